Source: an optimization exercise on an open RTL-to-GDS flow (aim: small area). Production flows keep margins and buffers that such runs may drop.
The RTL was checked by simulation tests, not by an equivalence proof against the original design.
Order is by start time. A run may have started before the one above it ended, and the first run may already hold edits.
The series may have gaps, and a smaller design here may also do less where the tests do not look.
No activity file was given, so power comes from the tool's default toggle rates.

## config.mk

```make
export PLATFORM = sky130hd
export DESIGN_NAME = cxd2545_core
export DESIGN_NICKNAME = cxd2545_core
export VERILOG_FILES = /design/flow/design.v
export SDC_FILE = /design/flow/constraint.sdc
export NUM_CORES = 4
export LEC_CHECK = 0
export CAP_MARGIN = 20
export CORE_MARGIN = 2
export CORE_UTILIZATION = 40
export PLACE_DENSITY = 0.6
export SLEW_MARGIN = 20
```

## constraint.sdc

```tcl
create_clock -name core_clock -period 10.0 [get_ports {clk}]
set_input_delay 2.0000 -clock core_clock [delete_from_list [all_inputs] [get_ports {clk}]]
set_output_delay 2.0000 -clock core_clock [all_outputs]
set_load 0.01 [all_outputs]
```

## design.v

```verilog
`timescale 1 ps / 1 ps
module CXD2545_CPU (
		input  wire        clk,          
		input  wire        rst_n,        
		input  wire [3:0]  m_addr,       
		output wire [31:0] m_read_data,  
		input  wire [31:0] m_write_data, 
		input  wire        m_read,       
		input  wire        m_write,      
		output wire        m_irq,        
		input  wire        CLOK,         
		input  wire        DATA,         
		input  wire        XLAT          
	);
	reg [23:0] cxd_cmd;
	reg [23:0] cxd_cur_cmd;
	reg reg_cur_clok;
	reg reg_prev_clok;
	reg reg_data_cur;
	reg reg_cur_xlat;
	reg reg_prev_xlat;
	reg irq;
	assign m_read_data[23:0] = cxd_cmd;
	assign m_read_data[31:24] = 8'h00;
	assign m_irq = irq;
	always @(posedge clk) begin
		if(rst_n == 1) begin
			irq <= 1'b1;
			cxd_cmd <= 24'h000000;
			cxd_cur_cmd <= 24'h000000;
			reg_cur_clok <= 1'b0;
			reg_prev_clok <= 1'b0;
			reg_data_cur <= 1'b0;
			reg_cur_xlat <= 1'b0;
			reg_prev_xlat <= 1'b0;
		end else begin
			reg_prev_clok <= reg_cur_clok;
			reg_cur_clok <= CLOK;
			reg_prev_xlat <= reg_cur_xlat;
			reg_cur_xlat <= XLAT;
			reg_data_cur <= DATA;
			if((reg_prev_clok == 1'b0) && (reg_cur_clok == 1'b1)) begin
				cxd_cur_cmd[23:0] <= {reg_data_cur, cxd_cur_cmd[23:1]};
			end
			if((reg_prev_xlat == 1'b1) && (reg_cur_xlat == 1'b0)) begin
				cxd_cmd <= cxd_cur_cmd;
				irq <= 1'b0;
			end
			if((m_read == 1'b0) && (m_addr == 4'h1)) begin
				irq <= 1'b1;
			end
		end
	end
endmodule
module CXD2545_SENS(
		input sclk,
		input rst,
		input clk,
		input data,
		input xlat,
		input [15:0] sens_data,
		output reg sens
);
reg [3:0] cnt;
reg [7:0] shift_reg;
reg [3:0] select_reg;
reg prev_clk;
reg prev_xlat;
always @(posedge sclk) begin
	if(rst == 1'b1) begin
		cnt <= 0;
		shift_reg <= 0;
		select_reg <= 0;
		prev_xlat <= 1'b0;
		prev_clk <= 1'b0;
		sens <= 1'b0;
	end else begin
	if((prev_xlat == 1'b1) && (xlat == 1'b0)) begin
		cnt <= 0;
		shift_reg[7:0] <= 0;
	end else begin
		if((prev_clk == 1'b0) && (clk == 1'b1)) begin
			shift_reg[7:0] <= {data, shift_reg[7:1]};
			if(cnt < 7) begin
				cnt <= cnt + 1'b1;
			end else begin
				select_reg <= {data, shift_reg[7:5]};
				cnt <= 0;
			end
		end
	end
	prev_xlat <= xlat;
	prev_clk <= clk;
	sens <= sens_data[select_reg];
	end
end
endmodule
module CXD2545_SOCT(
	input sclk,
	input rst,
	input xlat,
	input [7:0] PER,
	input [2:0] C1,
	input [2:0] C2,
	input FOK,
	input GFS,
	input LOCK,
	input EMPH,
	input clk,
	output reg out
);
reg [16:0] soct;
reg prev_xlat;
reg prev_clk;
always @(posedge sclk) begin
	if(rst == 1'b1) begin
		soct <= 17'h00000;
		out <= 1'b0;
		prev_clk <= 1'b0;
		prev_xlat <= 1'b0;
	end else begin
	if((prev_xlat == 1'b1) && (xlat == 1'b0)) begin
		soct <= {PER[1], PER[2], PER[3], PER[4], PER[5], PER[6], PER[7], 
					 C1[2:0], C2[2:0], FOK, GFS, LOCK, EMPH};
		out <= PER[0];
	end
	if((clk == 1'b0) && (prev_clk == 1'b1)) begin
		soct <= {soct[15:0], 1'b0};
		out <= soct[16];
	end
	prev_clk <= clk;
	prev_xlat <= xlat;
	end
end
endmodule
module CXD2545_TRACK_COUNTER(
	input clk,
	input rst,
	input [15:0] div,
	input [15:0] toggle_cnt,
	input trigger,
	output reg toggle_clk,
	output reg [31:0] track_count
);
reg [32:0] cnt_50;
reg [32:0] cnt_div_50;
reg prev_trigger;
reg [30:0] trc_cnt;
reg trk_clk;
always @(posedge clk) begin
	if(rst == 1'b1) begin
		cnt_50 <= 0;
		cnt_div_50 <= 0;
		prev_trigger <= 1'b0;
		trc_cnt <= 0;
		trk_clk <= 1'b0;
		toggle_clk <= 1'b0;
		track_count <= 0;
	end else
	if(cnt_50 < div) begin
		cnt_50 <= cnt_50 + 1'b1;
	end else begin
		cnt_50 <= 0;
		trk_clk <= ~trk_clk;
		if(cnt_div_50 < 256) begin
			cnt_div_50 <= cnt_div_50 + 1'b1;
		end else begin
			cnt_div_50 <= 0;
			toggle_clk <= ~toggle_clk;
		end
		if((prev_trigger == 1'b1) && (trigger == 1'b0)) begin
			track_count <= {1'b1, trc_cnt};
		end else if((prev_trigger == 1'b0) && (trigger == 1'b1)) begin
			trc_cnt <= 0;
			track_count <= 0;
		end else begin
			trc_cnt <= trc_cnt + 1'b1;
		end
	prev_trigger <= trigger;
	end
end
endmodule
`timescale 1 ps / 1 ps
module CXD2545S_OUT (
		input  wire        clk,       
		input  wire        rst,       
		output wire        in_ready,  
		input  wire        in_valid,  
		input  wire [31:0] in_data,   
		input  wire        in_sof,    
		input  wire        in_eof,    
		input  wire [1:0]  in_empty,  
		output reg			cd_c2po,
		output wire			cd_clk,
		output reg			cd_lr,
		output reg			cd_data
	);
	assign in_ready = wait_data;	
	reg [47:0] cddata;
	reg [47:0] cddata_new;
	reg wait_data;
	reg [9:0] word_cnt;
	reg new_c2po;
	always @(posedge clk) begin
		if(rst == 0) begin
			wait_data <= 1'b1;
			word_cnt <= 10'h000;
			new_c2po <= 1'b0;
			cddata <= 48'h000000000000;
			cddata_new <= 48'h000000000000;
		end else begin
			if((wait_data == 1) && (in_valid == 1)) begin
				if(in_sof == 1'b1) begin
					word_cnt <= 10'h000;
				end else begin
					word_cnt <= word_cnt + 1'b1;
				end
				if((word_cnt < 587) || (in_sof == 1'b1)) begin
					cddata_new <= { in_data[31], in_data[31], in_data[31], in_data[31], in_data[31], in_data[31], in_data[31], in_data[31], in_data[31:16],
										 in_data[15], in_data[15], in_data[15], in_data[15], in_data[15], in_data[15], in_data[15], in_data[15], in_data[15:0]
									  };
					wait_data  <= 1'b0;
				end
			end
			if((cd_cnt == 0) && (clk_out == 1)) begin
				if(wait_data == 0) begin
					wait_data <= 1'b1;
					cddata 	 <= cddata_new;
					new_c2po  <= 1'b0;
				end else begin
					cddata 	<= 48'h000000000000;
					new_c2po <= 1'b1;
				end
			end
		end
	end
	reg [5:0] cd_cnt;
	reg clk_out;
	reg [47:0] cdout_data;
	reg c2po_delay;
	always @(posedge clk) begin
		if(rst == 0) begin
			clk_out <= 1'b0;
			cd_c2po <= 1'b0;
			cd_cnt <= 6'd0;
			cdout_data <= 48'h000000000000;
			c2po_delay <= 1'b0;
			cd_lr <= 1'b0;
			cd_data <= 1'b0;
		end else begin
		clk_out <= ~clk_out;
		if(clk_out == 1'b1) begin
			cd_c2po <= c2po_delay;
			if(cd_cnt > 0) begin
				cd_cnt <= cd_cnt - 1'b1;
			end else begin
				cd_cnt <= 47;
				cdout_data <= cddata;
				c2po_delay <= new_c2po;
			end
			cd_lr   <= (cd_cnt < 24) ? 1'b0 : 1'b1;
			cd_data <= cdout_data[cd_cnt];
		end
		end
	end
	assign cd_clk = clk_out;
endmodule
`timescale 1 ps / 1 ps
module CXD2545S_SUBQ (
	input  wire        clk,        
	input  wire        reset,      
	input  wire        in_eof,     
	input  wire        in_sof,     
	output wire        out_ready,  
	input  wire        in_valid,   
	input  wire [31:0] in_data,    
	input  wire [1:0]  in_empty,   
	input  wire        in_sqck,    
	output reg         out_sqso,   
	output reg         out_scor,   
	output wire        out_emph    
);
assign out_ready = 1'b1;
reg [95:0] sub_q;
reg [31:0] sub_q_2;
reg [31:0] sub_q_1;
reg sqck_cur;
reg sqck_prev;
reg [3:0] scor_latch;
assign out_emph = 1'b0;
always @(posedge clk) begin
	if(reset == 1'b1) begin
		sub_q <= 96'h0;
		sub_q_2 <= 32'h0;
		sub_q_1 <= 32'h0;
		out_sqso <= 1'b0;
		out_scor <= 1'b0;
		scor_latch <= 4'h0;
		sqck_cur <= 1'b0;
		sqck_prev <= 1'b0;
	end else begin
	if(in_valid == 1'b1) begin
		sub_q_1 <= in_data;
		sub_q_2 <= sub_q_1;
		if(in_eof == 1'b1) begin
			sub_q <= {sub_q_2, sub_q_1, in_data};
			out_sqso <= 1'b1;
		end
	end
	if((in_valid == 1'b1) && (in_eof == 1'b1)) begin
			scor_latch <= 4'b1111;
			out_scor <= 1'b1;
	end else begin
		if(scor_latch > 0) begin
			scor_latch <= scor_latch - 1'b1;
		end else begin
			out_scor <= 1'b0;
		end
	end
	if((sqck_cur == 1'b0) && (sqck_prev == 1'b1)) begin
		out_sqso <= sub_q[95];
		sub_q <= {sub_q[94:0], 1'b0};
	end
	sqck_cur  <= in_sqck; 
	sqck_prev <= sqck_cur;
	end
end
endmodule
`timescale 1 ps / 1 ps
module avalon_st_drainer (
		input  wire        clk,        
		input  wire        reset,      
		output wire        out_valid,  
		output wire        out_sof,    
		output wire        out_eof,    
		output wire [31:0] out_data,   
		output wire [1:0]  out_empty,  
		input  wire        out_ready,  
		input  wire        in_valid,   
		input  wire        in_sof,     
		input  wire        in_eof,     
		input  wire [31:0] in_data,    
		input  wire [1:0]  in_empty,   
		output wire        in_ready,   
		input  wire        drain       
);
assign out_eof		= (lock_drain == 1'b0) ? in_eof	  : 1'b0;
assign out_valid	= (lock_drain == 1'b0) ? in_valid  : 1'b0;
assign in_ready	= ((drain == 1'b0)  || (in_sof == 1'b1)) ? out_ready	: 1'b1;
assign out_sof		= in_sof;
assign out_empty 	= in_empty;
assign out_data	= in_data;
reg lock_drain;
always @(posedge clk) begin
	if(reset == 1'b0) begin
		lock_drain <= 1'b0;
	end else
	if(drain == 1'b1) begin 
		lock_drain <= 1'b1;
	end else begin
		if(in_sof == 1'b1) begin
			lock_drain <= 1'b0;
		end
	end
end
endmodule
module cxd2545_core (
	input         clk,
	input         rst_n,
	input         cxd_clk,
	input         cxd_data,
	input         cxd_xlat,
	input         sqck,
	input         host_read_n,
	input  [3:0]  host_addr,
	output [23:0] host_cmd,
	output        host_irq_n,
	input  [15:0] sens_pins,
	input         soct_sel,
	input         trc_en,
	input         drain,
	input  [15:0] trc_div,
	output [31:0] track_count,
	output        trc_toggle,
	input         st_valid,
	input  [31:0] st_data,
	input         st_sof,
	input         st_eof,
	output        st_ready,
	output        sens,
	output        subq,
	output        scor,
	output        c2po,
	output        cd_bclk,
	output        cd_lrck,
	output        cd_data
);
	wire rst = ~rst_n;
	reg REG_CLK1, REG_DATA1, REG_XLAT1, REG_SQCK1;
	reg REG_CLK2, REG_DATA2, REG_XLAT2, REG_SQCK2;
	reg REG_CLK,  REG_DATA,  REG_XLAT,  REG_SQCK;
	always @(posedge clk) begin
		if(rst == 1'b1) begin
			{REG_CLK1, REG_DATA1, REG_XLAT1, REG_SQCK1} <= 4'b0000;
			{REG_CLK2, REG_DATA2, REG_XLAT2, REG_SQCK2} <= 4'b0000;
			{REG_CLK,  REG_DATA,  REG_XLAT,  REG_SQCK}  <= 4'b0000;
		end else begin
			REG_CLK1  <= cxd_clk;
			REG_DATA1 <= cxd_data;
			REG_XLAT1 <= cxd_xlat;
			REG_SQCK1 <= sqck;
			REG_CLK2  <= REG_CLK1;
			REG_DATA2 <= REG_DATA1;
			REG_XLAT2 <= REG_XLAT1;
			REG_SQCK2 <= REG_SQCK1;
			REG_CLK   <= REG_CLK2;
			REG_DATA  <= REG_DATA2;
			REG_XLAT  <= REG_XLAT2;
			REG_SQCK  <= REG_SQCK2;
		end
	end
	wire [31:0] cpu_read_data;
	assign host_cmd = cpu_read_data[23:0];
	CXD2545_CPU cpu_inst (
		.clk(clk),
		.rst_n(rst),
		.m_addr(host_addr),
		.m_read_data(cpu_read_data),
		.m_write_data(32'h00000000),
		.m_read(host_read_n),
		.m_write(1'b1),
		.m_irq(host_irq_n),
		.CLOK(cxd_clk),
		.DATA(cxd_data),
		.XLAT(cxd_xlat)
	);
	wire c2po_w;
	CXD2545_TRACK_COUNTER trc_cnt_inst (
		.clk(clk),
		.rst(rst),
		.div(trc_div),
		.toggle_cnt(16'd256),
		.toggle_clk(trc_toggle),
		.trigger(trc_en),
		.track_count(track_count)
	);
	CXD2545_SENS sens_inst (
		.sclk(clk),
		.rst(rst),
		.clk(REG_CLK),
		.data(REG_DATA),
		.xlat(REG_XLAT),
		.sens_data({sens_pins[15:14], c2po_w, trc_toggle, sens_pins[11], ~c2po_w, sens_pins[9:0]}),
		.sens(sens)
	);
	wire soct_out;
	CXD2545_SOCT soct_inst (
		.sclk(clk),
		.rst(rst),
		.xlat(REG_XLAT),
		.PER(8'hff),
		.C1(3'b000),
		.C2(3'b000),
		.FOK(sens_pins[5]),
		.GFS(~c2po_w),
		.LOCK(~c2po_w),
		.EMPH(1'b0),
		.clk(REG_SQCK),
		.out(soct_out)
	);
	wire        drn_valid, drn_sof, drn_eof;
	wire [31:0] drn_data;
	wire [1:0]  drn_empty;
	wire        split_ready;
	avalon_st_drainer drain_inst (
		.clk(clk),
		.reset(rst_n),
		.out_valid(drn_valid),
		.out_sof(drn_sof),
		.out_eof(drn_eof),
		.out_data(drn_data),
		.out_empty(drn_empty),
		.out_ready(split_ready),
		.in_valid(st_valid),
		.in_sof(st_sof),
		.in_eof(st_eof),
		.in_data(st_data),
		.in_empty(2'b00),
		.in_ready(st_ready),
		.drain(drain)
	);
	wire sout_ready, subq_ready;
	assign split_ready = sout_ready & subq_ready;
	wire split_valid = drn_valid & split_ready;
	CXD2545S_OUT sout_inst (
		.clk(clk),
		.rst(rst_n),
		.in_ready(sout_ready),
		.in_valid(split_valid),
		.in_data(drn_data),
		.in_sof(drn_sof),
		.in_eof(drn_eof),
		.in_empty(drn_empty),
		.cd_c2po(c2po_w),
		.cd_clk(cd_bclk),
		.cd_lr(cd_lrck),
		.cd_data(cd_data)
	);
	wire sqso, scor_w;
	CXD2545S_SUBQ subq_inst (
		.clk(clk),
		.reset(rst),
		.in_eof(drn_eof),
		.in_sof(drn_sof),
		.out_ready(subq_ready),
		.in_valid(split_valid),
		.in_data(drn_data),
		.in_empty(drn_empty),
		.in_sqck(REG_SQCK),
		.out_sqso(sqso),
		.out_scor(scor_w),
		.out_emph()
	);
	assign c2po = c2po_w;
	assign scor = (soct_sel == 1'b0) ? scor_w : 1'b0;
	assign subq = (soct_sel == 1'b0) ? sqso : soct_out;
endmodule
```

## run.sh

```bash
#!/bin/bash
# synth_recipe.tcl (not shown) runs the flow's synth.tcl, then flattens the netlist and writes it again
# the make line also repeats each setting of config.mk as NAME=value (left out here)
make -C /OpenROAD-flow-scripts/flow DESIGN_CONFIG=/design/flow/config.mk WORK_HOME=/design/flow/orfs CLKGATE_MAP_FILE= SYNTH_SCRIPT=/design/flow/synth_recipe.tcl finish
```

==> results of run 1 <==
-- power by group through the flow --
stage | Combinational, W | Sequential, W | Clock [W]
after global routing | 0.000354 | 0.00215 | 0.00215
final | 0.000315 | 0.00215 | 0.00202
after floorplan | 0.000230 | 0.00217 | 0
after detailed placement | 0.000317 | 0.00219 | 0
after CTS | 0.000319 | 0.00215 | 0.00207
after global placement | 0.000309 | 0.00219 | 0
-- Yosys cell counts, types with 13 or more instances --
master      n
mux4_2     14
o21ai_0    59
xor2_1     19
inv_1      39
clkbuf_1  164
a311oi_1   96
a22o_1     32
nand3_1   128
and2_1     21
dfxtp_1   511
or3_1      17
or4_1      23
nand2_1   452
buf_1      15
ha_1       25
nor3_1     17
mux2i_1    39
a21oi_1   258
nor2_1    226
nand4_1    49
and3_1     17
buf_2      13
o31ai_1    22
-- metrics by stage --
step | util (%) | area [µm²]
floorplan | - | 20400
detailed placement | 44.2 | 22200
global route | 47.8 | 24000
CTS | 47.8 | 24000
finish | 47.8 | 24000
global placement | 44.1 | 22100
-- cell type report --
cell class	count	area, µm²
clock buffers	85	1600
clock inverters	14	201
fillers	4791	26200
inverters	40	163
multi-input cells	1665	9370
flip-flops and latches	511	10200
well taps	672	841
repair buffers	161	1570
-- worst max-delay path by stage --
stage / start / end / slack [ps] / cells after the start
final: soct_sel / subq / 4720 / 3
after CTS: st_sof / st_ready / 4690 / 4
after global routing: st_sof / st_ready / 4650 / 4
after global placement: trc_div[14] / trc_cnt_inst.cnt_div_50[27] / 4330 / 10
after detailed placement: trc_div[14] / trc_cnt_inst.cnt_div_50[27] / 4580 / 10
after floorplan: soct_sel / subq / 5660 / 1
-- cells by family after synthesis --
group / count (synthesis)
buffers and inverters: 234
flip-flops: 511
AO/OA/AOI/OAI: 526
XOR/XNOR: 31
multiplexers: 54
other: 1
AND/OR/NAND/NOR: 1013
adder cells (fa/ha/maj): 25
-- per-layer routing --
metal  track usage (%)  share of wire (%)  vias up
met2              29.2                 45      349
met3              3.05                5.0       74
met5                 0              0.075        -
li1                  -                  -     8495
met4              5.54                2.1        6
met1              25.3                 48     8091
==> flow_summary.ini, run 1 <==
[status]
outcome = finished clean

[cts]
clock_path_buffers = 3
cts_tree = done
clk_latency_ps = 610
cts-buffers-inserted = 54
cts.clk_slew.worst_paths_ps = 60
cts_hold_buf = 0
cts-root-buf = clkbuf_16
htree_levels = 2
cts-resized-gates = 0
post_cts_buffers = 0
clock_sinks = 511

[route]
vias_per_cell = 5.41
wl_per_cell_um = 15.6
antenna_left = 0
vias = 17000
totalWireLength_um = 49200
first_pass_iters = 5
drcViolationCount = 0
drtIter0Drc = 1273

[synth]
synth_ff_type = dfxtp_1
mappedNetlistArea_um2 = 20400
synth_edf_count = 0
async_flop_share_pct = 0
synth_adder_area_share_pct = 1.54
yosys.area.top_type = dfxtp_1
yosysTopAreaCellShare_pct = 50.2
synth_compound_area_share_pct = 16.5
synth.area.mux_share_pct = 3.52
synth-xor-area-share_pct = 1.33
ys_warn_count = 8
synth_area_leaders = dfxtp_1, nand2_1, a21oi_1
synth-simple-area-share_pct = 22.5
synth_top_family_by_area = simple AND/OR/NAND/NOR gates
syn_inst = 2395
synth.distinct_cells = 66
seq_area_frac_synth_pct = 50.2
ys_ff_latch = 511
synth_area_per_cell_um2 = 8.50

[sta]
fin_ws_ps = 4720
fin_crit_ps = 5280
relSlewSlack_pct = 27.5
setup-violations-final = 0
holdWs_ps = 435
finalHoldViolations = 0
slew_violations = 0
finalCritPeriodShare_pct = 52.8
rsz0062_at_grt = no
max_clock_freq_mhz = 189
setup-tns-final_ps = 0
worst_pin_slew_ps = 1090
skew_ps = 27.8

[finish]
largestRegisters = subq_inst.sub_q x96, trc_cnt_inst.cnt_50 x33, trc_cnt_inst.cnt_div_50 x33
drive_above_1_share_pct = 5.45
instances_no_fill = 3148
layout_common_cells = dfxtp_1, nand2_1, a21oi_1, nor2_1, clkdlybuf4s50_1
num_antenna_cells = 0
top_register = subq_inst.sub_q
final_common_cell = dfxtp_1
fin_nets = 2539
largest_reg_flops = 96
area_growth_pct = 17.7

[run]
maxCapViolations = 0

[worst_hold_path]
hold_end = REG_DATA
hold_class = flop to flop
min_from = REG_DATA2
whs_path_depth = 1

[setup_path]
critPathRequiredTime_ps = 8000
r2r-end = trc_cnt_inst.cnt_div_50[27]
r2r_cells = 8
critPathLaunchType = input pin
worst-setup-path-type = input pin to output port
crit_chain = clkdlybuf4s50_1, mux2_2, clkdlybuf4s50_1
worst_path_most_repeated_cell = clkdlybuf4s50_1
worstPathArrival_ps = 3280
crit_buf_inv = 2
end_kind = output port
worst-r2r-setup-slack_ps = 6760
slowest_delay_ps = 480
crit_fanout = 2
path_delay_family = buffers and inverters
r2r-start = trc_cnt_inst.cnt_50[14]
critPathSlowestCell = clkdlybuf4s50_1

[power]
power.density_nw_per_um2 = 187
p_clk_share_pct = 45.1
swShare_pct = 23.8
p_switching_w = 0.00107
peakVddDrop_mv = 0.141
p_leak_nw = 8.32
p_int_w = 0.00341
power_frac_comb_pct = 7.0
finalPower_w = 0.00448
p_seq_share_pct = 47.9

[floorplan]
start_util_pct = 40.6
rows = 82
die_h_um = 230
die_area_um2 = 52700
core-area_um2 = 50200
die_x_um = 230
io_pins = 147

[global_route]
grt_pass1_wl_um = 81500
antenna_found_initial = 3
grt_start_max_net_pins = 198
grt_util_all_layers_pct = 18.3
overflow = 0
grt_pass1_vias = 15800

[placement]
dp_cells = 3049
dpl_worst_slack_ps = 4580
io_buffers = 143
dp_hpwl_um = 30400
place_congestion = 0.801
==> run 2, diff against run 1 <==
==> design.v (replaced) <==
module cxd2545_core (
	input         clk,
	input         rst_n,
	input         cxd_clk,
	input         cxd_data,
	input         cxd_xlat,
	input         sqck,
	input         host_read_n,
	input  [3:0]  host_addr,
	output [23:0] host_cmd,
	output        host_irq_n,
	input  [15:0] sens_pins,
	input         soct_sel,
	input         trc_en,
	input         drain,
	input  [15:0] trc_div,
	output [31:0] track_count,
	output        trc_toggle,
	input         st_valid,
	input  [31:0] st_data,
	input         st_sof,
	input         st_eof,
	output        st_ready,
	output        sens,
	output        subq,
	output        scor,
	output        c2po,
	output        cd_bclk,
	output        cd_lrck,
	output        cd_data
);
	wire rst = ~rst_n;
	reg [4:1] clk_d, xlat_d;
	reg [5:1] sqck_d;
	reg [3:1] data_d;
	always @(posedge clk) begin
		data_d <= {data_d[2:1], cxd_data};
		if (rst) begin
			clk_d  <= 4'b0;
			xlat_d <= 4'b0;
			sqck_d <= 5'b0;
		end else begin
			clk_d  <= {clk_d[3:1], cxd_clk};
			xlat_d <= {xlat_d[3:1], cxd_xlat};
			sqck_d <= {sqck_d[4:1], sqck};
		end
	end
	wire cpu_clk_rise  = clk_d[1] & ~clk_d[2];
	wire cpu_xlat_fall = ~xlat_d[1] & xlat_d[2];
	wire s_clk_rise    = clk_d[3] & ~clk_d[4];
	wire s_xlat_fall   = ~xlat_d[3] & xlat_d[4];
	wire soct_sq_fall  = ~sqck_d[3] & sqck_d[4];
	wire subq_sq_fall  = ~sqck_d[4] & sqck_d[5];
	reg [23:0] cur_cmd;
	reg [23:0] cmd;
	reg        irq_n;
	always @(posedge clk) begin
		if (rst) begin
			cur_cmd <= 24'h0;
			cmd     <= 24'h0;
			irq_n   <= 1'b1;
		end else begin
			if (cpu_clk_rise)
				cur_cmd <= {data_d[1], cur_cmd[23:1]};
			if (cpu_xlat_fall)
				cmd <= cur_cmd;
			if (!host_read_n && host_addr == 4'h1)
				irq_n <= 1'b1;
			else if (cpu_xlat_fall)
				irq_n <= 1'b0;
		end
	end
	assign host_cmd   = cmd;
	assign host_irq_n = irq_n;
	reg cd_c2po;
	assign c2po = cd_c2po;
	reg [15:0] pre_cnt;
	reg [8:0]  div_cnt;
	reg        toggle;
	reg        prev_trig;
	reg        trk_done;
	reg [30:0] trk_cnt;
	wire tick = ~(pre_cnt < trc_div);
	always @(posedge clk) begin
		if (rst) begin
			pre_cnt   <= 16'h0;
			div_cnt   <= 9'h0;
			toggle    <= 1'b0;
			prev_trig <= 1'b0;
			trk_done  <= 1'b0;
		end else if (!tick) begin
			pre_cnt <= pre_cnt + 1'b1;
		end else begin
			pre_cnt <= 16'h0;
			if (!div_cnt[8]) begin
				div_cnt <= div_cnt + 1'b1;
			end else begin
				div_cnt <= 9'h0;
				toggle  <= ~toggle;
			end
			prev_trig <= trc_en;
			if (prev_trig && !trc_en)
				trk_done <= 1'b1;
			else if (!prev_trig && trc_en)
				trk_done <= 1'b0;
		end
	end
	always @(posedge clk) begin
		if (tick) begin
			if (!prev_trig && trc_en)
				trk_cnt <= 31'h0;
			else if (!trk_done && !(prev_trig && !trc_en))
				trk_cnt <= trk_cnt + 1'b1;
		end
	end
	assign trc_toggle  = toggle;
	assign track_count = {trk_done, trk_cnt & {31{trk_done}}};
	reg [2:0] s_cnt;
	reg [2:0] s_shift;
	reg [3:0] s_sel;
	reg       sens_r;
	wire [15:0] sens_data = {sens_pins[15:14], cd_c2po, toggle, sens_pins[11],
	                         ~cd_c2po, sens_pins[9:0]};
	always @(posedge clk) begin
		if (s_clk_rise)
			s_shift <= {data_d[3], s_shift[2:1]};
	end
	always @(posedge clk) begin
		if (rst) begin
			s_cnt  <= 3'h0;
			s_sel  <= 4'h0;
			sens_r <= 1'b0;
		end else begin
			if (s_xlat_fall) begin
				s_cnt <= 3'h0;
			end else if (s_clk_rise) begin
				s_cnt <= s_cnt + 1'b1;
				if (s_cnt == 3'd7)
					s_sel <= {data_d[3], s_shift};
			end
			sens_r <= sens_data[s_sel];
		end
	end
	assign sens = sens_r;
	reg [4:0] o_pos;
	reg       o_fok;
	reg       o_lock;
	reg       o_out;
	always @(posedge clk) begin
		if (s_xlat_fall && !soct_sq_fall) begin
			o_fok  <= sens_pins[5];
			o_lock <= ~cd_c2po;
		end
	end
	always @(posedge clk) begin
		if (rst) begin
			o_pos <= 5'd16;
			o_out <= 1'b0;
		end else if (soct_sq_fall) begin
			if (!o_pos[4])
				o_pos <= o_pos + 1'b1;
			o_out <= (o_pos <= 5'd6) | (o_pos == 5'd13 && o_fok) |
			         ((o_pos == 5'd14 || o_pos == 5'd15) && o_lock);
		end else if (s_xlat_fall) begin
			o_pos <= 5'd0;
			o_out <= 1'b1;
		end
	end
	reg lock_drain;
	always @(posedge clk) begin
		if (rst)
			lock_drain <= 1'b0;
		else if (drain)
			lock_drain <= 1'b1;
		else if (st_sof)
			lock_drain <= 1'b0;
	end
	reg wait_data;
	assign st_ready = (!drain || st_sof) ? wait_data : 1'b1;
	wire acc = st_valid & ~lock_drain & wait_data;
	reg [9:0]  word_cnt;
	reg [31:0] w_new;
	reg [31:0] w_next;
	reg        w_next_v;
	reg        new_c2po;
	reg [31:0] w_out;
	reg        w_out_v;
	reg        c2po_delay;
	reg [5:0]  cd_cnt;
	reg        clk_out;
	reg        cd_data_r;
	wire frame = (cd_cnt == 6'd0) & clk_out;
	always @(posedge clk) begin
		if (acc && (word_cnt < 10'd587 || st_sof))
			w_new <= st_data;
		if (frame) begin
			if (!wait_data)
				w_next <= w_new;
			w_out <= w_next;
		end
	end
	reg frame_bit;
	always @(*) begin
		if (cd_cnt >= 6'd40)
			frame_bit = w_out[31];
		else if (cd_cnt >= 6'd24)
			frame_bit = w_out[cd_cnt - 6'd8];
		else if (cd_cnt >= 6'd16)
			frame_bit = w_out[15];
		else
			frame_bit = w_out[cd_cnt[3:0]];
	end
	always @(posedge clk) begin
		if (rst) begin
			wait_data  <= 1'b1;
			word_cnt   <= 10'h0;
			w_next_v   <= 1'b0;
			new_c2po   <= 1'b0;
			w_out_v    <= 1'b0;
			c2po_delay <= 1'b0;
			cd_c2po    <= 1'b0;
			cd_cnt     <= 6'd0;
			clk_out    <= 1'b0;
			cd_data_r  <= 1'b0;
		end else begin
			if (acc) begin
				if (st_sof)
					word_cnt <= 10'h0;
				else
					word_cnt <= word_cnt + 1'b1;
				if (word_cnt < 10'd587 || st_sof)
					wait_data <= 1'b0;
			end
			if (frame) begin
				if (!wait_data)
					wait_data <= 1'b1;
				w_next_v  <= ~wait_data;
				new_c2po  <= wait_data;
			end
			clk_out <= ~clk_out;
			if (clk_out) begin
				cd_c2po <= c2po_delay;
				if (cd_cnt != 6'd0) begin
					cd_cnt <= cd_cnt - 1'b1;
				end else begin
					cd_cnt     <= 6'd47;
					w_out_v    <= w_next_v;
					c2po_delay <= new_c2po;
				end
				cd_data_r <= w_out_v & frame_bit;
			end
		end
	end
	assign cd_bclk = clk_out;
	assign cd_lrck = (cd_cnt >= 6'd23) && (cd_cnt != 6'd47);
	assign cd_data = cd_data_r;
	wire load_q = acc & st_eof;
	reg [31:0] q1, q2;
	reg [95:0] sub_q;
	reg        sub_q_v;
	reg        sqso;
	reg        scor_r;
	reg [3:0]  scor_latch;
	always @(posedge clk) begin
		if (subq_sq_fall)
			sub_q <= {sub_q[94:0], 1'b0};
		else if (load_q)
			sub_q <= {q2, q1, st_data};
	end
	always @(posedge clk) begin
		if (rst) begin
			q1         <= 32'h0;
			q2         <= 32'h0;
			sub_q_v    <= 1'b0;
			sqso       <= 1'b0;
			scor_r     <= 1'b0;
			scor_latch <= 4'h0;
		end else begin
			if (acc) begin
				q1 <= st_data;
				q2 <= q1;
			end
			if (subq_sq_fall)
				sqso <= sub_q_v & sub_q[95];
			else if (load_q) begin
				sqso    <= 1'b1;
				sub_q_v <= 1'b1;
			end
			if (load_q) begin
				scor_latch <= 4'hf;
				scor_r     <= 1'b1;
			end else if (scor_latch != 4'h0)
				scor_latch <= scor_latch - 1'b1;
			else
				scor_r <= 1'b0;
		end
	end
	assign scor = ~soct_sel & scor_r;
	assign subq = soct_sel ? o_out : sqso;
endmodule
==> run 2 against run 1 <==
Against the previous run: fmax hardly changed; die area is 13% lower; count of clock-buffer cells in the layout is 24 lower; synthesized cell count is 29% lower; sequential power is 8% lower; wire length is 26% lower; design area is 12% lower; sequential share of layout area is 8.9 points higher; via count is 29% lower; cell count is 23% lower; largest power group unchanged.
==> flow_summary.ini, run 2 <==
[status]
outcome = finished clean

[setup_path]
path_delay_family = buffers and inverters
slowest_delay_ps = 480
worstPathArrival_ps = 3290
worst-setup-path-type = input pin to output port
critPathLaunchType = input pin
end_kind = output port
crit_chain = clkdlybuf4s50_1, mux2_2, clkdlybuf4s50_1
crit_buf_inv = 2
critPathSlowestCell = clkdlybuf4s50_1
worst_path_most_repeated_cell = clkdlybuf4s50_1
crit_fanout = 2
critPathRequiredTime_ps = 8000

[sta]
max_clock_freq_mhz = 189
relSlewSlack_pct = 27.4
worst_pin_slew_ps = 1090
slew_violations = 0
setup-tns-final_ps = 0
fin_crit_ps = 5290
rsz0062_at_grt = no
finalCritPeriodShare_pct = 52.9
finalHoldViolations = 0
fin_ws_ps = 4710
holdWs_ps = 339
skew_ps = 13.0
setup-violations-final = 0

[floorplan]
rows = 77
die_x_um = 215
core-area_um2 = 44000
start_util_pct = 40.3
io_pins = 147
die_h_um = 215
die_area_um2 = 46100

[global_route]
use_met3_pct = 2.52
grt_util_met1_pct = 20.4
top_usage_layer = met2
grt_pass1_vias = 11700
use_met2_pct = 26.5
antenna_found_initial = 0
grt_util_all_layers_pct = 15.7
grt_pass1_wl_um = 59800
grt_start_max_net_pins = 108
overflow = 0

[finish]
final_common_cell = nand2_1
drive_above_1_share_pct = 6.02
num_antenna_cells = 0
fin_util_pct = 48.0
layout_common_cells = nand2_1, edfxtp_1, dfxtp_1, clkdlybuf4s50_1, a21boi_0
instances_no_fill = 2435
top_register = sub_q
fin_nets = 1921
largest_reg_flops = 96
area_growth_pct = 18.9

[placement]
dp_cells = 2349
place_congestion = 0.785
io_buffers = 143
dpl_worst_slack_ps = 4710
dp_hpwl_um = 22000

[route]
antenna_left = 0
wl_per_cell_um = 15.0
drcViolationCount = 0
vias_per_cell = 4.94
first_pass_iters = 6
totalWireLength_um = 36400
vias = 12000
drtIter0Drc = 766

[synth]
syn_inst = 1700
ys_warn_count = 1
mappedNetlistArea_um2 = 17800
synth_area_leaders = edfxtp_1, dfxtp_1, nand2_1
async_flop_share_pct = 0
synth_area_per_cell_um2 = 10.4
seq_area_frac_synth_pct = 61.4
synth_edf_count = 227
yosys.area.top_type = edfxtp_1
synth_most_common_cell = nand2_1
yosysTopAreaCellShare_pct = 38.4
synth_ff_type = edfxtp_1
ys_ff_latch = 431
synthTopCellsByCount = nand2_1, edfxtp_1, dfxtp_1
synth.distinct_cells = 54

[power]
p_clk_share_pct = 42.0
power.density_nw_per_um2 = 181
p_switching_w = 0.000878
p_leak_nw = 7.32
p_int_w = 0.00294
swShare_pct = 23.0
peakVddDrop_mv = 0.106
power_frac_comb_pct = 6.4
p_seq_share_pct = 51.6

[cts]
clock_path_buffers = 3
htree_levels = 2
clk_latency_ps = 570
clock_sinks = 431
cts-resized-gates = 0
cts-buffers-inserted = 46
post_cts_buffers = 0
cts.clk_slew.worst_paths_ps = 60
cts_hold_buf = 0
cts-root-buf = clkbuf_16
cts_tree = done

[run]
maxCapViolations = 0

[worst_hold_path]
hold_class = flop to flop
## run 2: changes by cell type after synthesis, moves of 38 or more
cell      before  now
nand3_1      128   39
a311oi_1      96    0
a21boi_0       0  119
nand4_1       49   11
nor2_1       226   82
clkbuf_1     164   88
a21oi_1      258   17
dfxtp_1      511  204
o21ai_0       59  111
edfxtp_1       0  227
## run 2: final cells by class
type                            instances  area (µm²)
Sequential cell                       431       10900
Timing Repair Buffer                  155        1530
Tap cell                              592         741
Clock inverter                         24         161
Multi-Input combinational cell       1138        6410
Clock buffer                           61        1250
Inverter                               34         128
Fill cell                            4067       22900
## run 2: power by group through the flow
| stage | sequential [W] | clock [W] | combinational (W) |
|---|---|---|---|
| 3_3_place_gp | 0.00201 | 0 | 0.000239 |
| 5_1_grt | 0.00198 | 0.00172 | 0.000275 |
| 4_1_cts | 0.00197 | 0.00165 | 0.000248 |
| 6_report | 0.00197 | 0.00160 | 0.000245 |
| 2_1_floorplan | 0.00200 | 0 | 0.000162 |
| 3_5_place_dp | 0.00201 | 0 | 0.000247 |
## run 2: cells by family (layout without fill, tap and decap cells)
kind of cell / Yosys count / in the layout / synth area share (%)
XOR/XNOR: 54 / 54 / 2.66
buffers and inverters: 131 / 274 / 2.83
adder cells (fa/ha/maj): 34 / 34 / 2.40
flip-flops: 431 / 431 / 61.4
AND/OR/NAND/NOR: 736 / 736 / 17.8
AO/OA/AOI/OAI: 284 / 284 / 10.3
multiplexers: 30 / 30 / 2.68
## run 2: final timing paths
path         depth (start not counted)  slack (ps)   endpoint       from
max                                  3        4710       subq   soct_sel
min                                  0         340  data_d[3]  data_d[2]
max reg2reg                          6        6710  sub_q[66]  wait_data
min reg2reg                          0         340  data_d[3]  data_d[2]
## run 2: worst reg2reg max path, stage by stage (launching register included)
cell and delay, ps:
dfxtp_1 520, nand2_1 180, nor2_4 100, buf_4 640, nand2_2 210, nand2_4 510
buf_4 740
## run 2: per-layer routing
layer | wire, µm | part of all wire, % | vias to the layer above
met5 | 0 | 0 | -
met1 | 17000 | 47 | 5760
met3 | 1410 | 3.9 | 51
li1 | - | - | 6016
met4 | 762 | 2.1 | 0
met2 | 17300 | 47 | 208
## run 2: stage by stage
| stage | power (W) | instance area [µm²] |
|---|---|---|
| 2_1_floorplan | 0.00216 | 17800 |
| 3_3_place_gp | 0.00225 | 19700 |
| 3_5_place_dp | 0.00226 | 19700 |
| 4_1_cts | 0.00387 | 21100 |
| 5_1_grt | 0.00397 | 21100 |
| 6_report | 0.00382 | 21100 |
==> run 3, diff against run 2 <==
==> flow/run.sh (new file) <==
#!/bin/bash
# Standard ORFS layout with smaller port buffers and a clock tree without
# dummy loads. Each tool's output goes to the ORFS logs under orfs/logs and
# make's own output to make.log in the work folder.
set -euo pipefail
cd "$(dirname "$0")/.."
bash standard.sh \
  "BUFFER_PORTS_ARGS=-buffer_cell sky130_fd_sc_hd__buf_1" \
  "CTS_ARGS=-sink_clustering_enable -repair_clock_nets -dont_use_dummy_load -buf_list sky130_fd_sc_hd__clkbuf_4" \
  finish > make.log 2>&1
==> standard.sh (new file) <==
#!/bin/bash
# synth_recipe.tcl (not shown) runs the flow's synth.tcl, then flattens the netlist and writes it again
# the make line also repeats each setting of config.mk as NAME=value (left out here)
make -C /OpenROAD-flow-scripts/flow DESIGN_CONFIG=/design/flow/config.mk WORK_HOME=/design/flow/orfs CLKGATE_MAP_FILE= SYNTH_SCRIPT=/design/flow/synth_recipe.tcl "${@:-finish}"
removed: run.sh
==> run 3 against run 2 <==
Against the previous run: clock power down 31%; still clean; largest cell class unchanged; combinational power down 9.4%; area after synthesis unchanged; sequential share of layout area up 3.8 points; wire length up 0.15%; setup slack better by 740 ps; synthesized cell count unchanged; cell count up 1.1%; power down 13%; die area unchanged; highest routed layer unchanged; critical path type unchanged; global-route usage up 0.26 points; worst hold slack worse by 14 ps.
==> flow_summary.ini, run 3 <==
[sta]
relSlewSlack_pct = 34.6
worst_pin_slew_ps = 976
skew_ps = 96.0
finalCritPeriodShare_pct = 45.5
rsz0062_at_grt = no
finalHoldViolations = 0
max_clock_freq_mhz = 220
slew_violations = 0
setup-violations-final = 0
setup-tns-final_ps = 0
fin_crit_ps = 4550

[synth]
synth_most_common_cell = nand2_1
mappedNetlistArea_um2 = 17800
synth_area_leaders = edfxtp_1, dfxtp_1, nand2_1
ys_warn_count = 1
yosys.area.top_type = edfxtp_1
synth_area_per_cell_um2 = 10.4
ys_ff_latch = 431
synth.distinct_cells = 54
synthTopCellsByCount = nand2_1, edfxtp_1, dfxtp_1
seq_area_frac_synth_pct = 61.4
yosysTopAreaCellShare_pct = 38.4
synth_edf_count = 227
synth_ff_type = edfxtp_1
async_flop_share_pct = 0
syn_inst = 1700

[route]
drtIter0Drc = 801
wl_met1_um = 16600
routed-wl-met3_um = 1760
drcViolationCount = 0
vias_per_cell = 5.01
wl_met2_um = 17200
vias = 12300
first_pass_iters = 5
wl_per_cell_um = 14.8
totalWireLength_um = 36500
antenna_left = 0
highest_layer = met4

[setup_path]
crit_start = soct_sel
end_kind = output port
critPathSlowestCell = mux2_2
slowest_delay_ps = 330
critPathLaunchType = input pin
worst-setup-path-type = input pin to output port
worst_path_most_repeated_cell = buf_1
crit_chain = buf_1, mux2_2, buf_1
crit_fanout = 2
crit_buf_inv = 2
critPathRequiredTime_ps = 8000
path_delay_family = multiplexers
worstPathArrival_ps = 2550
r2r-start = pre_cnt[2]

[placement]
place_area_um2 = 18800
dp_cells = 2350
place_congestion = 0.832
io_buffers = 143
dp_hpwl_um = 22000

[floorplan]
die_h_um = 215
die_x_um = 215
rows = 77
core-area_um2 = 44000
die_area_um2 = 46100
io_pins = 147
start_util_pct = 40.3

[global_route]
grt_pass1_wl_um = 60400
grt_util_all_layers_pct = 15.9
antenna_found_initial = 1
grt_start_max_net_pins = 107
grt_pass1_vias = 12400
overflow = 0

[cts]
post_cts_buffers = 0
cts-resized-gates = 0
clock_path_buffers = 3
clock_sinks = 431
clk_latency_ps = 820
htree_levels = 3
cts.clk_slew.worst_paths_ps = 60
cts_tree = done
cts-root-buf = clkbuf_4
cts-buffers-inserted = 112
cts_hold_buf = 0

[finish]
instances_no_fill = 2463
fin_util_pct = 44.6
final_common_cell = nand2_1
area_growth_pct = 10.7
fin_area_um2 = 19700
fin_nets = 1987
seqCellArea_um2 = 10900
multiInputGateArea_um2 = 6410
largest_reg_flops = 96
layout_common_cells = nand2_1, edfxtp_1, dfxtp_1, buf_1, a21boi_0
num-fill-cells = 4260
drive_above_1_share_pct = 8.45
top_register = sub_q

[power]
power.density_nw_per_um2 = 168
p_clk_share_pct = 33.6
p_leak_nw = 6.78
swShare_pct = 24.0
peakVddDrop_mv = 0.0799
p_int_w = 0.00252
power_frac_comb_pct = 6.7
p_switching_w = 0.000792
p_seq_share_pct = 59.7

[worst_hold_path]
min_from = data_d[2]
hold_class = flop to flop

[status]
outcome = finished clean

[run]
maxCapViolations = 0
==> run 3: cell count changes in the layout (fill, tap and decap cells not counted), sizes merged <==
cell | before | now
clkdlybuf4s50 | 142 | 0
buf | 13 | 154
clkbuf | 61 | 113
clkinv | 20 | 1
inv | 36 | 33
bufinv | 1 | 0
clkinvlp | 1 | 0
diode | 0 | 1
==> run 3: final cells by class <==
type,count,area share (%)
clock buffers,112,4.28
well taps,592,3.77
multi-input cells,1138,32.6
inverters,34,0.649
diodes,1,0.0127
repair buffers,155,3.21
flip-flops and latches,431,55.5
==> run 3: worst paths after layout <==
kind,end,slack [ps],cells past startpoint
worst min-delay path,data_d[3],320,0
worst min register to register,data_d[3],320,0
worst max-delay path,subq,5450,3
worst max register to register,pre_cnt[4],7190,7
==> run 3: cell families after synthesis <==
logic type / count (synthesis) / synth area share (%)
simple gates: 736 / 17.8
flops: 431 / 61.4
compound gates: 284 / 10.3
buf+inv: 131 / 2.83
xor+xnor: 54 / 2.66
fa+ha+maj: 34 / 2.40
mux: 30 / 2.68
==> run 3: metrics by stage <==
| stage | hold slack, ps | setup slack, ps | total power (W) |
|---|---|---|---|
| 2_1_floorplan | 310 | 4770 | 0.00216 |
| 3_3_place_gp | 311 | 5450 | 0.00223 |
| 3_5_place_dp | 312 | 5410 | 0.00224 |
| 4_1_cts | 319 | 5330 | 0.00337 |
| 5_1_grt | 329 | 5260 | 0.00348 |
| 6_report | 325 | 5450 | 0.00331 |
==> run 3: per-layer routing <==
layer	up-vias	GRT usage [%]
met4	0	6.94
li1	6141	-
met5	-	0
met1	5835	19.8
met2	296	26.6
met3	69	3.67
==> run 3: power by group through the flow <==
stage | registers [W] | logic (W) | clock network, W
6_report | 0.00197 | 0.000222 | 0.00111
3_3_place_gp | 0.00201 | 0.000217 | 0
2_1_floorplan | 0.00200 | 0.000162 | 0
5_1_grt | 0.00198 | 0.000254 | 0.00125
4_1_cts | 0.00197 | 0.000226 | 0.00117
3_5_place_dp | 0.00201 | 0.000225 | 0
==> run 4, diff against run 3 <==
==> flow/run.sh (replaced) <==
#!/bin/bash
# Standard ORFS layout with smaller port buffers and a clock tree of
# clkbuf_4 cells without dummy loads. Each tool's output goes to the ORFS
# logs under orfs/logs and make's own output to make.log in the work folder.
set -euo pipefail
cd "$(dirname "$0")/.."
bash standard.sh \
  "BUFFER_PORTS_ARGS=-buffer_cell sky130_fd_sc_hd__buf_1" \
  "CTS_ARGS=-sink_clustering_enable -repair_clock_nets -dont_use_dummy_load -buf_list sky130_fd_sc_hd__clkbuf_4 -sink_clustering_size 8 -sink_clustering_max_diameter 50" \
  finish > make.log 2>&1
--- a/config.mk
+++ b/config.mk
@@ -9,4 +9,4 @@
 export CORE_MARGIN = 2
-export CORE_UTILIZATION = 40
-export PLACE_DENSITY = 0.6
+export CORE_UTILIZATION = 65
+export PLACE_DENSITY = 0.75
 export SLEW_MARGIN = 20
==> run 4 against run 3 <==
Against the previous run: sequential cell count stayed put; clock skew shrank 24 ps; critical endpoint unchanged; non-clock buffer count rose by 2; worst hold slack improved by 12 ps; count of clock-buffer cells in the layout is 52 lower; sequential power barely moved; sequential share of layout area up 2.0 points; largest power group unchanged; power decreased by 9.7%; still clean.
==> flow_summary.ini, run 4 <==
[sta]
setup-violations-final = 0
worst_pin_slew_ps = 1070
finalCritPeriodShare_pct = 45.6
relSlewSlack_pct = 28.7
slew_violations = 0
holdWs_ps = 336
finalHoldViolations = 0
fin_crit_ps = 4560
skew_ps = 71.9
rsz0062_at_grt = no
max_clock_freq_mhz = 219
setup-tns-final_ps = 0

[setup_path]
r2r-end = sub_q[92]
crit_start = soct_sel
r2r_cells = 7
worst-r2r-setup-slack_ps = 6370
critPathLaunchType = input pin
end_kind = output port
worst-setup-path-type = input pin to output port
crit_fanout = 2
critPathRequiredTime_ps = 8000
critPathSlowestCell = mux2_2
crit_end = subq
worstPathArrival_ps = 2560
slowest_delay_ps = 330
r2r-start = wait_data
worst_path_most_repeated_cell = buf_1
crit_chain = buf_1, mux2_2, buf_1

[cts]
cts_hold_buf = 0
clock_path_buffers = 3
clock_sinks = 431
post_cts_buffers = 0
cts-buffers-inserted = 60
cts-resized-gates = 0
cts-root-buf = clkbuf_4
htree_levels = 2
clk_latency_ps = 730
cts_tree = done
cts.clk_slew.worst_paths_ps = 80

[floorplan]
core-area_um2 = 26900
start_util_pct = 66.1
die_area_um2 = 28700
io_pins = 147
die_x_um = 169
rows = 60
die_h_um = 169

[finish]
fin_nets = 1937
area_growth_pct = 6.82
drive_above_1_share_pct = 5.88
num-fill-cells = 2109
final_common_cell = nand2_1
top_register = sub_q
layout_common_cells = nand2_1, edfxtp_1, dfxtp_1, buf_1, a21boi_0
largest_reg_flops = 96

[synth]
async_flop_share_pct = 0
synthTopCellsByCount = nand2_1, edfxtp_1, dfxtp_1
ys_warn_count = 1
synth_edf_count = 227
synth_area_per_cell_um2 = 10.4
synth_ff_type = edfxtp_1
ys_ff_latch = 431
yosys.area.top_type = edfxtp_1
synth_most_common_cell = nand2_1
seq_area_frac_synth_pct = 61.4
mappedNetlistArea_um2 = 17800
yosysTopAreaCellShare_pct = 38.4
synth_area_leaders = edfxtp_1, dfxtp_1, nand2_1
synth.distinct_cells = 54
syn_inst = 1700

[status]
outcome = finished clean

[route]
vias = 12000
totalWireLength_um = 33200
wl_per_cell_um = 15.4
vias_per_cell = 5.55
antenna_left = 0
drcViolationCount = 0
first_pass_iters = 7
drtIter0Drc = 886

[run]
maxCapViolations = 0

[placement]
io_buffers = 143
place_congestion = 0.794
dp_hpwl_um = 20500

[power]
p_clk_share_pct = 26.8
p_seq_share_pct = 65.9
p_int_w = 0.00228
p_switching_w = 0.000706
swShare_pct = 23.6
peakVddDrop_mv = 0.108
p_leak_nw = 6.55
power.density_nw_per_um2 = 158
power_frac_comb_pct = 7.3

[global_route]
overflow = 0
grt_start_max_net_pins = 113
antenna_found_initial = 2
grt_pass1_vias = 11400
grt_pass1_wl_um = 55100
grt_util_all_layers_pct = 23.3

[worst_hold_path]
hold_class = flop to flop
[run 4: cell families (layout without fill, tap and decap cells)]
family | after synthesis | after routing | synth area share, %
AND/OR/NAND/NOR | 736 | 736 | 17.8
flip-flops | 431 | 431 | 61.4
AO/OA/AOI/OAI | 284 | 284 | 10.3
buffers and inverters | 131 | 251 | 2.83
XOR/XNOR | 54 | 54 | 2.66
adder cells (fa/ha/maj) | 34 | 34 | 2.40
multiplexers | 30 | 30 | 2.68
other | 0 | 3 | 0
[run 4: how the worst min path moves through the flow]
| stage | from | endpoint | slack, ps | cells past startpoint |
|---|---|---|---|---|
| 6_report | data_d[2] | data_d[3] | 340 | 0 |
| 3_3_place_gp | data_d[2] | data_d[3] | 320 | 0 |
| 3_5_place_dp | data_d[2] | data_d[3] | 320 | 0 |
| 2_1_floorplan | data_d[2] | data_d[3] | 310 | 0 |
| 5_1_grt | data_d[2] | data_d[3] | 350 | 0 |
| 4_1_cts | data_d[2] | data_d[3] | 340 | 0 |
[run 4: area by class of cell]
type / count / area, µm² / share of cell area [%]
Tap cell: 341 / 427 / 2.25
Sequential cell: 431 / 10900 / 57.5
Multi-Input combinational cell: 1138 / 6410 / 33.8
Timing Repair Buffer: 157 / 646 / 3.40
Clock buffer: 60 / 450 / 2.37
Inverter: 34 / 128 / 0.673
Antenna cell: 3 / 7.51 / 0.0396
[run 4: power by group through the flow]
stage	clock network (W)	logic, W	registers (W)
5_1_grt	0.000897	0.000247	0.00198
4_1_cts	0.000829	0.000220	0.00197
3_5_place_dp	0	0.000219	0.00201
3_3_place_gp	0	0.000210	0.00201
6_report	0.000801	0.000217	0.00197
2_1_floorplan	0	0.000162	0.00200
[run 4: layer usage]
layer / track usage (%) / wire [µm]
met1: 32.0 / 14800
met2: 38.5 / 16100
met3: 4.27 / 1860
met4: 6.06 / 523
met5: 0 / 0
[run 4: worst max-delay path: cells and delay by family]
family                 cells  cell delay, ps
buffers and inverters      2             230
multiplexers               1             330
[run 4: per-stage QoR]
step	setup slack [ps]	instance area [µm²]	utilization [%]	total power, W	cells
finish	5440	19000	70.6	0.00299	2164
global route	5320	19000	70.6	0.00312	2162
CTS	5440	19000	70.5	0.00302	2161
detailed placement	4850	18500	68.9	0.00223	2101
global placement	4860	18500	68.9	0.00222	2101
floorplan	4770	17800	-	0.00216	1700
==> run 5, diff against run 4 <==
--- a/config.mk
+++ b/config.mk
@@ -9,4 +9,4 @@
 export CORE_MARGIN = 2
-export CORE_UTILIZATION = 65
-export PLACE_DENSITY = 0.75
+export CORE_UTILIZATION = 40
+export PLACE_DENSITY = 0.6
 export SLEW_MARGIN = 20
==> run 5 against run 4 <==
Against the previous run: largest cell class unchanged; still clean on timing, DRC and antenna; cell count up 12%; critical path depth did not move; wire length rose by 9.0%; synthesized cell count unchanged; combinational power increased by 2%; sequential share of layout area down 0.92 points; fmax grew 0.29%.
==> flow_summary.ini, run 5 <==
[synth]
syn_inst = 1700
yosys.area.top_type = edfxtp_1
mappedNetlistArea_um2 = 17800
synth_area_leaders = edfxtp_1, dfxtp_1, nand2_1
async_flop_share_pct = 0
yosysTopAreaCellShare_pct = 38.4
synth.distinct_cells = 54
synth_ff_type = edfxtp_1
synth_area_per_cell_um2 = 10.4
synthTopCellsByCount = nand2_1, edfxtp_1, dfxtp_1
seq_area_frac_synth_pct = 61.4
ys_warn_count = 1
ys_ff_latch = 431
synth_edf_count = 227
synth_most_common_cell = nand2_1

[cts]
htree_levels = 2
post_cts_buffers = 0
cts-buffers-inserted = 61
clk_latency_ps = 850
cts_tree = done
cts-resized-gates = 0
cts_hold_buf = 0
cts-root-buf = clkbuf_4
clock_path_buffers = 3
clock_sinks = 431
cts.clk_slew.worst_paths_ps = 90

[floorplan]
rows = 77
die_h_um = 215
start_util_pct = 40.3
die_area_um2 = 46100
die_x_um = 215
io_pins = 147
core-area_um2 = 44000

[sta]
finalHoldViolations = 0
slew_violations = 0
holdWs_ps = 343
skew_ps = 105
fin_crit_ps = 4550
rsz0062_at_grt = no
max_clock_freq_mhz = 220
setup-tns-final_ps = 0
worst_pin_slew_ps = 976
finalCritPeriodShare_pct = 45.5
relSlewSlack_pct = 34.6
setup-violations-final = 0

[finish]
largest_reg_flops = 96
seqCellArea_um2 = 10900
drive_above_1_share_pct = 5.88
instances_no_fill = 2414
final_common_cell = nand2_1
top_register = sub_q
layout_common_cells = nand2_1, edfxtp_1, dfxtp_1, buf_1, a21boi_0
fin_nets = 1936
fin_area_um2 = 19300
num-fill-cells = 4250
area_growth_pct = 8.56
fin_util_pct = 43.8
multiInputGateArea_um2 = 6410

[global_route]
antenna_found_initial = 2
grt_util_all_layers_pct = 15.8
grt_start_max_net_pins = 107
overflow = 0
grt_pass1_vias = 11900
grt_pass1_wl_um = 59700

[setup_path]
worst-r2r-setup-slack_ps = 7140
critPathLaunchType = input pin
path_delay_family = multiplexers
crit_buf_inv = 2
crit_fanout = 2
worst-setup-path-type = input pin to output port
crit_chain = buf_1, mux2_2, buf_1
worst_path_most_repeated_cell = buf_1
critPathSlowestCell = mux2_2
slowest_delay_ps = 330
critPathRequiredTime_ps = 8000
end_kind = output port
worstPathArrival_ps = 2550

[route]
antenna_left = 0
wl_per_cell_um = 15.0
first_pass_iters = 5
totalWireLength_um = 36300
vias = 12100
vias_per_cell = 5.02
drcViolationCount = 0
drtIter0Drc = 802

[power]
p_leak_nw = 6.54
peakVddDrop_mv = 0.0830
power.density_nw_per_um2 = 157

[worst_hold_path]
hold_class = flop to flop

[run]
maxCapViolations = 0

[placement]
dp_hpwl_um = 22000
place_area_um2 = 18800
io_buffers = 143
dp_cells = 2350
place_congestion = 0.832

[status]
outcome = finished clean
[run 5: cell counts after synthesis]
No cell type changed its count.
[run 5: power breakdown]
group | switching (W) | internal, W | total, W
logic | 0.000142 | 0.0000800 | 0.000222
registers | 0.0000412 | 0.00193 | 0.00197
clock network | 0.000555 | 0.000278 | 0.000833
total | 0.000739 | 0.00229 | 0.00303
[run 5: final timing paths]
path,start,cells past startpoint,endpoint
setup / recovery,soct_sel,3,subq
hold / removal,data_d[2],0,data_d[3]
setup reg to reg,pre_cnt[2],7,pre_cnt[10]
hold reg to reg,data_d[2],0,data_d[3]
[run 5: layout make-up]
| class | count | share of cell area [%] |
|---|---|---|
| Multi-Input combinational cell | 1138 | 33.3 |
| Sequential cell | 431 | 56.5 |
| Antenna cell | 3 | 0.0389 |
| Inverter | 34 | 0.662 |
| Tap cell | 592 | 3.84 |
| Timing Repair Buffer | 155 | 3.27 |
| Clock buffer | 61 | 2.38 |
[run 5: cell families after synthesis]
family                   count (synthesis)  synth area share, %
adder cells (fa/ha/maj)                 34                 2.40
flip-flops                             431                 61.4
AO/OA/AOI/OAI                          284                 10.3
AND/OR/NAND/NOR                        736                 17.8
multiplexers                            30                 2.68
XOR/XNOR                                54                 2.66
buffers and inverters                  131                 2.83
[run 5: worst reg2reg max path: stages (launching register included)]
cell      delay [ps]
dfxtp_1          430
ha_1             280
a21oi_1          160
o21ai_1           80
a221oi_1         270
o41a_1           770
nand2_1          550
nor2_1           220
[run 5: through the flow]
step                      setup WS, ps  total power, W
after floorplan                   4770         0.00216
after global placement            5450         0.00223
after detailed placement          5410         0.00224
after CTS                         5260         0.00308
after global routing              5140         0.00319
final                             5450         0.00303
[run 5: per-layer routing]
layer / GRT usage (%) / up-vias / wire (µm)
li1: - / 6018 / -
met1: 20.2 / 5804 / 16900
met2: 26.5 / 237 / 17100
met3: 3.64 / 53 / 1620
met4: 4.93 / 0 / 720
met5: 0 / - / 0
==> run 6, diff against run 5 <==
==> flow/run.sh (replaced) <==
#!/bin/bash
# Layout flow: the standard synthesis, then its combinational gates re-mapped
# for area by ABC (flip-flops untouched), then the standard ORFS layout with
# smaller port buffers and a clock tree of clkbuf_4 cells without dummy
# loads. Each tool writes its full output to a log of its own: make.synth.log,
# resyn.log and make.layout.log in the work folder, and ORFS's per-step logs
# under orfs/logs.
set -euo pipefail
cd "$(dirname "$0")/.."
W=$PWD
R=$W/orfs/results/$FLOW_PLATFORM/cxd2545_core/base
bash standard.sh "$R/1_2_yosys.v" > make.synth.log 2>&1
cp "$R/1_2_yosys.v" "$W/1_2_yosys.standard.v"
RESYN_LIB=$FLOW_HOME/platforms/$FLOW_PLATFORM/lib/sky130_fd_sc_hd__tt_025C_1v80.lib \
RESYN_IN=$W/1_2_yosys.standard.v RESYN_OUT=$W/1_2_yosys.resyn.v RESYN_TOP=$FLOW_TOP \
RESYN_SCRIPT=$W/flow/resyn.abc \
  yosys -c flow/resyn.tcl > resyn.log 2>&1
cp "$W/1_2_yosys.resyn.v" "$R/1_2_yosys.v"
bash standard.sh \
  "BUFFER_PORTS_ARGS=-buffer_cell sky130_fd_sc_hd__buf_1" \
  "CTS_ARGS=-sink_clustering_enable -repair_clock_nets -dont_use_dummy_load -buf_list sky130_fd_sc_hd__clkbuf_4 -sink_clustering_size 8 -sink_clustering_max_diameter 50" \
  finish > make.layout.log 2>&1
==> flow/resyn.abc (new file) <==
strash
&get -n
&st
&b
&dch -f
&nf -a -R 1000
&put
==> flow/resyn.tcl (new file) <==
# Re-map the combinational logic of the standard synthesis netlist for area.
# The flip-flops and tie cells are kept as they are (same instances, names
# and cell types); only the gates between them are re-mapped by ABC.
yosys -import
set lib $::env(RESYN_LIB)
set out $::env(RESYN_OUT)
set top $::env(RESYN_TOP)
# models of the combinational cells, so that they can be flattened
read_liberty -ignore_miss_func $lib
delete sky130_fd_sc_hd__*df* sky130_fd_sc_hd__*dl* sky130_fd_sc_hd__conb_1 sky130_fd_sc_hd__*lpflow*
write_verilog -noattr $out.cells.v
design -reset
read_liberty -lib $lib
read_verilog -overwrite $out.cells.v
read_verilog $::env(RESYN_IN)
hierarchy -top $top
tee -o $out.before.txt stat -liberty $lib
flatten
techmap
opt_clean -purge
abc -liberty $lib -dont_use sky130_fd_sc_hd__probe_p_8 -dont_use sky130_fd_sc_hd__probec_p_8 \
  -dont_use *lpflow* -script $::env(RESYN_SCRIPT)
setundef -zero
opt_clean -purge
select $top
write_verilog -noattr -selected $out.raw.v
# the mapped netlist again, now with every cell a library cell
design -reset
read_liberty -lib $lib
read_verilog $out.raw.v
hierarchy -top $top
splitnets
yosys rename -hide w:*.*
opt_clean -purge
opt_clean -purge
hilomap -singleton -hicell sky130_fd_sc_hd__conb_1 HI -locell sky130_fd_sc_hd__conb_1 LO
insbuf -buf sky130_fd_sc_hd__buf_4 A X
opt_clean -purge
tee -o $out.after.txt stat -liberty $lib
check -assert -mapped
write_verilog -noattr -noexpr -nohex -nodec $out
==> run 6 against run 5 <==
Against the previous run: wire length is 15% lower; combinational power is 25% lower; design area is 9.4% lower; non-clock buffer count is 7 higher; count of clock-buffer cells in the layout is 6 higher; largest cell class unchanged; via count is 18% lower; register-to-register slack worse by 310 ps; clock power is 3.1% higher; largest power group unchanged; worst hold slack worse by 13 ps; still clean on timing, DRC and antenna; critical path depth stayed put.
==> flow_summary.ini, run 6 <==
[status]
outcome = finished clean

[route]
first_pass_iters = 5
wl_met2_um = 14100
drcViolationCount = 0
drtIter0Drc = 616
wl_per_cell_um = 16.4
antenna_left = 0
routed-wl-met3_um = 1750
vias_per_cell = 5.30
totalWireLength_um = 30900
vias = 9978
wl_met1_um = 14500
highest_layer = met4

[finish]
fin_nets = 1442
top_register = sub_q
layout_common_cells = edfxtp_1, a22o_1, dfxtp_1, buf_1, nor2_1
drive_above_1_share_pct = 7.65
area_growth_pct = 12.1
final_common_cell = edfxtp_1
instances_no_fill = 1881
fin_area_um2 = 17500
num-fill-cells = 3601
largest_reg_flops = 96

[cts]
cts_hold_buf = 0
htree_levels = 3
cts.clk_slew.worst_paths_ps = 80
clock_sinks = 431
cts-root-buf = clkbuf_4
cts-resized-gates = 0
cts_tree = done
cts-buffers-inserted = 67
post_cts_buffers = 0
clk_latency_ps = 730
clock_path_buffers = 3

[power]
power.density_nw_per_um2 = 171
peakVddDrop_mv = 0.0856
p_leak_nw = 6.00

[worst_hold_path]
min_from = data_d[2]
hold_class = flop to flop

[floorplan]
die_area_um2 = 40500
io_pins = 147
die_x_um = 201
die_h_um = 201
rows = 72
start_util_pct = 40.4
core-area_um2 = 38600

[setup_path]
critPathLaunchType = input pin
crit_start = soct_sel
worst-r2r-setup-slack_ps = 6830
crit_fanout = 2
worstPathArrival_ps = 2550
r2r-start = trk_cnt[0]
end_kind = output port
critPathSlowestCell = mux2_1
crit_chain = buf_1, mux2_1, buf_1
worst_path_most_repeated_cell = buf_1
r2r-end = trk_cnt[30]
crit_end = subq
r2r_cells = 9
worst-setup-path-type = input pin to output port
slowest_delay_ps = 320
critPathRequiredTime_ps = 8000

[global_route]
grt_pass1_wl_um = 50400
antenna_found_initial = 3
overflow = 0
grt_util_all_layers_pct = 15.3
grt_pass1_vias = 9759
grt_start_max_net_pins = 98

[synth]
synth_area_per_cell_um2 = 13.8
syn_inst = 1131
ys_warn_count = 1
mappedNetlistArea_um2 = 15600

[run]
maxCapViolations = 0

[placement]
dp_hpwl_um = 18600
place_congestion = 0.789
io_buffers = 143
place_area_um2 = 16900
dp_cells = 1810

[sta]
rsz0062_at_grt = no
slew_violations = 0
worst_pin_slew_ps = 1110
max_clock_freq_mhz = 220
fin_crit_ps = 4550
finalCritPeriodShare_pct = 45.5
setup-violations-final = 0
setup-tns-final_ps = 0
skew_ps = 92.4
finalHoldViolations = 0
relSlewSlack_pct = 25.7
## run 6: power breakdown
group	internal [W]	switching, W
clock	0.000309	0.000550
sequential	0.00193	0.0000386
combinational	0.0000612	0.000106
total	0.00230	0.000694
## run 6: final cells by class
| type | instances | area, µm² | area share (%) |
|---|---|---|---|
| tap | 518 | 648 | 3.71 |
| multi-input combinational | 670 | 4610 | 26.4 |
| sequential | 431 | 10900 | 62.4 |
| antenna | 4 | 10.0 | 0.0573 |
| inverter | 29 | 109 | 0.623 |
| timing repair buffer | 162 | 681 | 3.90 |
| clock buffer | 67 | 503 | 2.88 |
## run 6: routing by layer
| metal | vias to the layer above | GRT usage [%] |
|---|---|---|
| li1 | 4896 | - |
| met1 | 4828 | 20.3 |
| met2 | 205 | 24.1 |
| met3 | 49 | 4.42 |
| met4 | 0 | 5.70 |
| met5 | - | 0 |
## run 6: critical path: cells and delay by family
family                 cells  cell delay [ps]
buffers and inverters      2              230
multiplexers               1              320
## run 6: worst min-delay path by stage
| stage | slack (ps) | endpoint | depth (start not counted) |
|---|---|---|---|
| finish | 330 | data_d[3] | 0 |
| global route | 340 | data_d[3] | 0 |
| CTS | 330 | data_d[3] | 0 |
| detailed placement | 310 | data_d[3] | 0 |
| global placement | 310 | data_d[3] | 0 |
| floorplan | 310 | data_d[3] | 0 |
## run 6: metrics by stage
step           total power, W  util [%]  hold slack (ps)  setup slack, ps
4_1_cts               0.00305      45.3              332             5440
2_1_floorplan         0.00211         -              310             2160
5_1_grt               0.00315      45.3              340             5420
6_report              0.00299      45.3              330             5450
3_3_place_gp          0.00217      44.0              315             5410
3_5_place_dp          0.00218      44.0              312             5290
==> run 7, diff against run 6 <==
--- a/flow/run.sh
+++ b/flow/run.sh
@@ -20,3 +20,3 @@
   "BUFFER_PORTS_ARGS=-buffer_cell sky130_fd_sc_hd__buf_1" \
-  "CTS_ARGS=-sink_clustering_enable -repair_clock_nets -dont_use_dummy_load -buf_list sky130_fd_sc_hd__clkbuf_4 -sink_clustering_size 8 -sink_clustering_max_diameter 50" \
+  "CTS_ARGS=-sink_clustering_enable -repair_clock_nets -dont_use_dummy_load -buf_list sky130_fd_sc_hd__clkbuf_4 -sink_clustering_size 9 -sink_clustering_max_diameter 50" \
   finish > make.layout.log 2>&1
==> flow/resyn.abc (replaced) <==
strash
&get -n
&st
&b
&dch -f
&nf -a -R 1000
&st
&b
&dch -f
&nf -a -R 1000
&st
&b
&dch -f
&nf -a -R 1000
&put
--- a/config.mk
+++ b/config.mk
@@ -7,3 +7,3 @@
 export LEC_CHECK = 0
-export CAP_MARGIN = 20
+export CAP_MARGIN = 10
 export CORE_MARGIN = 2
@@ -11,2 +11,2 @@
 export PLACE_DENSITY = 0.6
-export SLEW_MARGIN = 20
+export SLEW_MARGIN = 10
==> run 7 against run 6 <==
Against the previous run: via count is 1.4% lower; design area down 1.6%; core utilization is 0.22 points higher; wire length is 2.8% lower.
==> flow_summary.ini, run 7 <==
[synth]
ys_warn_count = 1
syn_inst = 1120
synth_area_per_cell_um2 = 13.8
mappedNetlistArea_um2 = 15400

[global_route]
grt_util_all_layers_pct = 15.0
grt_start_max_net_pins = 96
antenna_found_initial = 3
overflow = 0
grt_pass1_wl_um = 49800
grt_pass1_vias = 9684

[floorplan]
die_area_um2 = 40100
die_h_um = 200
rows = 71
start_util_pct = 40.8
core-area_um2 = 37800
die_x_um = 200
io_pins = 147

[route]
vias_per_cell = 5.32
drcViolationCount = 0
first_pass_iters = 5
antenna_left = 0
vias = 9835
totalWireLength_um = 30000
wl_per_cell_um = 16.2
drtIter0Drc = 565

[worst_hold_path]
hold_end = data_d[3]
hold_class = flop to flop
whs_path_depth = 0
min_from = data_d[2]

[finish]
area_growth_pct = 11.5
layout_common_cells = edfxtp_1, a22o_1, dfxtp_1, buf_1, nor2_1
final_common_cell = edfxtp_1
drive_above_1_share_pct = 6.44
fin_util_pct = 45.5
fin_area_um2 = 17200
fin_nets = 1418
instances_no_fill = 1849
largest_reg_flops = 96
top_register = sub_q

[status]
outcome = finished clean

[sta]
max_clock_freq_mhz = 209
setup-violations-final = 0
finalHoldViolations = 0
fin_ws_ps = 5210
fin_crit_ps = 4790
finalCritPeriodShare_pct = 47.9
relSlewSlack_pct = 25.2
setup-tns-final_ps = 0
skew_ps = 73.2
slew_violations = 0
rsz0062_at_grt = no
worst_pin_slew_ps = 1120

[cts]
clock_sinks = 431
cts_hold_buf = 0
cts-root-buf = clkbuf_4
cts-resized-gates = 0
post_cts_buffers = 0
cts.clk_slew.worst_paths_ps = 100
htree_levels = 2
cts_tree = done
clk_latency_ps = 790
cts-buffers-inserted = 56
clock_path_buffers = 3

[setup_path]
slowest_delay_ps = 600
r2r_cells = 16
worst-setup-path-type = input pin to flop
crit_fanout = 21
critPathSlowestCell = nand2_1
worstPathArrival_ps = 5410
worst-r2r-setup-slack_ps = 5660
r2r-end = trk_cnt[30]
critPathRequiredTime_ps = 10620
r2r-start = trk_cnt[0]
end_kind = flop
worst_path_most_repeated_cell = nand2_1
critPathLaunchType = input pin
crit_chain = buf_1, nor2b_1, maj3_1, maj3_1, a21oi_1, a2bb2oi_1, a21oi_1, nor2_1, a221oi_1, o2bb2ai_1, nand4_1, a211oi_1, a221o_1, clkinv_1, nand2_1, nand2_1, nand2_1, o21ai_0

[placement]
dpl_worst_slack_ps = 4400
dp_hpwl_um = 18200
dp_cells = 1790
io_buffers = 143
place_area_um2 = 16800
place_congestion = 0.780

[run]
maxCapViolations = 0

[power]
peakVddDrop_mv = 0.0929
power.density_nw_per_um2 = 171
p_leak_nw = 5.89
==> run 7: worst max path at each step <==
stage	slack, ps	from	end	depth (start not counted)
2_1_floorplan	2140	sqck_d[4]	sub_q[10]	3
3_3_place_gp	4400	trc_div[0]	div_cnt[6]	18
3_5_place_dp	4400	trc_div[0]	div_cnt[6]	18
4_1_cts	5240	trc_div[0]	div_cnt[6]	18
5_1_grt	4870	trc_div[0]	div_cnt[6]	18
6_report	5210	trc_div[0]	div_cnt[6]	18
==> run 7: final cells by class <==
cell class	count	area, µm²
flip-flops and latches	431	10900
fillers	3492	20600
multi-input cells	662	4450
inverters	26	97.6
clock buffers	56	420
repair buffers	160	666
well taps	511	639
diodes	3	7.51
==> run 7: power breakdown <==
part / internal [W] / leakage (nW) / switching [W] / total, W
clock: 0.000256 / 0.258 / 0.000541 / 0.000797
sequential: 0.00193 / 3.78 / 0.0000405 / 0.00197
combinational: 0.0000598 / 1.86 / 0.000112 / 0.000172
total: 0.00225 / 5.89 / 0.000694 / 0.00294
==> run 7: metrics by stage <==
step | power [W] | hold WS [ps]
2_1_floorplan | 0.00212 | 310
3_3_place_gp | 0.00218 | 318
3_5_place_dp | 0.00219 | 318
4_1_cts | 0.00300 | 337
5_1_grt | 0.00309 | 350
6_report | 0.00294 | 341
==> run 7: per-layer routing <==
metal,GRT usage [%],part of all wire (%)
met3,3.87,5.2
met2,23.9,46
met4,4.76,2.3
met1,20.0,47
met5,0,0
==> run 7: critical path: cells and delay by family <==
| kind | cells | cell delay (ps) |
|---|---|---|
| buffers and inverters | 2 | 330 |
| and+or+nand+nor | 6 | 1150 |
| AOI/OAI and AO/OA | 8 | 1220 |
| adders and majority gates | 2 | 700 |
==> run 8, diff against run 7 <==
--- a/flow/resyn.abc
+++ b/flow/resyn.abc
@@ -2,2 +2,3 @@
 &get -n
+&deepsyn -T 60
 &st
==> run 8 against run 7 <==
Against the previous run: wire length up 0.13%; largest cell class unchanged; clock power up 1%; design area is 0.88% lower; via count shrank 2.6%; combinational power down 5%; non-clock buffer count is 1 lower; critical path type is now flop to flop; clock skew decreased by 12 ps; sequential cell count did not move; power is 0.33% lower; still clean.
==> flow_summary.ini, run 8 <==
[floorplan]
rows = 71
die_x_um = 199
die_area_um2 = 39700
io_pins = 147
start_util_pct = 40.6
die_h_um = 199
core-area_um2 = 37600

[cts]
cts_tree = done
clock_path_buffers = 3
cts-buffers-inserted = 57
cts_hold_buf = 0
cts-resized-gates = 0
htree_levels = 2
post_cts_buffers = 0
cts.clk_slew.worst_paths_ps = 100
cts-root-buf = clkbuf_4
clock_sinks = 431
clk_latency_ps = 790

[power]
power.density_nw_per_um2 = 172
peakVddDrop_mv = 0.0839
p_leak_nw = 5.88
finalPower_w = 0.00293

[setup_path]
crit_start = trk_cnt[0]
critPathSlowestCell = edfxtp_1
worst_path_most_repeated_cell = and3_1
crit_buf_inv = 0
path_delay_family = simple AND/OR/NAND/NOR gates
worstPathArrival_ps = 5700
worst-r2r-setup-slack_ps = 4750
end_kind = flop
r2r-end = trk_cnt[30]
r2r-start = trk_cnt[0]
slowest_delay_ps = 430
crit_chain = and3_1, and3_1, and2_0, and3_1, and2_0, and3_1, and2_0, and3_1, and2_0, and3_1, and2_0, and3_1, and2_0, and3_1, and2_0, and3_1, and2_0, and3_1, and3_1, nor3_1
worst-setup-path-type = flop to flop
r2r_cells = 20
critPathRequiredTime_ps = 10450
critPathLaunchType = flop
crit_fanout = 6

[synth]
ys_warn_count = 1
mappedNetlistArea_um2 = 15300
syn_inst = 1089
synth_area_per_cell_um2 = 14.0

[worst_hold_path]
hold_end = data_d[3]
min_from = data_d[2]
whs_path_depth = 0
hold_class = flop to flop

[route]
vias_per_cell = 5.27
drtIter0Drc = 564
vias = 9575
totalWireLength_um = 30100
antenna_left = 0
drcViolationCount = 0
first_pass_iters = 5
wl_per_cell_um = 16.5

[sta]
finalHoldViolations = 0
finalCritPeriodShare_pct = 52.5
rsz0062_at_grt = no
max_clock_freq_mhz = 190
fin_ws_ps = 4750
relSlewSlack_pct = 32.5
skew_ps = 61.1
setup-tns-final_ps = 0
slew_violations = 0
setup-violations-final = 0
worst_pin_slew_ps = 1010
fin_crit_ps = 5250

[finish]
drive_above_1_share_pct = 6.60
layout_common_cells = edfxtp_1, a22o_1, dfxtp_1, buf_1, a21oi_1
fin_nets = 1387
final_common_cell = edfxtp_1
area_growth_pct = 11.6
instances_no_fill = 1818
multiInputGateArea_um2 = 4310
seqCellArea_um2 = 10900
num-fill-cells = 3467
top_register = sub_q
largest_reg_flops = 96
fin_util_pct = 45.3

[placement]
place_congestion = 0.782
dp_hpwl_um = 18200
dp_cells = 1758
dpl_worst_slack_ps = 4560
io_buffers = 143

[run]
maxCapViolations = 0

[global_route]
grt_start_max_net_pins = 75
grt_util_all_layers_pct = 15.1
overflow = 0
grt_pass1_vias = 9117
grt_pass1_wl_um = 47500
antenna_found_initial = 3

[status]
outcome = finished clean
==> run 8: cell count changes in the layout (fill, tap and decap cells not counted), moves of 4 or more <==
| cell | delta |
|---|---|
| nand3_1 | -11 |
| a21oi_1 | +10 |
| a31oi_1 | -7 |
| nor2_1 | -7 |
| nor2b_1 | -7 |
| and2_0 | +6 |
| o21ai_0 | -5 |
| a222oi_1 | +4 |
==> run 8: per-layer routing <==
layer / share of wire (%) / global-route usage, % / wire (µm) / vias up
met2: 45 / 23.5 / 13500 / 190
met3: 5.0 / 3.95 / 1520 / 47
met5: 0 / 0 / 0 / -
met1: 48 / 20.7 / 14500 / 4642
met4: 1.8 / 4.48 / 535 / 0
li1: - / - / - / 4696
==> run 8: through the flow <==
stage | hold slack (ps) | instance area (µm²)
floorplan | 310 | 15300
finish | 337 | 17000
CTS | 336 | 17000
global route | 340 | 17000
detailed placement | 312 | 16600
global placement | 316 | 16600
==> run 8: report_power, final <==
group | leakage (nW) | total (W) | switching, W | internal, W
Combinational | 1.84 | 0.000163 | 0.000109 | 0.0000540
Clock | 0.262 | 0.000806 | 0.000546 | 0.000260
Sequential | 3.78 | 0.00196 | 0.0000334 | 0.00193
==> run 8: worst register-to-register path, stage by stage, from the launching register on <==
cell      delay (ps)
edfxtp_1         430
and3_1           250
and3_1           210
and2_0           240
and3_1           220
and2_0           250
and3_1           230
and2_0           240
and3_1           220
and2_0           240
and3_1           220
and2_0           250
and3_1           230
and2_0           250
and3_1           230
and2_0           260
and3_1           240
and2_0           250
and3_1           270
and3_1           180
nor3_1            50
==> run 8: worst max path at each step <==
stage                        endpoint  slack [ps]  depth (start not counted)
final                     trk_cnt[30]        4750                         20
after global routing      trk_cnt[30]        4280                         20
after detailed placement   div_cnt[7]        4560                         20
after global placement     div_cnt[7]        4640                         20
after floorplan             sub_q[10]        2160                          3
after CTS                 trk_cnt[30]        4780                         20
==> run 8: final cells by class <==
class | instances | area share (%)
multi-input cells | 633 | 25.3
clock buffers | 57 | 2.51
diodes | 3 | 0.0441
flip-flops and latches | 431 | 64.0
repair buffers | 159 | 3.86
inverters | 24 | 0.529
well taps | 511 | 3.75
==> run 9, diff against run 8 <==
--- a/design.v
+++ b/design.v
@@ -34,5 +34,5 @@
 	reg [5:1] sqck_d;
-	reg [3:1] data_d;
-	always @(posedge clk) begin
-		data_d <= {data_d[2:1], cxd_data};
+	reg       data_d;
+	always @(posedge clk) begin
+		data_d <= cxd_data;
 		if (rst) begin
@@ -63,3 +63,3 @@
 			if (cpu_clk_rise)
-				cur_cmd <= {data_d[1], cur_cmd[23:1]};
+				cur_cmd <= {data_d, cur_cmd[23:1]};
 			if (cpu_xlat_fall)
@@ -118,3 +118,2 @@
 	reg [2:0] s_cnt;
-	reg [2:0] s_shift;
 	reg [3:0] s_sel;
@@ -123,6 +122,2 @@
 	                         ~cd_c2po, sens_pins[9:0]};
-	always @(posedge clk) begin
-		if (s_clk_rise)
-			s_shift <= {data_d[3], s_shift[2:1]};
-	end
 	always @(posedge clk) begin
@@ -138,3 +133,3 @@
 				if (s_cnt == 3'd7)
-					s_sel <= {data_d[3], s_shift};
+					s_sel <= cur_cmd[23:20];
 			end
@@ -147,3 +142,2 @@
 	reg       o_lock;
-	reg       o_out;
 	always @(posedge clk) begin
@@ -155,15 +149,12 @@
 	always @(posedge clk) begin
-		if (rst) begin
-			o_pos <= 5'd16;
-			o_out <= 1'b0;
-		end else if (soct_sq_fall) begin
-			if (!o_pos[4])
+		if (rst)
+			o_pos <= 5'd17;
+		else if (soct_sq_fall) begin
+			if (o_pos != 5'd17)
 				o_pos <= o_pos + 1'b1;
-			o_out <= (o_pos <= 5'd6) | (o_pos == 5'd13 && o_fok) |
-			         ((o_pos == 5'd14 || o_pos == 5'd15) && o_lock);
-		end else if (s_xlat_fall) begin
+		end else if (s_xlat_fall)
 			o_pos <= 5'd0;
-			o_out <= 1'b1;
-		end
-	end
+	end
+	wire o_out = (o_pos <= 5'd7) | (o_pos == 5'd14 && o_fok) |
+	             ((o_pos == 5'd15 || o_pos == 5'd16) && o_lock);
 	reg lock_drain;
@@ -180,4 +171,4 @@
 	wire acc = st_valid & ~lock_drain & wait_data;
+	reg [31:0] q1, q2;
 	reg [9:0]  word_cnt;
-	reg [31:0] w_new;
 	reg [31:0] w_next;
@@ -193,7 +184,5 @@
 	always @(posedge clk) begin
-		if (acc && (word_cnt < 10'd587 || st_sof))
-			w_new <= st_data;
 		if (frame) begin
 			if (!wait_data)
-				w_next <= w_new;
+				w_next <= q1;
 			w_out <= w_next;
@@ -257,3 +246,2 @@
 	wire load_q = acc & st_eof;
-	reg [31:0] q1, q2;
 	reg [95:0] sub_q;
==> run 9 against run 8 <==
Against the previous run: largest power group unchanged; register-to-register slack better by 200 ps; critical path depth is 1 lower; design area is 7.0% lower; worst hold slack better by 56 ps; critical path type is now input pin to flop; sequential share of layout area is 2.2 points lower; power is 9.2% lower; die area is 6.9% lower; first-iteration DRC count is 4.8% lower; critical endpoint is now toggle; wire length is 3.7% lower; setup slack worse by 360 ps; core utilization is 0.31 points higher.
==> flow_summary.ini, run 9 <==
[status]
outcome = finished clean

[floorplan]
core-area_um2 = 34700
start_util_pct = 40.9
die_x_um = 192
io_pins = 147
rows = 68
die_h_um = 192
die_area_um2 = 37000

[global_route]
grt_util_all_layers_pct = 15.5
grt_pass1_wl_um = 46400
grt_pass1_vias = 8954
overflow = 0
grt_start_max_net_pins = 95
antenna_found_initial = 1

[route]
drcViolationCount = 0
wl_per_cell_um = 16.7
antenna_left = 0
vias = 9358
first_pass_iters = 5
vias_per_cell = 5.39
totalWireLength_um = 29000
drtIter0Drc = 537

[sta]
worst_pin_slew_ps = 1100
finalCritPeriodShare_pct = 56.1
setup-violations-final = 0
skew_ps = 84.6
holdWs_ps = 393
max_clock_freq_mhz = 178
slew_violations = 0
rsz0062_at_grt = no
finalHoldViolations = 0
fin_crit_ps = 5610
relSlewSlack_pct = 26.9
setup-tns-final_ps = 0

[cts]
htree_levels = 2
cts-buffers-inserted = 52
post_cts_buffers = 0
cts_hold_buf = 0
clk_latency_ps = 680
cts-resized-gates = 0
cts_tree = done
clock_path_buffers = 3
cts.clk_slew.worst_paths_ps = 100
cts-root-buf = clkbuf_4
clock_sinks = 393

[placement]
io_buffers = 143
dp_hpwl_um = 17300
place_congestion = 0.768

[worst_hold_path]
min_from = w_next[30]
whs_path_depth = 0
hold_class = flop to flop
hold_end = w_out[30]

[setup_path]
worst_path_most_repeated_cell = maj3_1
end_kind = flop
slowest_delay_ps = 600
worstPathArrival_ps = 6170
critPathSlowestCell = nand2_1
r2r-start = trk_cnt[0]
r2r-end = trk_cnt[30]
worst-setup-path-type = input pin to flop
r2r_cells = 19
worst-r2r-setup-slack_ps = 4950
crit_fanout = 22
crit_buf_inv = 1
critPathLaunchType = input pin
critPathRequiredTime_ps = 10560
path_delay_family = adder cells
crit_chain = buf_1, nor2b_1, maj3_1, maj3_1, a21oi_1, o2bb2ai_1, a21oi_1, o2bb2ai_1, o221ai_1, o21ai_0, maj3_1, maj3_1, maj3_1, a21oi_1, a221oi_1, a2bb2oi_1, nand2_1, and2_0, a21oi_1

[synth]
synth_area_per_cell_um2 = 13.3
mappedNetlistArea_um2 = 14200
ys_warn_count = 1
syn_inst = 1070

[power]
peakVddDrop_mv = 0.0859
power.density_nw_per_um2 = 168
p_leak_nw = 5.49

[finish]
fin_nets = 1362
top_register = sub_q
final_common_cell = a22o_1
layout_common_cells = a22o_1, dfxtp_1, edfxtp_1, buf_1, and2_0
area_growth_pct = 11.7
drive_above_1_share_pct = 5.94
largest_reg_flops = 96

[run]
maxCapViolations = 0
## run 9: changes by cell type in the layout (fill, tap and decap cells not counted), moves of 4 or more
cell | previous run | this run
edfxtp_1 | 227 | 192
a21oi_1 | 67 | 51
nand2_1 | 37 | 47
o22ai_1 | 6 | 16
a222oi_1 | 7 | 2
clkbuf_4 | 57 | 52
clkinv_1 | 24 | 28
mux4_2 | 4 | 0
nor2b_1 | 6 | 10
o21ai_0 | 35 | 39
or3_1 | 1 | 5
## run 9: worst max-delay path by stage
stage / start / endpoint / slack, ps / cells after the start
floorplan: sqck_d[5] / sub_q[10] / 2130 / 3
global placement: trc_div[0] / toggle / 3730 / 19
detailed placement: trc_div[0] / toggle / 3690 / 19
CTS: trc_div[0] / toggle / 4430 / 19
global route: trc_div[0] / toggle / 4110 / 19
finish: trc_div[0] / toggle / 4390 / 19
## run 9: area by class of cell
type	instances	area [µm²]
antenna	1	2.50
clock buffer	52	390
fill	3223	18900
inverter	29	110
multi-input combinational	647	4330
sequential	393	9790
tap	455	569
timing repair buffer	158	649
## run 9: metrics by stage
| stage | util, % | total power, W | cell area (µm²) | std cells | worst slack, ps |
|---|---|---|---|---|---|
| floorplan | - | 0.00190 | 14200 | 1070 | 2130 |
| global placement | 44.5 | 0.00197 | 15400 | 1682 | 3730 |
| detailed placement | 44.5 | 0.00197 | 15400 | 1682 | 3690 |
| CTS | 45.6 | 0.00271 | 15800 | 1734 | 4430 |
| global route | 45.6 | 0.00279 | 15800 | 1735 | 4110 |
| finish | 45.6 | 0.00266 | 15800 | 1735 | 4390 |
## run 9: worst reg2reg max path: stages, from the launching register on
cell	delay (ps)
edfxtp_1	430
and3_1	260
and3_1	220
and2_0	240
and3_1	250
and2_0	250
and3_1	260
and3_1	210
and2_0	260
and3_1	250
and3_1	250
and3_1	220
and2_0	240
and3_1	220
and2_0	240
and3_1	220
and2_0	240
and3_1	270
and3_1	180
nor3_1	50
## run 9: metal layers
layer / part of all wire [%] / GRT usage [%]
met5: 0 / 0
met4: 2.3 / 4.49
met3: 5.3 / 3.00
met2: 44 / 24.1
met1: 48 / 22.0
## run 9: power by group
group / switching [W] / total (W) / internal, W
Clock: 0.000493 / 0.000731 / 0.000238
Sequential: 0.0000348 / 0.00178 / 0.00174
Combinational: 0.000100 / 0.000153 / 0.0000526
Total: 0.000628 / 0.00266 / 0.00203
==> run 10, diff against run 9 <==
==> run.sh (new file) <==
#!/bin/bash
# synth_recipe.tcl (not shown) runs the flow's synth.tcl, then flattens the netlist and writes it again
# the make line also repeats each setting of config.mk as NAME=value (left out here)
make -C /OpenROAD-flow-scripts/flow DESIGN_CONFIG=/design/flow/config.mk WORK_HOME=/design/flow/orfs CLKGATE_MAP_FILE= SYNTH_SCRIPT=/design/flow/synth_recipe.tcl finish
--- a/config.mk
+++ b/config.mk
@@ -7,3 +7,3 @@
 export LEC_CHECK = 0
-export CAP_MARGIN = 10
+export CAP_MARGIN = 20
 export CORE_MARGIN = 2
@@ -11,2 +11,2 @@
 export PLACE_DENSITY = 0.6
-export SLEW_MARGIN = 10
+export SLEW_MARGIN = 20
removed: flow/run.sh
removed: flow/resyn.abc
removed: flow/resyn.tcl
removed: standard.sh
==> run 10 against run 9 <==
Against the previous run: area after synthesis grew 18%; setup slack improved by 380 ps; clock power increased by 120%; sequential cell count unchanged; critical path type unchanged; critical endpoint is now sub_q[93]; largest power group unchanged.
==> flow_summary.ini, run 10 <==
[status]
outcome = finished clean

[global_route]
overflow = 0
antenna_found_initial = 0
grt_start_max_net_pins = 89
grt_util_all_layers_pct = 16.2
grt_pass1_vias = 11500
grt_pass1_wl_um = 58300

[synth]
synth_ff_type = dfxtp_1
async_flop_share_pct = 0
yosysTopAreaCellShare_pct = 34.5
synth.distinct_cells = 58
seq_area_frac_synth_pct = 58.5
ys_warn_count = 1
synth_area_per_cell_um2 = 9.98
synthTopCellsByCount = nand2_1, dfxtp_1, edfxtp_1
synth_edf_count = 192
mappedNetlistArea_um2 = 16700
synth_most_common_cell = nand2_1
synth_area_leaders = edfxtp_1, dfxtp_1, nand2_1
yosys.area.top_type = edfxtp_1
ys_ff_latch = 393
syn_inst = 1676

[route]
first_pass_iters = 4
wl_per_cell_um = 14.9
drcViolationCount = 0
antenna_left = 0
vias_per_cell = 5.01
drtIter0Drc = 672
totalWireLength_um = 35000
vias = 11800

[sta]
finalCritPeriodShare_pct = 52.3
max_clock_freq_mhz = 191
worst_pin_slew_ps = 976
holdWs_ps = 413
slew_violations = 0
finalHoldViolations = 0
setup-violations-final = 0
fin_ws_ps = 4770
skew_ps = 15.1
relSlewSlack_pct = 34.9
setup-tns-final_ps = 0
rsz0062_at_grt = no
fin_crit_ps = 5230

[placement]
io_buffers = 143
dp_cells = 2266
place_congestion = 0.788
dp_hpwl_um = 21700
dpl_worst_slack_ps = 4160

[floorplan]
io_pins = 147
core-area_um2 = 41000
die_area_um2 = 43500
die_h_um = 208
rows = 74
die_x_um = 208
start_util_pct = 40.8

[cts]
clock_path_buffers = 3
cts-resized-gates = 0
cts_tree = done
cts-root-buf = clkbuf_16
clock_sinks = 393
htree_levels = 2
post_cts_buffers = 0
cts-buffers-inserted = 43
clk_latency_ps = 570
cts.clk_slew.worst_paths_ps = 60
cts_hold_buf = 0

[setup_path]
crit_fanout = 70
r2r-start = wait_data
critPathLaunchType = input pin
critPathRequiredTime_ps = 10190
worst-r2r-setup-slack_ps = 6100
r2r-end = sub_q[93]
crit_end = sub_q[93]
worstPathArrival_ps = 5420
crit_start = st_valid
worst-setup-path-type = input pin to flop
end_kind = flop
r2r_cells = 6

[finish]
instances_no_fill = 2346
top_register = sub_q
largest_reg_flops = 96
fin_nets = 1895
num_antenna_cells = 0
drive_above_1_share_pct = 6.28
final_common_cell = nand2_1
layout_common_cells = nand2_1, dfxtp_1, edfxtp_1, clkdlybuf4s50_1, a21boi_0
area_growth_pct = 19.8
fin_util_pct = 48.9

[worst_hold_path]
whs_path_depth = 0
hold_class = flop to flop

[power]
peakVddDrop_mv = 0.125
p_leak_nw = 6.92
power.density_nw_per_um2 = 181

[run]
maxCapViolations = 0
-- run 10: worst max-delay path, cell delays in order --
cell and delay, ps:
clkdlybuf4s50_1 460, nand2_1 100, nor2_4 100, buf_4 580, nand2_2 610, nand2_4 540
buf_4 800
-- run 10: layer usage --
| layer | GRT usage (%) | vias to the layer above | part of all wire [%] |
|---|---|---|---|
| li1 | - | 5924 | - |
| met5 | 0 | - | 0 |
| met1 | 21.3 | 5600 | 47 |
| met4 | 4.49 | 0 | 1.8 |
| met2 | 27.4 | 201 | 47 |
| met3 | 3.14 | 40 | 4.3 |
-- run 10: how the worst min path moves through the flow --
stage / endpoint / slack [ps] / from
floorplan: w_out[0] / 400 / w_next[0]
global placement: w_out[5] / 400 / w_next[5]
detailed placement: w_out[3] / 400 / w_next[3]
CTS: w_out[6] / 420 / w_next[6]
global route: w_out[15] / 420 / w_next[15]
finish: w_out[15] / 410 / w_next[15]
-- run 10: metrics by stage --
stage | instance area, µm² | power (W)
floorplan | 16700 | 0.00197
global placement | 18600 | 0.00205
detailed placement | 18600 | 0.00206
CTS | 20000 | 0.00368
global route | 20000 | 0.00377
finish | 20000 | 0.00363
-- run 10: layout make-up --
class                           count  area, µm²
Inverter                           36        135
Timing Repair Buffer              156       1530
Clock buffer                       67       1290
Clock inverter                     13        173
Tap cell                          532        666
Sequential cell                   393       9790
Multi-Input combinational cell   1149       6460
Fill cell                        3787      21000
-- run 10: logic make-up (layout without fill, tap and decap cells) --
family,Yosys count,count (layout),synth area share (%)
buffers and inverters,134,272,3.07
adder cells (fa/ha/maj),35,35,2.62
multiplexers,24,24,2.42
XOR/XNOR,50,50,2.62
flip-flops,393,393,58.5
AND/OR/NAND/NOR,735,735,19.1
AO/OA/AOI/OAI,305,305,11.6
-- run 10: report_power, final --
| group | leakage [nW] | internal (W) | switching [W] |
|---|---|---|---|
| Sequential | 3.41 | 0.00175 | 0.0000431 |
| Clock | 0.720 | 0.000969 | 0.000637 |
| Combinational | 2.80 | 0.0000987 | 0.000131 |
==> run 11, diff against run 10 <==
==> flow/run.sh (new file) <==
#!/bin/bash
# Layout flow: the standard synthesis, then its combinational gates re-mapped
# for area by ABC (flip-flops untouched), then the standard ORFS layout with
# smaller port buffers and a clock tree of clkbuf_4 cells without dummy
# loads. Each tool writes its full output to a log of its own: make.synth.log,
# resyn.log and make.layout.log in the work folder, and ORFS's per-step logs
# under orfs/logs.
set -euo pipefail
cd "$(dirname "$0")/.."
W=$PWD
R=$W/orfs/results/$FLOW_PLATFORM/cxd2545_core/base
bash standard.sh "$R/1_2_yosys.v" > make.synth.log 2>&1
cp "$R/1_2_yosys.v" "$W/1_2_yosys.standard.v"
RESYN_LIB=$FLOW_HOME/platforms/$FLOW_PLATFORM/lib/sky130_fd_sc_hd__tt_025C_1v80.lib \
RESYN_IN=$W/1_2_yosys.standard.v RESYN_OUT=$W/1_2_yosys.resyn.v RESYN_TOP=$FLOW_TOP \
RESYN_SCRIPT=$W/flow/resyn.abc \
  yosys -c flow/resyn.tcl > resyn.log 2>&1
cp "$W/1_2_yosys.resyn.v" "$R/1_2_yosys.v"
bash standard.sh \
  "BUFFER_PORTS_ARGS=-buffer_cell sky130_fd_sc_hd__buf_1" \
  "CTS_ARGS=-sink_clustering_enable -repair_clock_nets -dont_use_dummy_load -buf_list sky130_fd_sc_hd__clkbuf_4 -sink_clustering_size 10 -sink_clustering_max_diameter 50" \
  finish > make.layout.log 2>&1
==> flow/resyn.abc (new file) <==
strash
&get -n
&deepsyn -T 60
&st
&b
&dch -f
&nf -a -R 1000
&st
&b
&dch -f
&nf -a -R 1000
&st
&b
&dch -f
&nf -a -R 1000
&put
==> flow/resyn.tcl (new file) <==
# Re-map the combinational logic of the standard synthesis netlist for area.
# The flip-flops and tie cells are kept as they are (same instances, names
# and cell types); only the gates between them are re-mapped by ABC.
yosys -import
set lib $::env(RESYN_LIB)
set out $::env(RESYN_OUT)
set top $::env(RESYN_TOP)
# models of the combinational cells, so that they can be flattened
read_liberty -ignore_miss_func $lib
delete sky130_fd_sc_hd__*df* sky130_fd_sc_hd__*dl* sky130_fd_sc_hd__conb_1 sky130_fd_sc_hd__*lpflow*
write_verilog -noattr $out.cells.v
design -reset
read_liberty -lib $lib
read_verilog -overwrite $out.cells.v
read_verilog $::env(RESYN_IN)
hierarchy -top $top
tee -o $out.before.txt stat -liberty $lib
flatten
techmap
opt_clean -purge
abc -liberty $lib -dont_use sky130_fd_sc_hd__probe_p_8 -dont_use sky130_fd_sc_hd__probec_p_8 \
  -dont_use *lpflow* -script $::env(RESYN_SCRIPT)
setundef -zero
opt_clean -purge
select $top
write_verilog -noattr -selected $out.raw.v
# the mapped netlist again, now with every cell a library cell
design -reset
read_liberty -lib $lib
read_verilog $out.raw.v
hierarchy -top $top
splitnets
yosys rename -hide w:*.*
opt_clean -purge
opt_clean -purge
hilomap -singleton -hicell sky130_fd_sc_hd__conb_1 HI -locell sky130_fd_sc_hd__conb_1 LO
insbuf -buf sky130_fd_sc_hd__buf_4 A X
opt_clean -purge
tee -o $out.after.txt stat -liberty $lib
check -assert -mapped
write_verilog -noattr -noexpr -nohex -nodec $out
==> standard.sh (new file) <==
#!/bin/bash
# synth_recipe.tcl (not shown) runs the flow's synth.tcl, then flattens the netlist and writes it again
# the make line also repeats each setting of config.mk as NAME=value (left out here)
make -C /OpenROAD-flow-scripts/flow DESIGN_CONFIG=/design/flow/config.mk WORK_HOME=/design/flow/orfs CLKGATE_MAP_FILE= SYNTH_SCRIPT=/design/flow/synth_recipe.tcl "${@:-finish}"
--- a/config.mk
+++ b/config.mk
@@ -7,3 +7,3 @@
 export LEC_CHECK = 0
-export CAP_MARGIN = 20
+export CAP_MARGIN = 0
 export CORE_MARGIN = 2
@@ -11,2 +11,2 @@
 export PLACE_DENSITY = 0.6
-export SLEW_MARGIN = 20
+export SLEW_MARGIN = 0
removed: run.sh
==> run 11 against run 10 <==
Against the previous run: still clean on timing, DRC and antenna; critical path depth grew 12; worst hold slack gained 15 ps; sequential share of layout area up 13 points.
==> flow_summary.ini, run 11 <==
[synth]
mappedNetlistArea_um2 = 14200
ys_warn_count = 1
syn_inst = 1070
synth_area_per_cell_um2 = 13.3

[finish]
fin_area_um2 = 15800
final_common_cell = a22o_1
largest_reg_flops = 96
fin_nets = 1357
top_register = sub_q
layout_common_cells = a22o_1, dfxtp_1, edfxtp_1, buf_1, and2_0
drive_above_1_share_pct = 5.57
area_growth_pct = 11.4

[floorplan]
core-area_um2 = 34700
start_util_pct = 40.9
io_pins = 147
die_h_um = 192
die_area_um2 = 37000
rows = 68
die_x_um = 192

[setup_path]
critPathLaunchType = input pin
crit_chain = buf_1, nor2b_1, maj3_1, maj3_1, a21oi_1, o2bb2ai_1, a21oi_1, o2bb2ai_1, o221ai_1, o21ai_0, maj3_1, maj3_1, maj3_1, a21oi_1, a221oi_1, a2bb2oi_1, nand2_1, and2_0, a21oi_1
critPathSlowestCell = nand2_1
r2r_cells = 19
worst-setup-path-type = input pin to flop
critPathRequiredTime_ps = 10560
worst_path_most_repeated_cell = maj3_1
worstPathArrival_ps = 6150
crit_fanout = 22
end_kind = flop
slowest_delay_ps = 590

[power]
finalPower_w = 0.00263
p_leak_nw = 5.47
peakVddDrop_mv = 0.0870
power.density_nw_per_um2 = 166

[route]
vias_per_cell = 5.40
drcViolationCount = 0
totalWireLength_um = 28800
wl_per_cell_um = 16.7
drtIter0Drc = 514
antenna_left = 0
vias = 9334
first_pass_iters = 4

[cts]
cts-buffers-inserted = 47
clock_path_buffers = 3
cts-root-buf = clkbuf_4
htree_levels = 2
cts-resized-gates = 0
clk_latency_ps = 710
post_cts_buffers = 0
cts_tree = done
cts_hold_buf = 0
cts.clk_slew.worst_paths_ps = 100
clock_sinks = 393

[sta]
finalHoldViolations = 0
setup-violations-final = 0
relSlewSlack_pct = 26.6
worst_pin_slew_ps = 1100
setup-tns-final_ps = 0
fin_crit_ps = 5590
skew_ps = 63.7
max_clock_freq_mhz = 179
rsz0062_at_grt = no
slew_violations = 0
finalCritPeriodShare_pct = 55.9

[global_route]
antenna_found_initial = 1
grt_start_max_net_pins = 95
grt_pass1_vias = 8866
grt_util_all_layers_pct = 15.5
overflow = 0
grt_pass1_wl_um = 46200

[placement]
io_buffers = 143
place_congestion = 0.768
dp_hpwl_um = 17300
place_area_um2 = 15400

[worst_hold_path]
hold_class = flop to flop
whs_path_depth = 0

[status]
outcome = finished clean

[run]
maxCapViolations = 0
## run 11: area by class of cell
cell class              instances  area (µm²)
clock buffers                  47         353
well taps                     455         569
repair buffers                158         649
diodes                          1        2.50
fillers                      3225       18900
inverters                      29         110
multi-input cells             647        4330
flip-flops and latches        393        9790
## run 11: critical path: cells and delay by family
kind            cells  cell delay [ps]
fa+ha+maj           5             1780
compound gates     10             1210
simple gates        3             1100
buf+inv             1               70
## run 11: final timing paths
check,from,endpoint,slack [ps]
setup reg to reg,trk_cnt[0],trk_cnt[30],4960
hold / removal,w_next[7],w_out[7],430
setup / recovery,trc_div[0],toggle,4410
hold reg to reg,w_next[7],w_out[7],430
## run 11: power breakdown
group	switching, W	total [W]	internal [W]
clock	0.000480	0.000697	0.000216
sequential	0.0000349	0.00178	0.00174
combinational	0.000100	0.000153	0.0000526
## run 11: layer usage
metal / part of all wire (%) / global-route usage (%)
met3: 5.9 / 3.09
met1: 48 / 21.9
met4: 2.1 / 4.58
met2: 44 / 24.2
met5: 0 / 0
## run 11: through the flow
stage | instances | hold slack, ps | utilization, % | setup slack, ps
global placement | 1682 | 405 | 44.5 | 3730
finish | 1730 | 428 | 45.5 | 4410
global route | 1730 | 438 | 45.5 | 4100
floorplan | 1070 | 400 | - | 2130
detailed placement | 1682 | 408 | 44.5 | 3690
CTS | 1729 | 426 | 45.5 | 4470
==> run 12, diff against run 11 <==
--- a/config.mk
+++ b/config.mk
@@ -7,6 +7,6 @@
 export LEC_CHECK = 0
-export CAP_MARGIN = 0
+export CAP_MARGIN = 10
 export CORE_MARGIN = 2
-export CORE_UTILIZATION = 40
-export PLACE_DENSITY = 0.6
-export SLEW_MARGIN = 0
+export CORE_UTILIZATION = 70
+export PLACE_DENSITY = 0.8
+export SLEW_MARGIN = 10
==> run 12 against run 11 <==
Against the previous run: fmax shrank 3.0%; first-iteration DRC count is 15% higher; die area shrank 42%; area after synthesis did not move; setup slack worse by 170 ps; non-clock buffer count down 2; sequential power about the same; synthesized cell count stayed put; critical path type unchanged; largest power group unchanged.
==> flow_summary.ini, run 12 <==
[route]
drcViolationCount = 0
vias = 9452
antenna_left = 0
first_pass_iters = 5
wl_per_cell_um = 17.5
totalWireLength_um = 27000
drtIter0Drc = 589
vias_per_cell = 6.13

[finish]
largest_reg_flops = 96
final_common_cell = a22o_1
fin_nets = 1353
layout_common_cells = a22o_1, dfxtp_1, edfxtp_1, buf_1, and2_0
area_growth_pct = 9.56
top_register = sub_q
drive_above_1_share_pct = 5.28

[cts]
cts-root-buf = clkbuf_4
cts_hold_buf = 0
cts-resized-gates = 0
post_cts_buffers = 0
cts_tree = done
htree_levels = 2
clock_sinks = 393
cts.clk_slew.worst_paths_ps = 100
clock_path_buffers = 3
cts-buffers-inserted = 45
clk_latency_ps = 660

[sta]
setup-tns-final_ps = 0
max_clock_freq_mhz = 173
worst_pin_slew_ps = 1120
finalHoldViolations = 0
fin_ws_ps = 4230
fin_crit_ps = 5770
relSlewSlack_pct = 25.1
finalCritPeriodShare_pct = 57.7
rsz0062_at_grt = no
skew_ps = 63.2
setup-violations-final = 0
slew_violations = 0

[worst_hold_path]
hold_class = flop to flop
hold_end = w_out[31]
whs_path_depth = 0
min_from = w_next[31]

[placement]
io_buffers = 143
dp_hpwl_um = 16700
dpl_worst_slack_ps = 3660
place_congestion = 0.786

[global_route]
grt_pass1_wl_um = 44300
grt_util_met1_pct = 36.1
grt_start_max_net_pins = 99
overflow = 0
antenna_found_initial = 1
top_usage_layer = met2
grt_pass1_vias = 9030
use_met2_pct = 40.6
use_met3_pct = 4.03
grt_util_all_layers_pct = 25.1

[floorplan]
core-area_um2 = 20000
die_h_um = 146
io_pins = 147
rows = 52
die_area_um2 = 21400
start_util_pct = 70.8
die_x_um = 146

[setup_path]
critPathRequiredTime_ps = 10490
end_kind = flop
critPathLaunchType = input pin
crit_fanout = 22
r2r_cells = 19
r2r-end = trk_cnt[30]
worst-setup-path-type = input pin to flop
r2r-start = trk_cnt[0]
crit_start = trc_div[0]
worst-r2r-setup-slack_ps = 4880
worstPathArrival_ps = 6260

[power]
p_int_w = 0.00200
p_switching_w = 0.000591
p_leak_nw = 5.45
p_clk_share_pct = 25.6
power.density_nw_per_um2 = 167
peakVddDrop_mv = 0.110
power_frac_comb_pct = 5.8
finalPower_w = 0.00260
p_seq_share_pct = 68.6
swShare_pct = 22.8

[run]
maxCapViolations = 0

[synth]
mappedNetlistArea_um2 = 14200
synth_area_per_cell_um2 = 13.3
syn_inst = 1070
ys_warn_count = 1

[status]
outcome = finished clean
run 12: cell count changes in the layout (fill, tap and decap cells not counted), sizes merged:
cell | previous run | this run
clkbuf | 47 | 45
buf | 158 | 156
run 12: power groups by stage:
stage	sequential [W]	clock [W]	combinational [W]
2_1_floorplan	0.00181	0	0.0000992
3_3_place_gp	0.00181	0	0.000148
3_5_place_dp	0.00182	0	0.000151
4_1_cts	0.00178	0.000687	0.000152
5_1_grt	0.00179	0.000747	0.000168
6_report	0.00178	0.000665	0.000151
run 12: area by class of cell:
class,instances,area [µm²]
Timing Repair Buffer,156,634
Clock buffer,45,338
Sequential cell,393,9790
Antenna cell,1,2.50
Fill cell,1332,4500
Inverter,29,110
Tap cell,270,338
Multi-Input combinational cell,647,4330
run 12: how the worst max path moves through the flow:
stage / end / slack [ps] / depth (start not counted)
after floorplan: sub_q[10] / 2130 / 3
after global placement: toggle / 3810 / 19
after detailed placement: toggle / 3660 / 19
after CTS: toggle / 4310 / 19
after global routing: toggle / 3970 / 19
final: toggle / 4230 / 19
run 12: worst max-delay path, cell delays in order:
cell and delay, ps:
buf_1 60, nor2b_1 120, maj3_1 370, maj3_1 360
a21oi_1 130, o2bb2ai_1 90, a21oi_1 160, o2bb2ai_1 70
o221ai_1 60, o21ai_0 130, maj3_1 370, maj3_1 360
maj3_1 360, a21oi_1 170, a221oi_1 80, a2bb2oi_1 230
nand2_1 610, and2_0 410, a21oi_1 110
run 12: stage by stage:
stage	utilization, %	cells	instance area [µm²]	hold WS [ps]
2_1_floorplan	-	1070	14200	400
3_3_place_gp	75.9	1495	15200	403
3_5_place_dp	75.9	1495	15200	405
4_1_cts	77.5	1540	15500	400
5_1_grt	77.6	1541	15500	398
6_report	77.6	1541	15500	396
run 12: routing by layer:
metal / vias up / wire, µm
li1: 4563 / -
met1: 4530 / 12100
met2: 314 / 12700
met3: 45 / 1680
met4: 0 / 538
met5: - / 0

-- port drivers added, routing unchanged --
The flow's constraints put no driver on any port. The routed layouts listed below were extracted and timed again, unchanged, in two steps.
Step 1, drivers: a clkbuf_16 drives clk and a buf_2 each remaining input, both assumed.
Step 2 times the ports against the registers' clock, not the clock port: input delays grow and output delays shrink by t, the midpoint of the rising clock arrivals with the driver on.
Three values: ideal ports, drivers, drivers and shift; two values: the first two.
run	t, ns	setup slack, ns	worst setup path at the end
run 1	0.652	4.717 / 4.659 / 4.557	input to register
run 2	0.621	4.713 / 4.688 / 4.688	input to output
run 3	0.820	5.449 / 5.427 / 5.374	input to register
run 4	0.738	5.436 / 5.413 / 4.810	input to register
run 5	0.839	5.449 / 5.401 / 5.347	input to register
run 6	0.729	5.446 / 5.422 / 5.422	input to output
run 7	0.794	5.206 / 5.230 / 4.435	input to register
run 8	0.806	4.750 / 4.750 / 4.599	input to register
run 9	0.703	4.392 / 4.419 / 3.716	input to register
run 10	0.620	4.767 / 4.770 / 4.179	input to register
run 11	0.724	4.407 / 4.434 / 3.710	input to register
run 12	0.673	4.232 / 4.255 / 3.581	input to register
After both steps setup and hold are still met in every run listed. The setup slack of run 7, which loses most, moves by +0.024 ns with the drivers and by -0.771 ns with both steps.
